Background: an optimization exercise with open tools, aiming at a short achievable clock period and few clock cycles. Do not read the settings as production practice. RTL that was checked went through simulation tests only; none was proved equivalent to the original. The runs stand in the order in which they began. Some may have run side by side, so a run need not build on the results above it, and the first need not be the original design. Not every run is shown, and edits may drop behaviour that the tests do not exercise. The RTL of run 3 was laid out without a check of its function. Power is estimated from default activity; no workload was simulated.

==> flow/design.v <==
module SingleCycle_MIPS( 
    clk,
    rst_n,
    IR_addr,
    IR,
    RF_writedata,
    ReadDataMem,
    CEN,
    WEN,
    A,
    ReadData2,
    OEN,
    RF_wen,
    RF_waddr
);
    input         clk, rst_n;
    input  [31:0] IR;
    output [31:0] IR_addr ,RF_writedata;
    input  [31:0] ReadDataMem;   
    output        CEN;   
    output        WEN;   
    output [6:0] A;   
    output [31:0] ReadData2;   
    output        OEN;   
    output        RF_wen;     
    output  [4:0] RF_waddr;   
wire [25:0] Inst_25_0;
wire [4:0] Inst_25_21;
wire [4:0] Inst_20_16;
wire [4:0] Inst_15_11;
wire [15:0] Inst_15_0;
wire [31:0] shamt; 
wire [31:0] pc; 
wire [5:0] opcode;
wire [5:0] func;
wire RegDST;
wire ALUSrc;
wire MemToReg;
wire RegWrite; 
wire MemRead;
wire MemWrite;
wire Jump;
wire branch;
wire ALUzero;
wire [3:0]  ALU_Control;
wire [1:0]  ALUOp;
wire [31:0] ALU_Result;
wire [31:0] ALU_datain2_src0;
wire [31:0] ALU_datain2;
wire [4:0]  r_wr_addr;
wire [4:0]  r_rd_addr1;
wire [4:0]  r_wr_addr0;
wire [31:0] r_wr_data;
wire [31:0] r_rd_data1;
wire [31:0] r_rd_data2;
wire [31:0] r_wr_data0;
wire [31:0] pc_plus_4;   
wire _JAL;     
wire _JR;      
wire [31:0] Inst_15_0_signext; 
wire [31:0] br_signext_sl2;
assign opcode = IR[31:26];
assign func  = IR[5:0];
assign Inst_25_0   = IR[25:0];
assign Inst_25_21  = IR[25:21];
assign Inst_20_16  = IR[20:16];
assign Inst_15_11  = IR[15:11];
assign Inst_15_0   = IR[15:0];
assign shamt       = {27'd0,IR[10:6]};
assign OEN = 0;
assign WEN = !MemWrite;
assign CEN = (!opcode)? 1:0;
assign ReadData2 = r_rd_data2;
pc pc_0 ( .clk              (clk           ),
          .rst              (rst_n         ), 
          .br_signextend_sl2(br_signext_sl2), 
          .Inst_25_0        (Inst_25_0     ),
          .Jump             (Jump          ), 
          .branch           (branch        ),
          .ALUzero          (ALUzero       ),
          .pc               (pc            ),
          .pc_plus_4        (pc_plus_4     ),
          ._JR              (_JR           ),
          .r_rd_data1         (r_rd_data1    )
         );
Control_Unit Control_Unit_0( .opcode     (opcode     ),
                             .func       (func       ),
                             .RegDST     (RegDST     ),
                             .ALUSrc     (ALUSrc     ),
                             .MemToReg   (MemToReg   ),
                             .RegWrite   (RegWrite   ),
                             .MemRead    (MemRead    ),
                             .MemWrite   (MemWrite   ),
                             .Jump       (Jump       ),
                             .Branch     (branch     ),
                             .ALUOp      (ALUOp      ),
                             ._JAL       (_JAL       ),
                             ._JR        (_JR        )
                            );
Register register_0(.clk      (clk         ),
                    .rst      (rst_n       ),
                    .RegWrite (RegWrite    ),
                    .Reg_R1   (Inst_25_21  ),
                    .Reg_R2   (Inst_20_16  ),
                    .Reg_W    (r_wr_addr  ),
                    .WriteData(r_wr_data   ),
                    .ReadData1(r_rd_data1  ),
                    .ReadData2(r_rd_data2  )
                    );
ALUControl ALUControl_0(.ALUctrl    (ALU_Control),
	                      .ALUOp      (ALUOp      ),
	                      .ALU_CtrlIn (func       )
                        );
ALU ALU_0(.ALUin1    (r_rd_data1  ),
	        .ALUin2    (ALU_datain2 ),
	        .ALUctrl   (ALU_Control ),
	        .ALUresult (ALU_Result  ),
	        .ALUzero   (ALUzero     )
         );
signextend signextend_0(.in  (Inst_15_0        ),
                        .out (Inst_15_0_signext)
                       );
shift br_lshift_0(.in(Inst_15_0_signext),
                  .out(br_signext_sl2   )
                 );
mux_5 MUX_RegDST(.in0(Inst_20_16), 
               .in1(Inst_15_11), 
               .out(r_wr_addr0), 
               .sel(RegDST    )
              );
mux_5 MUX_RegDST_1(.in0(r_wr_addr0), 
                 .in1(5'd31     ), 
                 .out(r_wr_addr ), 
                 .sel(_JAL      )
                );
mux_32 MUX_Src(.in0(r_rd_data2       ), 
            .in1(Inst_15_0_signext), 
            .out(ALU_datain2      ), 
            .sel(ALUSrc           )
           );
mux_32 MUX_MemToReg(.in0(ALU_Result ), 
                 .in1(ReadDataMem), 
                 .out(r_wr_data0 ), 
                 .sel(MemToReg   )
                );
mux_32 MUX_MemToReg_1(.in0(r_wr_data0), 
                   .in1(pc_plus_4 ), 
                   .out(r_wr_data ), 
                   .sel(_JAL      )
                  );
assign IR_addr = pc;
assign RF_writedata = r_wr_data;
assign RF_wen = RegWrite && (r_wr_addr != 5'd0);
assign RF_waddr = r_wr_addr;
assign A = ALU_Result[8:2];
endmodule
module ALUControl(ALUctrl, ALUOp, ALU_CtrlIn); 
output reg[3:0] ALUctrl;  
input [1:0] ALUOp;  
input [5:0] ALU_CtrlIn;
always@(ALUOp or ALU_CtrlIn)begin
if(ALUOp != 2'b10)begin
case (ALUOp)
  2'b00 : ALUctrl = 4'b0010;  
  2'b01 : ALUctrl = 4'b0110;  
    default: ALUctrl = 4'b1111;
endcase
end
else begin
case(ALU_CtrlIn)
    6'b100000 : ALUctrl = 4'b0010;  
    6'b100010 : ALUctrl = 4'b0110;  
    6'b100100 : ALUctrl = 4'b0000;  
    6'b100101 : ALUctrl = 4'b0001;  
    6'b101010 : ALUctrl = 4'b0111;  
    default: ALUctrl = 4'b1111;
endcase
end
end
endmodule
module ALU(ALUresult, ALUzero, ALUin1, ALUin2, ALUctrl);
input [31:0] ALUin1,ALUin2;
input [3:0] ALUctrl;
output  ALUzero;
output reg[31:0] ALUresult;
always@(ALUin1 or ALUin2 or ALUctrl)begin
case (ALUctrl)
    4'b0010 : ALUresult = ALUin1 + ALUin2;
    4'b0110 : ALUresult = ALUin1 - ALUin2;
    4'b0000 : ALUresult = ALUin1 & ALUin2;
    4'b0001 : ALUresult = ALUin1 | ALUin2;
    4'b0111 : ALUresult = (ALUin1 < ALUin2) ? 1 : 0;
  default: ALUresult = 0;
endcase
end
assign ALUzero = (ALUctrl == 4'b0110 && ALUresult == 0) ? 1 : 0;
endmodule
module mux_32(out, sel, in0, in1);
input [31:0] in0, in1;
input sel;
output reg[31:0] out;
always @(in0 or in1 or sel)begin
case(sel)
    1'b0 : out = in0;
    1'b1 : out = in1;
  default : out = 0 ;
endcase
end
endmodule
module mux_5(out, sel, in0, in1);
input [4:0] in0, in1;
input sel;
output reg[4:0] out;
always @(in0 or in1 or sel)begin
case(sel)
    1'b0 : out = in0;
    1'b1 : out = in1;
  default : out = 0 ;
endcase
end
endmodule
module Control_Unit(opcode, func, RegDST, Jump, Branch, MemRead, MemToReg, ALUOp, MemWrite, ALUSrc, RegWrite,_JAL,_JR);
input[5:0] opcode;
input[5:0] func;
output RegDST;   
output Jump;
output Branch;  
output MemRead;  
output MemToReg;  
output reg[1:0] ALUOp;  
output MemWrite;  
output ALUSrc;  
output RegWrite;
output _JAL; 
output _JR;
assign RegDST    = (opcode==6'b0);
assign ALUSrc    = (opcode!=6'b0) && (opcode!=6'b000100);
assign MemToReg  = (opcode==6'b100011);
assign RegWrite  = (opcode!=6'b101011) && (opcode!=6'b000100) && (opcode!=6'b000010) && (!((opcode==6'd0) &&  (func==6'b001000))); 
assign MemRead   = (opcode==6'b100011);
assign MemWrite  = (opcode==6'b101011) && (opcode !=6'b000010) && (opcode !=6'b000011);
assign Jump      = (opcode==6'b000010) || (opcode== 6'b000011);
assign Branch    = (opcode==6'b000100);
assign _JAL      = (opcode==6'b000011);
assign _JR       = (opcode==6'b0) && (func==6'b001000);
always@(*)begin
    if(opcode == 6'b0) ALUOp = 2'b10;
    else begin
        if(opcode!=6'b000100)ALUOp = 2'b00;
        else ALUOp = 2'b01;
    end
end
endmodule
module shift(in, out);
input [31:0] in;
output [31:0] out;
reg [31:0] shift;
always@(in)begin
shift = in << 2;
end
assign out = shift;
endmodule
module Register(clk,rst,RegWrite, Reg_R1, Reg_R2, Reg_W, WriteData, ReadData1, ReadData2);
input clk;
input rst;
input RegWrite;
input  [4:0] Reg_R1;
input  [4:0] Reg_R2;
input  [4:0] Reg_W;
input  [31:0] WriteData;
output [31:0] ReadData1;
output [31:0] ReadData2;
reg[31:0] register[1:31];
always@(posedge clk or negedge rst) begin
if(rst == 1'b0)begin
register[1] <= 0;
register[2] <= 0;
register[3] <= 0;
register[4] <= 0;
register[5] <= 0;
register[6] <= 0;
register[7] <= 0;
register[8] <= 0;
register[9] <= 0;
register[10] <= 0;
register[11] <= 0;
register[12] <= 0;
register[13] <= 0;
register[14] <= 0;
register[15] <= 0;
register[16] <= 0;
register[17] <= 0;
register[18] <= 0;
register[19] <= 0;
register[20] <= 0;
register[21] <= 0;
register[22] <= 0;
register[23] <= 0;
register[24] <= 0;
register[25] <= 0;
register[26] <= 0;
register[27] <= 0;
register[28] <= 0;
register[29] <= 0;
register[30] <= 0;
register[31] <= 0;
end
else if((RegWrite==1'b1) && (Reg_W!=5'd0)) begin
    register[Reg_W] <= WriteData;
  end
end
assign ReadData1 = (Reg_R1==5'd0) ? 32'd0 : register[Reg_R1];   
assign ReadData2 = (Reg_R2==5'd0) ? 32'd0 : register[Reg_R2];
endmodule
module pc(clk, rst, br_signextend_sl2, Inst_25_0, Jump, branch, ALUzero, pc, pc_plus_4,_JR,r_rd_data1);
input clk, rst;
input [31:0] br_signextend_sl2;
input [25:0] Inst_25_0;
input Jump;
input branch;
input ALUzero;
input _JR;
input[31:0] r_rd_data1;
output [31:0] pc;
output [31:0] pc_plus_4;
reg  [31:0] pc_val;
wire [31:0] br_loc;
wire branch_EN;
assign pc_plus_4 = pc_val + 32'd4;       
assign branch_EN = branch & ALUzero;
assign br_loc = pc_plus_4 + br_signextend_sl2;
assign pc = pc_val;
wire [4:0] Inst_25_21;
assign Inst_25_21 = Inst_25_0[25:21];
always @ (posedge clk or negedge rst) 
begin 
  if (rst==1'b0) begin
    pc_val <= 31'd0;
  end 
 else if (Jump==1'b1) begin
    pc_val <= {pc_plus_4[31:28],Inst_25_0,2'b00};
  end 
  else if (branch_EN==1'b1) begin
    pc_val <= br_loc;
  end
  else if(_JR==1'b1)begin
    pc_val <= r_rd_data1;
  end
  else begin
    pc_val <= pc_plus_4;
  end
end
endmodule
module signextend(in, out);
input [15:0] in;
output [31:0] out;
reg [31:0] ext;
always @(*) begin
 ext [15:0]  = in;
 ext [31:16] = {16{in[15]}};
end
assign out = ext;
endmodule
==> flow/run.sh <==
#!/bin/bash
# synth_recipe.tcl (not shown) runs the flow's synth.tcl, then flattens the netlist and writes it again
# the make line also repeats each setting of config.mk as NAME=value (left out here)
make -C /OpenROAD-flow-scripts/flow DESIGN_CONFIG=/design/flow/config.mk WORK_HOME=/design/flow/orfs CLKGATE_MAP_FILE= SYNTH_SCRIPT=/design/flow/synth_recipe.tcl finish
==> flow/config.mk <==
export PLATFORM = sky130hd
export DESIGN_NAME = SingleCycle_MIPS
export DESIGN_NICKNAME = SingleCycle_MIPS
export VERILOG_FILES = /design/flow/design.v
export SDC_FILE = /design/flow/constraint.sdc
export NUM_CORES = 4
export LEC_CHECK = 0
export CAP_MARGIN = 20
export CORE_MARGIN = 2
export CORE_UTILIZATION = 35
export PLACE_DENSITY = 0.55
export SETUP_SLACK_MARGIN = 0.5
export SLEW_MARGIN = 20
==> flow/constraint.sdc <==
create_clock -name core_clock -period 10.0 [get_ports {clk}]
set_input_delay 2.0000 -clock core_clock [delete_from_list [all_inputs] [get_ports {clk}]]
set_output_delay 2.0000 -clock core_clock [all_outputs]
set_load 0.01 [all_outputs]
==> results of run 1 <==
[logic make-up after synthesis]
group / count (synthesis)
AOI/OAI and AO/OA: 2498
other: 1
and+or+nand+nor: 2112
muxes: 48
xor gates and xnor gates: 54
adders and majority gates: 129
buffers and inverters: 748
DFF: 1024
[per-layer routing]
| layer | track usage, % | vias to the layer above | share of wire (%) |
|---|---|---|---|
| met4 | 26.4 | 15 | 8.0 |
| li1 | - | 26100 | - |
| met3 | 14.3 | 1474 | 12 |
| met1 | 53.0 | 31000 | 38 |
| met5 | 0 | - | 0.037 |
| met2 | 62.8 | 4823 | 42 |
[worst min-delay path, cell delays in order (launching register included)]
cell and delay, ns:
dfrtp_1 0.35, nand2_1 0.05, o21ai_0 0.06
[cell usage in the layout (no fill, tap or decap), types with 20 or more instances in the layout]
cell,netlist,routed
clkbuf_8,0,21
nor2_1,379,288
xnor2_1,37,37
a21o_1,37,37
a221oi_1,171,124
buf_12,0,93
a221oi_2,0,44
nor3_2,1,31
clkbuf_1,524,20
dfrtp_1,1024,1024
a222oi_1,60,60
buf_8,1,26
nand2_1,1124,1094
buf_6,4,142
a22oi_1,505,495
inv_1,145,131
clkbuf_16,0,121
a21oi_1,286,250
o21ai_0,1037,1000
nor2_4,1,78
buf_4,9,965
nand3_1,145,130
a22o_1,158,157
clkinv_2,0,26
a211oi_1,40,29
mux2i_1,44,40
clkdlybuf4s50_1,0,144
nor3_1,95,57
nand4_1,131,131
and3_1,45,43
ha_1,126,101
a21oi_2,2,30
[repair_timing]
action	4_1_cts	5_1_grt
resized for setup	515	264
pin swaps	169	162
cloned	3	3
setup endpoints to repair	37	56
buffers inserted	147	63
[layout make-up]
class | instances | area [sq um]
multi-input combinational | 4842 | 31300
fill | 15400 | 83500
sequential | 1024 | 25600
inverter | 146 | 578
antenna | 7 | 17.5
clock buffer | 158 | 3290
tap | 2160 | 2700
clock inverter | 53 | 627
timing repair buffer | 1400 | 12900
[through the flow]
stage                     utilization [%]  cells  setup TNS [ns]
after global routing                 48.0   9783               0
after global placement               42.4   9353          -27.70
final                                48.0   9790               0
after CTS                            46.8   9714               0
after floorplan                         -   6614               0
after detailed placement             42.4   9353          -25.30
[worst max-delay path by stage]
stage / from / end / slack, ns / cells after the start
after global routing: IR[18] / RF_writedata[31] / 0.17 / 37
after global placement: IR[20] / RF_writedata[31] / -1.80 / 33
after CTS: IR[19] / RF_writedata[29] / 0.41 / 33
after floorplan: IR[19] / RF_writedata[31] / 0.61 / 27
final: IR[19] / RF_writedata[31] / 0.29 / 32
after detailed placement: IR[20] / RF_writedata[31] / -1.74 / 33
[power groups by stage]
stage / sequential [mW] / clock, mW / combinational [mW]
after floorplan: 7.29 / 0 / 3.88
after global placement: 8.38 / 0 / 7.47
after detailed placement: 8.34 / 0 / 7.57
after CTS: 8.32 / 4.53 / 8.18
after global routing: 8.61 / 4.69 / 9.51
final: 8.55 / 4.52 / 8.86
[sequential cells by signal, summed over array words and instances (netlist names)]
signal / count
pc_0.pc_val: 32
register_0.register: 992
==> impl_results.md, run 1 <==
- Placed cell area: 0.0681 sq mm
- Distinct cell type count after synthesis: 94
- Psw: roughly 9.6 mW
- Unrepaired setup endpoints after global routing: true
- Worst-path maximum fanout: 11
- Port Buffers: 176
- CTS H-Tree Depth: 3
- Synth top area cells: dfrtp_1 (45%), o21ai_0 (9.2%), nand2_1 (7.4%), a22oi_1 (6.7%), clkbuf_1 (3.5%)
- P&R area growth vs syn: 36.0%
- Worst setup margin: 0.288 ns
- Via/cell ratio: 6.47
- Post-synthesis compound-gate area fraction: between 20% and 30%
- Final setup fails: 0
- Fin area: 0.0770 sq mm
- Final Power: roughly 22 mW
- Main combinational cell family by area after synthesis: compound AO/OA/AOI/OAI gates
- Synth Area in Simple Gates: between 15 and 20%
- Slowest stage delay, CP: between 0.5 and 0.6 ns
- Yosys top cell area share: a little under half
- Clock Latency Late Sink: approximately 0.80 ns
- Cell Int Power: approximately 12 mW
- Drt total wl: between 300000 and 400000 microns
- Fin nets: between 7000 and 8000
- Register area share after synthesis: roughly 45%
- Leakage power: between 30 and 40 nW
- Period utilization: 97.1%
- First-pass GRT wire length: 489000 microns
- Top cells by count, synth: nand2_1 (1124), o21ai_0 (1037), dfrtp_1 (1024), clkbuf_1 (524), a22oi_1 (505)
- Switching Fraction: 43.8%
- CP delay by family, top: simple AND/OR/NAND/NOR gates
- Gate power share: 40.4%
- Fraction of registers with async set/reset: 100%
- DR DRC count: 0
- CTS tree: built
- RD Place Congestion: roughly 1.1
- YS warnings: 10
- Clock Skews: around 0.061 ns
- Peak Freq: roughly 0.1 GHz
- Area leader, netlist: dfrtp_1
- CTS Root Cell: clkbuf_16
- Crit Reg-Reg Startpoint: register_0.register[30][10]$_DFFE_PN0P_
- Slew Viols, Final: 0
- Most common cell in the synthesized netlist: nand2_1
- Most used cell, CP: buf_4
- Vias in the first global route: about 60000
- Clock Sinks: about 1000
- Clock transition at the registers of the reported paths: 0.06 ns
- Syn nets: around 7000
- Maximum number of pins on one net before global-route repair: 164
- Power per Cell Area: 285 mW/mm^2
- Total number of vias: around 63000
- Total of max-cap violations: 0
- Syn Inst Count: about 6600
- Worst slew margin: 18.2%
- Share of layout cells above drive strength 1: between 20% and 30%
- Register-to-register path setup slack: roughly 2 ns
- Syn avg cell area: approximately 8.6 sq um
- Mapped Area: about 0.057 sq mm
- Hold slack: approximately 0.5 ns
- Seq pwr share: between 30% and 40%
- Die Width: 406 microns
- Critical path launch point type: input port
- Row count: approximately 150
- Core area: roughly 0.16 sq mm
- Yosys reg bits: 1024
- Max Root-Sink Buffers: 3
- Fraction of the mapped netlist area in adder cells: roughly 2.9%
- HP Start: register_0.register[13][23]$_DFFE_PN0P_
- Critical path class: in2out
- Fin. Hold Viols: 0
- Sink of the worst hold path: register_0.register[13][23]$_DFFE_PN0P_
- Drt wl/cell: between 30 and 40 microns
- Crit end category: output pin
- Grt ovf: 0
- Initial DRC count: 9710
- Worst VDD drop: between 0.15 and 0.2 mV
- WHS Path Cells: 2
- Num CTS Buffers: between 100 and 150
- Number of flops mapped to enable cells by yosys: 0
- Final HPWL DP: between 200000 and 250000 microns
- Tot GR Track Use: a little over two fifths
- XOR/XNOR Fraction of Synth Area: less than 1%
- Mux cell area share after synthesis: less than 1%
- Starting density of the core: a little over a third
- Main synth FF type: dfrtp_1
- Worst slew pin tran: about 1.2 ns
- Status: timing/DRC/antenna clean
- Die area: between 0.15 and 0.2 sq mm
- Pre-CTS setup slack: -1.74 ns
- CP required: ~8.0 ns
- RR Endpoint: pc_0.pc_val[27]$_DFF_PN0_
- Cts hold-fix bufs: 0
- Final Critical Period: around 9.7 ns
- Antenna-violating nets left: 0
- CP bufs+invs: 13
- Arr. time, crit path: between 7 and 8 ns
- Die Y: 406 microns
- Worst reg2reg path depth: 51
- I/O pins: around 180
- Clock network power share: roughly a fifth
- HP Class: reg2reg
- Slowest-stage cell, CP: or4_1
- Drt first pass iters: 13
- Antenna violations before repair: 12
Testbench counts, summed over its fixed seeds: cycles 129,679.
==> run 2: changes to the inputs <==
==> flow/design.v (replaced) <==
module SingleCycle_MIPS(
    clk,
    rst_n,
    IR_addr,
    IR,
    RF_writedata,
    ReadDataMem,
    CEN,
    WEN,
    A,
    ReadData2,
    OEN,
    RF_wen,
    RF_waddr
);
    input         clk, rst_n;
    input  [31:0] IR;
    output [31:0] IR_addr, RF_writedata;
    input  [31:0] ReadDataMem;
    output        CEN;
    output        WEN;
    output  [6:0] A;
    output [31:0] ReadData2;
    output        OEN;
    output        RF_wen;
    output  [4:0] RF_waddr;
    reg  [31:0] pcF;
    reg         vD;
    reg  [31:0] irD, pcD;
    reg         vE, wenE, ldE, stE, brE, ptE;
    reg   [4:0] waE;
    reg  [31:0] aE, bE, sdE, altE;
    reg         fA, fB, fS;
    reg         opAdd, opSub, opAnd, opOr, opSlt;
    reg         wenM, ldM, cenM, wenMemM;
    reg   [4:0] waM;
    reg  [31:0] resM, sdM;
    reg         wenW;
    reg   [4:0] waW;
    reg  [31:0] wdW;
    reg  [31:0] rf [1:31];
    wire [5:0] op = irD[31:26];
    wire [5:0] fn = irD[5:0];
    wire [4:0] rs = irD[25:21];
    wire [4:0] rt = irD[20:16];
    wire [4:0] rd = irD[15:11];
    wire isR   = (op == 6'h00);
    wire isJR  = isR && (fn == 6'h08);
    wire isJ   = (op == 6'h02);
    wire isJAL = (op == 6'h03);
    wire isBEQ = (op == 6'h04);
    wire isLW  = (op == 6'h23);
    wire isSW  = (op == 6'h2b);
    wire useRs = !(isJ || isJAL);
    wire useRt = isR || isBEQ || isSW;
    wire [4:0] waD = isJAL ? 5'd31 : (isR ? rd : rt);
    wire wrD   = !(isSW || isBEQ || isJ || isJR) && (waD != 5'd0);
    wire rsEqRt = (rs == rt);
    wire brTaken = isBEQ && (rsEqRt || irD[15]);    
    wire [31:0] sext = {{16{irD[15]}}, irD[15:0]};
    wire [31:0] pc4D = pcD + 32'd4;
    wire [31:0] btgt = pc4D + {sext[29:0], 2'b00};
    wire [31:0] jtgt = {pc4D[31:28], irD[25:0], 2'b00};
    function [31:0] rdreg;
        input [4:0] r;
        begin
            if (r == 5'd0) rdreg = 32'd0;
            else if (wenM && waM == r) rdreg = ldM ? ReadDataMem : resM;
            else if (wenW && waW == r) rdreg = wdW;
            else rdreg = rf[r];
        end
    endfunction
    wire [31:0] rsV = rdreg(rs);
    wire [31:0] rtV = rdreg(rt);
    wire eHitRs = vE && wenE && (waE == rs);
    wire eHitRt = vE && wenE && (waE == rt);
    wire ldUse  = vE && ldE && wenE && ((useRs && waE == rs) || (useRt && waE == rt));
    wire jrHaz  = isJR && (eHitRs || (wenM && ldM && waM == rs));
    wire stall  = vD && (ldUse || jrHaz);
    wire redirE = vE && brE && (eq != ptE);
    wire redirD = vD && !stall && (isJ || isJAL || brTaken || isJR);
    wire [31:0] tgtD = isJR ? rsV : (isBEQ ? btgt : jtgt);
    wire goD = vD && !stall && !redirE;    
    wire [31:0] xa = fA ? resM : aE;
    wire [31:0] xb = fB ? resM : bE;
    wire [31:0] xs = fS ? resM : sdE;
    wire eq = (xa == xb);
    wire [31:0] sum  = xa + xb;
    wire [31:0] diff = xa - xb;
    wire ltu = (xa < xb);
    wire [31:0] res = ({32{opAdd}} & sum) | ({32{opSub}} & diff) |
                      ({32{opAnd}} & (xa & xb)) | ({32{opOr}} & (xa | xb)) |
                      {31'd0, opSlt & ltu};
    integer i;
    always @(posedge clk or negedge rst_n) begin
        if (!rst_n) begin
            pcF <= 32'd0;
            vD <= 1'b0; irD <= 32'd0; pcD <= 32'd0;
            vE <= 1'b0; wenE <= 1'b0; ldE <= 1'b0; stE <= 1'b0; brE <= 1'b0; ptE <= 1'b0;
            waE <= 5'd0; aE <= 32'd0; bE <= 32'd0; sdE <= 32'd0; altE <= 32'd0;
            fA <= 1'b0; fB <= 1'b0; fS <= 1'b0;
            opAdd <= 1'b0; opSub <= 1'b0; opAnd <= 1'b0; opOr <= 1'b0; opSlt <= 1'b0;
            wenM <= 1'b0; ldM <= 1'b0; cenM <= 1'b1; wenMemM <= 1'b1;
            waM <= 5'd0; resM <= 32'd0; sdM <= 32'd0;
            wenW <= 1'b0; waW <= 5'd0; wdW <= 32'd0;
        end else begin
            if (redirE) begin
                pcF <= altE;
                vD <= 1'b0;
            end else if (stall) begin
                pcF <= pcF;
            end else if (redirD) begin
                pcF <= tgtD;
                vD <= 1'b0;
            end else begin
                pcF <= pcF + 32'd4;
                vD <= 1'b1;
                irD <= IR;
                pcD <= pcF;
            end
            vE   <= goD && !(isJ || isJR || (isBEQ && rsEqRt));
            wenE <= goD && wrD;
            ldE  <= goD && isLW;
            stE  <= goD && isSW;
            brE  <= goD && isBEQ && !rsEqRt;
            ptE  <= irD[15];
            altE <= irD[15] ? pc4D : btgt;
            waE  <= waD;
            aE   <= isJAL ? pc4D : rsV;
            bE   <= (isR || isBEQ) ? rtV : (isJAL ? 32'd0 : sext);
            sdE  <= rtV;
            fA   <= eHitRs && !isJAL;
            fB   <= eHitRt && (isR || isBEQ);
            fS   <= eHitRt;
            opAdd <= !isR || (fn == 6'h20);
            opSub <= isR && (fn == 6'h22);
            opAnd <= isR && (fn == 6'h24);
            opOr  <= isR && (fn == 6'h25);
            opSlt <= isR && (fn == 6'h2a);
            wenM <= vE && wenE;
            ldM  <= vE && ldE;
            cenM <= !(vE && (ldE || stE));
            wenMemM <= !(vE && stE);
            waM  <= waE;
            resM <= res;
            sdM  <= xs;
            wenW <= wenM;
            waW  <= waM;
            wdW  <= ldM ? ReadDataMem : resM;
        end
    end
    genvar g;
    generate
        for (g = 1; g < 32; g = g + 1) begin : regs
            always @(posedge clk or negedge rst_n) begin
                if (!rst_n) rf[g] <= 32'd0;
                else if (wenW && waW == g) rf[g] <= wdW;
            end
        end
    endgenerate
    assign IR_addr      = pcF;
    assign A            = resM[8:2];
    assign ReadData2    = sdM;
    assign CEN          = cenM;
    assign WEN          = wenMemM;
    assign OEN          = 1'b0;
    assign RF_wen       = wenW;
    assign RF_waddr     = waW;
    assign RF_writedata = wdW;
endmodule
==> run 2 against run 1 <==
Synthesized area grew 28%. Global-route usage shrank 8.5 points. Register-to-register slack gained 2.1 ns. Count of clock-buffer cells in the layout grew 65. Sequential share of layout area grew 7.4 points. Sequential cell count grew 323. Power grew 14%. Non-clock buffer count shrank 999. Highest routed layer unchanged.
==> impl_results.md, run 2 <==
- Clock Latency Late Sink: 0.87 ns (+0.07 ns)
- Register-to-register path setup slack: 4.15 ns (+2.13 ns)
- Grt ovf: 0 (unchanged)
- P&R area growth vs syn: 14.5%
- Fin. Hold Viols: 0 (unchanged)
- Fin nets: 6844 (-11%)
- Most frequent cells in the layout: dfrtp_1 (1340), mux2_2 (1123), a22oi_1 (752)
- Area leader, netlist: dfrtp_1
- Fraction of registers with async set/reset: 100% (unchanged)
- Critical path class: reg2reg
- Worst slew pin tran: 1.33 ns (+0.108 ns)
- Die area: 0.211 sq mm (+28%)
- Most common cell after layout, fill and taps aside: dfrtp_1
- Slowest-stage cell, CP: and2_1
- Main synth FF type: dfrtp_1
- Largest register FFs: 992 (unchanged)
- Clock Skews: 0.0626 ns (+0.00141 ns)
- Post-CTS Resized: 0 (-100%)
- Worst-path maximum fanout: 44 (+33)
- First-pass GRT wire length: 505000 microns (+3.3%)
- Setup bufs post-CTS: 0 (-100%)
- Syn nets: 6884 (+1.1%)
- Mapped Area: 0.0724 sq mm (+28%)
- HP Class: reg2reg
- CP bufs+invs: 2 (-11)
- Synth top area cells: dfrtp_1 (46%), mux2_2 (17%), a22oi_1 (7.8%), ha_1 (2.3%), clkbuf_1 (2.1%)
- Peak Freq: 0.171 GHz (+66%)
- Die Width: 459 microns (+13%)
- Hold slack: 0.443 ns (-0.0538 ns)
- Status: timing/DRC/antenna clean
- Biggest register: rf
- Total of max-cap violations: 0 (unchanged)
- Worst reg2reg path depth: 11 (-78%)
- Crit Reg-Reg Startpoint: irD[22]$_DFFE_PN0P_
- Initial DRC count: 12800 (+32%)
- Antenna-violating nets left: 0 (unchanged)
- Clock Sinks: 1347 (+32%)
- CP required: 10.74 ns (+2.74 ns)
- I/O pins: 178 (unchanged)
- Critical path launch point type: flop
- Yosys reg bits: 1347 (+32%)
- HP Start: pcD[0]$_DFFE_PN0P_
- Leakage power: 35.2 nW (+2.4%)
- Clock transition at the registers of the reported paths: 0.06 ns (about the same)
- Psw: 10.0 mW (+4.2%)
- Num CTS Buffers: 152 (+31%)
- Drt total wl: 369000 microns (+2.8%)
- CTS tree: built
- Max Root-Sink Buffers: 3 (unchanged)
- Total number of vias: 65300 (+3.1%)
- CTS H-Tree Depth: 4 (+1)
- Power per Cell Area: 302 mW/mm^2 (+6.0%)
- Worst setup margin: 4.15 ns (+3.86 ns)
- Seq pwr share: 42.0% (+3.0 points)
- Slew Viols, Final: 0 (unchanged)
- WHS Path Cells: 0 (-2)
- Worst-path cell chain: nor2b_4 > buf_4 > and2_1 > buf_4 > a22oi_1 > nand4_1 > nor4_1 > o21ai_0 > o211ai_1 > a21o_1 > o22ai_1
- Switching Fraction: 40.0% (-3.8 points)
- Drt first pass iters: 14 (+1)
- Vias in the first global route: 62100 (+4.2%)
- CP delay by family, top: compound AO/OA/AOI/OAI gates
- Gate power share: 33.9% (-6.5 points)
- Distinct cell type count after synthesis: 94 (unchanged)
- YS warnings: 34 (+24)
- RR Endpoint: pcF[19]$_DFFE_PN0P_
- Setup Total Neg Slack: 0 ns (unchanged)
- Share of layout cells above drive strength 1: 25.9% (+0.50 points)
- Yosys top cell area share: 46.5% (+1.2 points)
- Crit end category: flop
- Cts hold-fix bufs: 0 (unchanged)
- Syn avg cell area: 10.8 sq um (+27%)
- Via/cell ratio: 6.89 (+6.5%)
- Worst slew margin: 11.0% (-7.2 points)
- Period utilization: 58.5% (-39 points)
- Core area: 0.205 sq mm (+28%)
- Row count: 166 (+13%)
- Sink of the worst hold path: altE[0]$_DFF_PN0_
- RD Place Congestion: 0.980 (-8.2%)
- Drt wl/cell: 38.9 microns (+6.2%)
- Pre-CTS setup slack: 4.46 ns (+6.20 ns)
- Port Buffers: 176 (unchanged)
- Final setup fails: 0 (unchanged)
- Cell Int Power: 15.0 mW (+22%)
- Final Critical Period: 5.85 ns (-3.86 ns)
- DR DRC count: 0 (unchanged)
- Unrepaired setup endpoints after global routing: false
- Number of flops mapped to enable cells by yosys: 0 (unchanged)
- Starting density of the core: 35.3% (about the same)
- Tot GR Track Use: 33.9% (-8.5 points)
- Most common cell in the synthesized netlist: dfrtp_1
- Syn Inst Count: 6681 (+1.0%)
- Final HPWL DP: 223000 microns (-10%)
- Slowest stage delay, CP: 1.12 ns (+0.59 ns)
- Die Y: 459 microns (+13%)
- Antenna violations before repair: 32 (+20)
- CTS Root Cell: clkbuf_16
- Clock network power share: 24.1% (+3.5 points)
- Most used cell, CP: buf_4
- Top cells by count, synth: dfrtp_1 (1345), mux2_2 (1123), a22oi_1 (752), clkbuf_1 (413), nand2_1 (355)
- Register area share after synthesis: 46.5% (+1.3 points)
- Worst VDD drop: 0.207 mV (+21%)
- Arr. time, crit path: 6.59 ns (-1.12 ns)
- Maximum number of pins on one net before global-route repair: 157 (-4.3%)
-- run 2: changes by cell type after synthesis, moves of 60 or more --
cell | before | now
dfrtp_1 | 1024 | 1345
a221oi_1 | 171 | 24
buf_1 | 38 | 99
clkbuf_1 | 524 | 413
o21ai_0 | 1037 | 163
mux2i_1 | 44 | 112
nand3_1 | 145 | 205
mux2_2 | 4 | 1123
a22o_1 | 158 | 26
nand2_1 | 1124 | 355
a22oi_1 | 505 | 752
nor2_1 | 379 | 241
and3_1 | 45 | 139
-- run 2: per-layer routing --
| metal | track usage (%) | vias to the layer above | share of wire, % |
|---|---|---|---|
| met1 | 42.5 | 32700 | 37 |
| li1 | - | 25100 | - |
| met3 | 14.5 | 1750 | 15 |
| met2 | 47.4 | 5803 | 40 |
| met5 | 1.03 | - | 0.091 |
| met4 | 22.0 | 19 | 8.2 |
-- run 2: how the worst max path moves through the flow --
stage	startpoint	end	depth (start not counted)
floorplan	fB$_DFF_PN0_	irD[0]$_DFFE_PN0P_	13
global placement	fB$_DFF_PN0_	pcF[26]$_DFFE_PN0P_	11
detailed placement	fB$_DFF_PN0_	pcD[1]$_DFFE_PN0P_	11
CTS	fB$_DFF_PN0_	pcD[1]$_DFFE_PN0P_	11
global route	fB$_DFF_PN0_	irD[6]$_DFFE_PN0P_	11
finish	irD[22]$_DFFE_PN0P_	pcF[19]$_DFFE_PN0P_	11
-- run 2: through the flow --
step / std cells / instance area [sq um] / total power [mW] / utilization [%]
after global placement: 9171 / 77500 / 18.4 / 37.8
after floorplan: 6681 / 72400 / 14.6 / -
after CTS: 9452 / 82800 / 24.6 / 40.4
after global routing: 9457 / 82900 / 25.9 / 40.4
after detailed placement: 9172 / 77500 / 18.5 / 37.8
final: 9472 / 82900 / 25.0 / 40.4
-- run 2: final cells by class --
cell class              instances  area (sq um)
well taps                    2688          3360
diodes                         17          42.5
clock buffers                 223          4560
multi-input cells            4589         36400
flip-flops and latches       1347         33700
repair buffers                401          3590
inverters                     150           563
clock inverters                57           763
fillers                     19800        122000
-- run 2: power by group through the flow --
stage	clock network [mW]	logic (mW)	registers, mW
2_1_floorplan	0	5.12	9.48
3_3_place_gp	0	8.01	10.4
3_5_place_dp	0	8.16	10.4
4_1_cts	6.05	8.20	10.3
5_1_grt	6.28	8.93	10.7
6_report	6.03	8.48	10.5
-- run 2: cells by family (layout without fill, tap and decap cells) --
family | after synthesis | after routing | share of synthesized area [%]
xor+xnor | 113 | 113 | 1.37
compound gates | 1661 | 1661 | 16.5
fa+ha+maj | 137 | 137 | 2.40
mux | 1235 | 1235 | 19.0
buf+inv | 745 | 831 | 4.08
other cells | 1 | 18 | 0.00518
flops | 1347 | 1347 | 46.5
simple gates | 1442 | 1442 | 10.1
Testbench counts for the RTL of run 2, summed over its fixed seeds: cycles 163,242.
==> run 3: changes to the inputs <==
==> flow/design.v (replaced) <==
module SingleCycle_MIPS(
    clk,
    rst_n,
    IR_addr,
    IR,
    RF_writedata,
    ReadDataMem,
    CEN,
    WEN,
    A,
    ReadData2,
    OEN,
    RF_wen,
    RF_waddr
);
    input         clk, rst_n;
    input  [31:0] IR;
    output [31:0] IR_addr, RF_writedata;
    input  [31:0] ReadDataMem;
    output        CEN;
    output        WEN;
    output  [6:0] A;
    output [31:0] ReadData2;
    output        OEN;
    output        RF_wen;
    output  [4:0] RF_waddr;
    localparam BI = 4;           
    localparam BN = 1 << BI;     
    reg  [31:0] pcF;
    reg         vD, hitD, bjrD, fjD;
    reg  [31:0] irD, pcD, pc4D, npD;
    reg  [31:0] rsRawD, rtRawD;     
    reg         fillW, fjrW, corrW;
    reg   [BI-1:0] cidxW;
    reg   [7:0] ctgtW;
    reg   [BI-1:0] fidxW;
    reg   [7-BI:0] ftagW;
    reg   [7:0] ftgtW;
    reg         vE, wenE, ldE, brE, jrE, ptE;
    reg   [4:0] waE;
    reg  [31:0] aE, bE, altE;
    reg         fA, fB;
    reg         opAdd, opSub, opAnd, opOr, opSlt;
    reg   [BI-1:0] idxE;
    reg         cenE, wenMemE;
    reg   [6:0] addrE;
    reg  [31:0] sdE;
    reg         wenW;
    reg   [4:0] waW;
    reg  [31:0] wdW;
    reg  [31:0] rf [1:31];
    reg  [31:1] rv;
    reg  [BN-1:0] bv, bjr;
    reg   [7-BI:0] bt_tag [0:BN-1];
    reg   [7:0] bt_tgt [0:BN-1];
    wire [BI-1:0] idxF = pcF[BI+1:2];
    wire [7-BI:0] tagF = pcF[9:BI+2];
    wire [BN-1:0] match;
    genvar h;
    generate
        for (h = 0; h < BN; h = h + 1) begin : bm
            assign match[h] = bv[h] && (bt_tag[h] == tagF);
        end
    endgenerate
    wire        hitF = match[idxF];
    wire [31:0] pc4F = pcF + 32'd4;
    wire        isJF   = (IR[31:27] == 5'b00001);
    wire [31:0] jtgtF  = {pc4F[31:28], IR[25:0], 2'b00};
    wire        useJF  = !hitF && isJF;
    wire [31:0] btbF   = {pcF[31:10], bt_tgt[idxF], pcF[1:0]};
    wire [31:0] npF    = useJF ? jtgtF : (hitF ? btbF : pc4F);
    function [31:0] rdreg;
        input [4:0] r;
        begin
            if (r == 5'd0) rdreg = 32'd0;
            else if (wenW && waW == r) rdreg = wdW;
            else rdreg = rf[r] & {32{rv[r]}};
        end
    endfunction
    wire [31:0] rsF = rdreg(IR[25:21]);
    wire [31:0] rtF = rdreg(IR[20:16]);
    wire [5:0] op = irD[31:26];
    wire [5:0] fn = irD[5:0];
    wire [4:0] rs = irD[25:21];
    wire [4:0] rt = irD[20:16];
    wire [4:0] rd = irD[15:11];
    wire isR   = (op == 6'h00);
    wire isJR  = isR && (fn == 6'h08);
    wire isJ   = (op == 6'h02);
    wire isJAL = (op == 6'h03);
    wire isBEQ = (op == 6'h04);
    wire isLW  = (op == 6'h23);
    wire isSW  = (op == 6'h2b);
    wire [4:0] waD = isJAL ? 5'd31 : (isR ? rd : rt);
    wire wrD   = !(isSW || isBEQ || isJ || isJR) && (waD != 5'd0);
    wire rsEqRt = (rs == rt);
    wire [31:0] sext = {{16{irD[15]}}, irD[15:0]};
    wire [31:0] btgt = pc4D + {sext[29:0], 2'b00};
    wire [31:0] jtgt = {pc4D[31:28], irD[25:0], 2'b00};
    wire [31:0] rsV = (wenW && waW == rs) ? wdW : rsRawD;
    wire [31:0] rtV = (wenW && waW == rt) ? wdW : rtRawD;
    wire [8:0]  addrD = rsV[8:0] + irD[8:0];
    wire eHitRs = wenE && (waE == rs);
    wire eHitRt = wenE && (waE == rt);
    wire predJr = isJR && hitD && bjrD;     
    wire memHaz = 1'b0;
    wire jrHaz  = isJR && !predJr && eHitRs;
    wire stall  = vD && (memHaz || jrHaz);
    wire early  = isBEQ && !rsEqRt && ((rs == 5'd0 && eHitRt) || (rt == 5'd0 && eHitRs)) &&
                  !ldE && (opAdd || opSub);
    wire takeD  = isJ || isJAL || (isBEQ && (rsEqRt || (early ? zE : irD[15])));
    wire [31:0] tgtBJ = isBEQ ? btgt : jtgt;
    wire fetchedT = fjD || (npD == tgtBJ);      
    wire fetchedS = (npD == pc4D);              
    wire rightD = isJR ? predJr : (takeD ? fetchedT : fetchedS);
    wire redirD = vD && !stall && !rightD;
    wire [31:0] dnext = isJR ? rsV : (takeD ? (isBEQ ? btgt : jtgt) : pc4D);
    wire [31:0] xa = fA ? wdW : aE;
    wire [31:0] xb = fB ? wdW : bE;
    wire eq   = (xa == xb);
    wire [31:0] zx = xa ^ xb;
    wire [31:0] zo = xa | xb;
    wire zAdd = !zx[0] && (zx[31:1] == zo[30:0]);
    wire zE   = opAdd ? zAdd : eq;
    wire jreq = (xa == altE);
    wire [31:0] sum  = xa + xb;
    wire [31:0] diff = xa - xb;
    wire ltu = (xa < xb);
    wire [31:0] res = ({32{opAdd}} & sum) | ({32{opSub}} & diff) |
                      ({32{opAnd}} & (xa & xb)) | ({32{opOr}} & (xa | xb)) |
                      {31'd0, opSlt & ltu};
    wire [31:0] wdNext = ldE ? ReadDataMem : res;
    wire [8:0]  addrF  = wdNext[8:0] + irD[8:0];
    wire redirE = vE && ((brE && (eq != ptE)) || (jrE && !jreq));
    wire [31:0] tgtE = jrE ? xa : altE;
    wire goD   = vD && !stall && !redirE;    
    wire fillD = redirD && !redirE && ((isBEQ && takeD && !early) || isJR);
    always @(posedge clk or negedge rst_n) begin
        if (!rst_n) begin
            pcF <= 32'd0;
            vD <= 1'b0;
            vE <= 1'b0; wenE <= 1'b0; ldE <= 1'b0; brE <= 1'b0; jrE <= 1'b0;
            cenE <= 1'b1; wenMemE <= 1'b1;
            wenW <= 1'b0;
        end else begin
            if (redirE) begin
                pcF <= tgtE;
                vD <= 1'b0;
            end else if (stall) begin
                pcF <= pcF;
            end else if (redirD) begin
                pcF <= dnext;
                vD <= 1'b0;
            end else begin
                pcF <= npF;
                vD <= 1'b1;
            end
            vE   <= goD && !(isJ || (isJR && !predJr) || (isBEQ && rsEqRt));
            jrE  <= goD && isJR && predJr;
            wenE <= goD && wrD;
            ldE  <= goD && isLW;
            brE  <= goD && isBEQ && !rsEqRt && !early;
            cenE <= !(goD && (isLW || isSW));
            wenMemE <= !(goD && isSW);
            wenW <= vE && wenE;
        end
    end
    always @(posedge clk) begin
        rsRawD <= stall ? rsV : rsF;
        rtRawD <= stall ? rtV : rtF;
        if (!stall) begin
            irD <= IR;
            pcD <= pcF;
            pc4D <= pc4F;
            npD <= npF;
            hitD <= hitF;
            fjD <= useJF;
            bjrD <= bjr[idxF];
        end
        idxE <= pcD[BI+1:2];
        ptE  <= irD[15];
        altE <= predJr ? npD : (irD[15] ? pc4D : btgt);
        waE  <= waD;
        aE   <= isJAL ? pc4D : rsV;
        bE   <= (isR || isBEQ) ? rtV : (isJAL ? 32'd0 : sext);
        fA   <= eHitRs && !isJAL;
        fB   <= eHitRt && (isR || isBEQ);
        opAdd <= !isR || (fn == 6'h20);
        opSub <= isR && (fn == 6'h22);
        opAnd <= isR && (fn == 6'h24);
        opOr  <= isR && (fn == 6'h25);
        opSlt <= isR && (fn == 6'h2a);
        addrE <= eHitRs ? addrF[8:2] : addrD[8:2];
        sdE  <= eHitRt ? wdNext : rtV;
        waW  <= waE;
        wdW  <= wdNext;
    end
    always @(posedge clk or negedge rst_n) begin
        if (!rst_n) begin
            bv <= {BN{1'b0}}; bjr <= {BN{1'b0}}; fillW <= 1'b0; corrW <= 1'b0;
        end else begin
            fillW <= fillD;
            corrW <= redirE && jrE;
            if (fillW) begin
                bv[fidxW] <= 1'b1;
                bjr[fidxW] <= fjrW;
            end
        end
    end
    always @(posedge clk) begin
        fjrW  <= isJR;
        fidxW <= pcD[BI+1:2];
        ftagW <= pcD[9:BI+2];
        ftgtW <= dnext[9:2];
        cidxW <= idxE;
        ctgtW <= xa[9:2];
        if (corrW) begin
            bt_tgt[cidxW] <= ctgtW;
        end else if (fillW) begin
            bt_tag[fidxW] <= ftagW;
            bt_tgt[fidxW] <= ftgtW;
        end
    end
    genvar g;
    generate
        for (g = 1; g < 32; g = g + 1) begin : regs
            always @(posedge clk)
                if (wenW && waW == g) rf[g] <= wdW;
            always @(posedge clk or negedge rst_n)
                if (!rst_n) rv[g] <= 1'b0;
                else if (wenW && waW == g) rv[g] <= 1'b1;
        end
    endgenerate
    assign IR_addr      = pcF;
    assign A            = addrE;
    assign ReadData2    = sdE;
    assign CEN          = cenE;
    assign WEN          = wenMemE;
    assign OEN          = 1'b0;
    assign RF_wen       = wenW;
    assign RF_waddr     = waW;
    assign RF_writedata = wdW;
endmodule
==> flow/flow/run.sh (new file) <==
#!/bin/bash
set -euo pipefail
bash standard.sh synth > synth.log 2>&1
bash standard.sh SETUP_SLACK_MARGIN=7 TNS_END_PERCENT=20 finish > layout.log 2>&1
==> flow/standard.sh (new file) <==
#!/bin/bash
# synth_recipe.tcl (not shown) runs the flow's synth.tcl, then flattens the netlist and writes it again
# the make line also repeats each setting of config.mk as NAME=value (left out here)
make -C /OpenROAD-flow-scripts/flow DESIGN_CONFIG=/design/flow/config.mk WORK_HOME=/design/flow/orfs CLKGATE_MAP_FILE= SYNTH_SCRIPT=/design/flow/synth_recipe.tcl "${@:-finish}"
--- a/flow/config.mk
+++ b/flow/config.mk
@@ -7,6 +7,9 @@
 export LEC_CHECK = 0
+export ABC_CLOCK_PERIOD_IN_PS = 2500
 export CAP_MARGIN = 20
 export CORE_MARGIN = 2
-export CORE_UTILIZATION = 35
-export PLACE_DENSITY = 0.55
+export CORE_UTILIZATION = 50
+export CTS_CLUSTER_DIAMETER = 50
+export CTS_CLUSTER_SIZE = 24
+export PLACE_DENSITY = 0.65
 export SETUP_SLACK_MARGIN = 0.5
removed: flow/run.sh
==> run 3 against run 2 <==
Sequential share of layout area increased by 7.0 points. Synthesized cell count decreased by 2.6%. Final cell count decreased by 2.4%. Count of clock-buffer cells in the layout decreased by 53. Synthesized area increased by 10%. Highest routed layer unchanged.
==> impl_results.md, run 3 <==
- Fraction of registers with async set/reset: 6.33% (-94 points)
- Antenna violations before repair: 34 (+6.3%)
- RD Place Congestion: 1.02 (+4.5%)
- Grt ovf: 0 (unchanged)
- Via/cell ratio: 7.74 (+12%)
- Placed cell area: 0.0848 sq mm (+9.4%)
- XOR/XNOR Fraction of Synth Area: 3.68% (+2.3 points)
- Post-synthesis compound-gate area fraction: 18.3% (+1.9 points)
- YS warnings: 34 (unchanged)
- Most common cell after layout, fill and taps aside: edfxtp_1
- Status: timing/DRC/antenna clean
- Most used cell, CP: buf_6
- Drt total wl: 410000 microns (+11%)
- Top cells by count, synth: edfxtp_1 (1291), nor2_1 (420), clkbuf_1 (375), nand2_1 (352), a221oi_1 (332)
- Clock Latency Late Sink: 0.87 ns (about the same)
- Worst VDD drop: 0.226 mV (+9.1%)
- Maximum number of pins on one net before global-route repair: 70 (-55%)
- Tot GR Track Use: 47.4% (+14 points)
- Most frequent cells in the layout: edfxtp_1 (1291), buf_4 (404), nand2_1 (325)
- Critical path launch point type: flop
- Final HPWL DP: 230000 microns (+3.1%)
- Arr. time, crit path: 5.52 ns (-1.07 ns)
- Antenna-violating nets left: 0 (unchanged)
- Fin area: 0.0989 sq mm (+19%)
- Main synth FF type: edfxtp_1
- Syn avg cell area: 12.2 sq um (+13%)
- Row count: 146 (-12%)
- HP Class: reg2reg
- CTS Root Cell: clkbuf_16
- Fraction of the mapped netlist area in adder cells: 2.40% (about the same)
- Worst setup margin: 5.20 ns (+1.05 ns)
- First-pass GRT wire length: 531000 microns (+5.1%)
- Biggest register: rf
- DR DRC count: 0 (unchanged)
- I/O pins: 178 (unchanged)
- Crit end category: flop
- Clock Skews: 0.0676 ns (+0.00506 ns)
- Yosys top cell area share: 48.6% (+2.2 points)
- Inst Count DP: 8504 (-7.3%)
- Num CTS Buffers: 152 (unchanged)
- Worst-path maximum fanout: 10 (-77%)
- Starting density of the core: 50.3% (+15 points)
- P&R area growth vs syn: 24.1%
- Core area: 0.158 sq mm (-23%)
- Period utilization: 48.0% (-11 points)
- Clock transition at the registers of the reported paths: 0.08 ns (+0.02 ns)
- CP required: 10.71 ns (-0.03 ns)
- Synth top area cells: edfxtp_1 (49%), dfxtp_1 (7.0%), a221oi_1 (3.6%), dfrtp_1 (3.3%), a22o_1 (3.1%)
- CTS tree: built
- Worst slew margin: 9.10% (-1.9 points)
- Pre-CTS setup slack: 3.15 ns (-1.31 ns)
- Critical path class: reg2reg
- Unrepaired setup endpoints after global routing: true
- Die Width: 403 microns (-12%)
- Drt wl/cell: 44.3 microns (+14%)
- Syn Inst Count: 6510 (-2.6%)
- Regs by FF count: rf: 992 flops, bt_tgt: 128 flops, bt_tag: 64 flops
- Die area: 0.163 sq mm (-23%)
- Final Critical Period: 4.80 ns (-1.05 ns)
- Share of layout cells above drive strength 1: 23.7% (-2.3 points)
- Fillers: 12100 (-39%)
- Power per Cell Area: 265 mW/mm^2 (-12%)
- Yosys reg bits: 1675 (+24%)
- Clock Sinks: 1675 (+24%)
- Fin. Hold Viols: 0 (unchanged)
- Die Y: 403 microns (-12%)
- Area leader, netlist: edfxtp_1
- Final setup fails: 0 (unchanged)
- Fin nets: 7224 (+5.6%)
- Vias in the first global route: 64900 (+4.5%)
- Register area share after synthesis: 59.0% (+12 points)
- Leakage power: 34.7 nW (-1.4%)
- Slew Viols, Final: 0 (unchanged)
- Total number of vias: 71500 (+9.5%)
- Total of max-cap violations: 0 (unchanged)
- Port Buffers: 176 (unchanged)
- Setup Total Neg Slack: 0 ns (unchanged)
- Final Non-Filler Cells: 9247 (-2.4%)
- CTS H-Tree Depth: 4 (unchanged)
- Synth Area in Simple Gates: 8.80% (-1.3 points)
- Slowest stage delay, CP: 0.49 ns (-0.63 ns)
- Mapped Area: 0.0797 sq mm (+10%)
- Largest register FFs: 992 (unchanged)
- Max Root-Sink Buffers: 3 (unchanged)
- Distinct cell type count after synthesis: 110 (+17%)
- Most common cell in the synthesized netlist: edfxtp_1
- Drt first pass iters: 11 (-3)
- Slowest-stage cell, CP: xor2_1
- Mux cell area share after synthesis: 4.74% (-14 points)
- Number of flops mapped to enable cells by yosys: 1291 (+1291)
- Main combinational cell family by area after synthesis: compound AO/OA/AOI/OAI gates
- Peak Freq: 0.208 GHz (+22%)
- Worst slew pin tran: 1.34 ns (+0.00220 ns)
- Worst-path cell chain: buf_12 > buf_16 > mux2i_4 > ha_4 > xor2_1 > nand4_1 > nor4_2 > a22oi_2 > nand2_2 > a21oi_4 > nand4b_1 > a2111oi_2 > nand4_1 > nor3_4 > buf_6 > a211oi_4 > buf_6 > buf_6 > a221o_1
- Syn nets: 6727 (-2.3%)
- Initial DRC count: 15500 (+22%)
==> run 3: cell types whose count changed after synthesis, moves of 278 or more <==
cell	change
a221oi_1	+308
a22oi_1	-443
dfrtp_1	-1241
dfxtp_1	+278
edfxtp_1	+1291
mux2_2	-1104
==> run 3: worst paths after layout <==
check                                 start                 end  slack (ns)  cells past startpoint
setup / recovery                 fA$_DFF_P_  pcF[5]$_DFFE_PN0P_        5.20                     19
hold / removal             pcD[8]$_DFFE_PN_    ftagW[2]$_DFF_P_        0.33                      0
setup reg to reg                 fA$_DFF_P_  pcF[5]$_DFFE_PN0P_        5.20                     19
hold reg to reg            pcD[8]$_DFFE_PN_    ftagW[2]$_DFF_P_        0.33                      0
max in group asynchronous             rst_n  rv[18]$_DFFE_PN0P_        7.41                      2
min in group asynchronous             rst_n  pcF[5]$_DFFE_PN0P_        1.17                      1
==> run 3: per-layer routing <==
metal,part of all wire [%],global-route usage [%],up-vias
met5,0.16,1.31,-
li1,-,-,26800
met2,39,64.3,7543
met4,10,33.6,50
met1,33,59.5,34900
met3,17,21.9,2272
==> run 3: where the power goes <==
group / switching [mW] / total, mW / internal [mW] / leakage [nW]
Combinational: 6.01 / 9.74 / 3.74 / 16.5
Clock: 3.20 / 6.46 / 3.26 / 2.64
Sequential: 0.999 / 9.96 / 8.96 / 15.5
Total: 10.2 / 26.2 / 16.0 / 34.7
==> run 3: layout make-up <==
type,instances,area (sq um),area share [%]
well taps,2072,2590,2.62
clock inverters,115,1520,1.53
inverters,170,692,0.700
clock buffers,170,4000,4.04
flip-flops and latches,1675,47100,47.7
repair buffers,804,8680,8.78
repair inverters,1,8.76,0.00886
multi-input cells,4203,34200,34.6
diodes,37,92.6,0.0936
==> run 3: logic make-up (layout without fill, tap and decap cells) <==
logic type,Yosys count,after routing
AND/OR/NAND/NOR,1444,1448
adder cells (fa/ha/maj),151,151
multiplexers,299,299
other,1,38
AO/OA/AOI/OAI,1971,1971
XOR/XNOR,333,333
buffers and inverters,636,1260
flip-flops,1675,1675
==> run 3: worst max-delay path: cells and delay by family (launching register included) <==
| family | cells | cell delay (ns) |
|---|---|---|
| multiplexers | 1 | 0.38 |
| XOR/XNOR | 1 | 0.49 |
| buffers and inverters | 5 | 0.74 |
| flip-flops | 1 | 0.46 |
| adder cells (fa/ha/maj) | 1 | 0.30 |
| AO/OA/AOI/OAI | 5 | 0.94 |
| AND/OR/NAND/NOR | 6 | 1.34 |
==> run 3: what timing repair did <==
item	in CTS	in global routing
resized for setup	688	478
gates cloned	18	23
hold buffers	0	0
endpoints found under the setup margin	633	672
setup buffers	205	175
pin swaps	108	89
==> run 3: stage by stage <==
step	hold WS (ns)	utilization, %	power (mW)
3_5_place_dp	0.327	53.5	17.0
2_1_floorplan	0.323	-	13.5
5_1_grt	0.354	62.4	26.5
6_report	0.330	62.4	26.2
3_3_place_gp	0.324	53.5	16.9
4_1_cts	0.337	60.2	24.3
==> run 4: changes to the inputs <==
==> flow/design.v (replaced) <==
module SingleCycle_MIPS(
    clk,
    rst_n,
    IR_addr,
    IR,
    RF_writedata,
    ReadDataMem,
    CEN,
    WEN,
    A,
    ReadData2,
    OEN,
    RF_wen,
    RF_waddr
);
    input         clk, rst_n;
    input  [31:0] IR;
    output [31:0] IR_addr, RF_writedata;
    input  [31:0] ReadDataMem;
    output        CEN;
    output        WEN;
    output  [6:0] A;
    output [31:0] ReadData2;
    output        OEN;
    output        RF_wen;
    output  [4:0] RF_waddr;
    localparam BI = 4;           
    localparam BN = 1 << BI;     
    reg  [31:0] pcF;
    reg         vD, hitD, bjrD, fjD;
    reg  [31:0] irD, pcD, pc4D, npD;
    reg  [31:0] rsRawD, rtRawD;     
    reg         rsOkD, rtOkD;       
    reg         byWs, byWt, by2s, by2t, eHitRs, eHitRt;
    reg         fillW, fjrW, corrW, fretW, retE, cretW, jalW;
    reg   [7:0] jtgtW;
    reg   [BI-1:0] cidxW;
    reg   [7-BI:0] ctagW, tagE;
    reg   [7:0] ctgtW;
    reg   [BI-1:0] fidxW;
    reg   [7-BI:0] ftagW;
    reg   [7:0] ftgtW;
    reg         vE, wenE, ldE, brE, jrE, ptE;
    reg   [4:0] waE;
    reg  [31:0] aE, bE, altE, ttgtE;
    reg         tbadE;              
    reg         opAdd, opSub, opAnd, opOr, opSlt;
    reg   [BI-1:0] idxE;
    reg         cenE, wenMemE;      
    reg         started;            
    reg         startedO;           
    reg         zE, zOkE;           
    reg   [6:0] addrE;
    reg  [31:0] sdE;
    reg         wenW;
    reg   [4:0] waW;
    reg  [31:0] wdW;
    reg         wen2;
    reg   [4:0] wa2;
    reg  [31:0] wd2;
    reg  [31:0] rf [1:31];
    reg  [31:1] rv;
    reg  [BN-1:0] bv, bjr, bret;    
    reg   [7-BI:0] bt_tag [0:BN-1];
    reg   [7:0] bt_tgt [0:BN-1];
    wire [BI-1:0] idxF = pcF[BI+1:2];
    wire [7-BI:0] tagF = pcF[9:BI+2];
    wire [BN-1:0] match;
    genvar h;
    generate
        for (h = 0; h < BN; h = h + 1) begin : bm
            assign match[h] = bv[h] && (bt_tag[h] == tagF);
        end
    endgenerate
    wire        hitF = match[idxF];
    wire [31:0] pc4F = pcF + 32'd4;
    wire        isJF   = (IR[31:27] == 5'b00001);
    wire [31:0] jtgtF  = {pc4F[31:28], IR[25:0], 2'b00};
    wire        useJF  = !hitF && isJF;
    wire [31:0] btbF   = {pcF[31:10], bt_tgt[idxF], pcF[1:0]};
    wire [31:0] npF    = useJF ? jtgtF : (hitF ? btbF : pc4F);
    wire [31:0] rfx [0:31];
    wire [31:0] rvx = {rv, 1'b0};
    genvar q;
    generate
        assign rfx[0] = 32'd0;
        for (q = 1; q < 32; q = q + 1) begin : rfw
            assign rfx[q] = rf[q];
        end
    endgenerate
    wire [31:0] rsF  = rfx[IR[25:21]];
    wire [31:0] rtF  = rfx[IR[20:16]];
    wire        rsOkF = rvx[IR[25:21]];
    wire        rtOkF = rvx[IR[20:16]];
    wire [5:0] opF    = IR[31:26];
    wire       fR     = (opF == 6'h00);
    wire       fJR    = fR && (IR[5:0] == 6'h08);
    wire       fJ     = (opF == 6'h02);
    wire       fJAL   = (opF == 6'h03);
    wire       fBEQ   = (opF == 6'h04);
    wire       fLW    = (opF == 6'h23);
    wire       fSW    = (opF == 6'h2b);
    wire [4:0] fWa    = fJAL ? 5'd31 : (fR ? IR[15:11] : IR[20:16]);
    wire       fWr    = !(fSW || fBEQ || fJ || fJR) && (fWa != 5'd0);
    wire       fEq    = (IR[25:21] == IR[20:16]);
    reg        isR, isJR, isJ, isJAL, isBEQ, isLW, isSW, wrD, rsEqRt;
    reg  [4:0] waD;
    wire [5:0] fn = irD[5:0];
    wire [4:0] rs = irD[25:21];
    wire [4:0] rt = irD[20:16];
    wire [31:0] sext = {{16{irD[15]}}, irD[15:0]};
    wire [29:0] btw;
    ksadd #(30, 5) add_bt(.a(pc4D[31:2]), .b(sext[29:0]), .ci(1'b0), .s(btw), .co());
    wire [31:0] btgt = {btw, pc4D[1:0]};
    wire [31:0] jtgt = {pc4D[31:28], irD[25:0], 2'b00};
    wire [31:0] rsV = byWs ? wdW : by2s ? wd2 : (rsRawD & {32{rsOkD}});
    wire [31:0] rtV = byWt ? wdW : by2t ? wd2 : (rtRawD & {32{rtOkD}});
    wire [8:0]  addrD;
    ksadd #(9, 4) add_ad(.a(rsV[8:0]), .b(irD[8:0]), .ci(1'b0), .s(addrD), .co());
    wire predJr = isJR && ((hitD && bjrD) || eHitRs);
    wire stall  = 1'b0;
    wire early  = isBEQ && !rsEqRt && ((rs == 5'd0 && eHitRt) || (rt == 5'd0 && eHitRs)) &&
                  zOkE;
    wire takeJ  = isJ || isJAL || (isBEQ && rsEqRt);
    wire takeT  = takeJ || (isBEQ && (early || irD[15]));
    wire takeN  = takeJ || (isBEQ && !early && irD[15]);
    wire [31:0] tgtBJ = isBEQ ? btgt : jtgt;
    wire [29:0] ka = pc4D[31:2], kb = sext[29:0], kk = npD[31:2];
    wire [29:0] kc = ka ^ kb ^ kk;
    wire [29:0] kg = (ka & kb) | ((ka | kb) & ~kk);
    wire mB = (npD[1:0] == pc4D[1:0]) && !kc[0] && (kc[29:1] == kg[28:0]);
    wire mJ = (npD == jtgt);
    wire claimT = fjD || (hitD && !bjrD);
    wire claimS = !fjD && !hitD;
    wire rightT = isJR ? predJr : (takeT ? claimT : claimS);
    wire rightN = isJR ? predJr : (takeN ? claimT : claimS);
    wire [31:0] dnT = isJR ? rsV : (takeT ? tgtBJ : pc4D);
    wire [31:0] dnN = isJR ? rsV : (takeN ? tgtBJ : pc4D);
    wire [31:0] nxT = (vD && !rightT) ? dnT : npF;
    wire [31:0] nxN = (vD && !rightN) ? dnN : npF;
    wire takeD  = zE ? takeT : takeN;
    wire rightD = zE ? rightT : rightN;
    wire redirD = vD && !stall && !rightD;
    wire [31:0] dnext = zE ? dnT : dnN;
    wire [31:0] nxD = zE ? nxT : nxN;
    wire [31:0] zA = isJAL ? pc4D : rsV;
    wire [31:0] zB = (isR || isBEQ) ? rtV : (isJAL ? 32'd0 : sext);
    wire [31:0] zx = zA ^ zB;
    wire [31:0] zo = zA | zB;
    wire zAddD = !zx[0] && (zx[31:1] == zo[30:0]);
    wire zSubD = (zA == zB);
    wire nAdd  = !isR || (fn == 6'h20);
    wire nSub  = isR && (fn == 6'h22);
    wire [31:0] xa = aE;
    wire [31:0] xb = bE;
    wire eq   = (xa == xb);
    wire jreq = (xa == altE);
    wire [31:0] sum, diff;
    wire        nbor;
    ksadd #(32, 5) add_s(.a(xa), .b(xb), .ci(1'b0), .s(sum), .co());
    ksadd #(32, 5) add_d(.a(xa), .b(~xb), .ci(1'b1), .s(diff), .co(nbor));
    wire ltu = !nbor;                       
    wire [31:0] res = ({32{opAdd}} & sum) | ({32{opSub}} & diff) |
                      ({32{opAnd}} & (xa & xb)) | ({32{opOr}} & (xa | xb)) |
                      {31'd0, opSlt & ltu};
    wire [31:0] wdNext = ldE ? ReadDataMem : res;
    wire [8:0]  im9 = irD[8:0];
    wire [8:0]  nb9 = ~xb[8:0];
    wire [8:0]  csA_s = xa[8:0] ^ xb[8:0] ^ im9;
    wire [8:0]  csA_c = (xa[8:0] & xb[8:0]) | (xa[8:0] & im9) | (xb[8:0] & im9);
    wire [8:0]  csS_s = xa[8:0] ^ nb9 ^ im9;
    wire [8:0]  csS_c = (xa[8:0] & nb9) | (xa[8:0] & im9) | (nb9 & im9);
    wire [8:0]  adAdd, adSub, adAnd, adOr, adL, adImm1;
    ksadd #(9, 4) add_fa(.a(csA_s), .b({csA_c[7:0], 1'b0}), .ci(1'b0), .s(adAdd), .co());
    ksadd #(9, 4) add_fs(.a(csS_s), .b({csS_c[7:0], 1'b1}), .ci(1'b0), .s(adSub), .co());
    ksadd #(9, 4) add_fn(.a(xa[8:0] & xb[8:0]), .b(im9), .ci(1'b0), .s(adAnd), .co());
    ksadd #(9, 4) add_fo(.a(xa[8:0] | xb[8:0]), .b(im9), .ci(1'b0), .s(adOr), .co());
    ksadd #(9, 4) add_fl(.a(ReadDataMem[8:0]), .b(im9), .ci(1'b0), .s(adL), .co());
    ksadd #(9, 4) add_f1(.a(9'd1), .b(im9), .ci(1'b0), .s(adImm1), .co());
    wire [8:0]  addrF = ldE ? adL :
                        ({9{opAdd}} & adAdd) | ({9{opSub}} & adSub) |
                        ({9{opAnd}} & adAnd) | ({9{opOr}} & adOr) |
                        ({9{opSlt}} & (ltu ? adImm1 : im9)) |
                        ({9{!(opAdd || opSub || opAnd || opOr || opSlt)}} & im9);
    wire tgtMis = tbadE && (eq || !brE);       
    wire redirE = vE && ((brE && (eq != ptE)) || (jrE && !jreq) || tgtMis);
    wire [31:0] tgtE = jrE ? xa : (tgtMis ? ttgtE : altE);
    wire goD   = vD && !stall && !redirE;    
    wire fillD = redirD && !redirE && ((isBEQ && takeD && !early) || isJR);
    always @(posedge clk)
        pcF <= (redirE || !started) ? (tgtE & {32{started}}) : nxD;
    always @(posedge clk) begin
        cenE <= !(goD && (isLW || isSW));
        wenMemE <= !(goD && isSW);
    end
    always @(posedge clk or negedge rst_n) begin
        if (!rst_n) begin
            started <= 1'b0; startedO <= 1'b0;
            vD <= 1'b0;
            vE <= 1'b0; wenE <= 1'b0; ldE <= 1'b0; brE <= 1'b0; jrE <= 1'b0; tbadE <= 1'b0;
            wenW <= 1'b0; wen2 <= 1'b0;
        end else begin
            started <= 1'b1;
            startedO <= started;
            vD  <= started && !redirE && !redirD;
            vE   <= goD && !(isJR && !predJr);
            jrE  <= goD && isJR && predJr;
            wenE <= goD && wrD;
            ldE  <= goD && isLW;
            brE  <= goD && isBEQ && !rsEqRt && !early;
            tbadE <= goD && !redirD && takeD && !fjD && !isJR && !(isBEQ ? mB : mJ);
            wenW <= vE && wenE;
            wen2 <= wenW;
        end
    end
    wire [4:0] nrs = IR[25:21];
    wire [4:0] nrt = IR[20:16];
    always @(posedge clk) begin
        rsRawD <= rsF;
        rtRawD <= rtF;
        rsOkD  <= rsOkF;
        rtOkD  <= rtOkF;
        byWs   <= wenE && (waE == nrs);
        byWt   <= wenE && (waE == nrt);
        by2s   <= wenW && (waW == nrs);
        by2t   <= wenW && (waW == nrt);
        eHitRs <= vD && wrD && (waD == nrs);
        eHitRt <= vD && wrD && (waD == nrt);
        wa2    <= waW;
        wd2    <= wdW;
        begin
            irD <= IR;
            isR <= fR; isJR <= fJR; isJ <= fJ; isJAL <= fJAL; isBEQ <= fBEQ;
            isLW <= fLW; isSW <= fSW; wrD <= fWr; rsEqRt <= fEq; waD <= fWa;
            pcD <= pcF;
            pc4D <= pc4F;
            npD <= npF;
            hitD <= hitF;
            fjD <= useJF;
            bjrD <= bjr[idxF];
        end
        idxE <= pcD[BI+1:2];
        tagE <= pcD[9:BI+2];
        retE <= (rs == 5'd31);
        ptE  <= irD[15];
        altE <= predJr ? npD : (irD[15] ? pc4D : btgt);
        ttgtE <= tgtBJ;
        waE  <= waD;
        aE   <= isJAL ? pc4D : (eHitRs ? wdNext : rsV);
        bE   <= (isR || isBEQ) ? (eHitRt ? wdNext : rtV) : (isJAL ? 32'd0 : sext);
        opAdd <= nAdd;
        opSub <= nSub;
        zE    <= nAdd ? zAddD : zSubD;
        zOkE  <= (nAdd || nSub) && !isLW && !(eHitRs && !isJAL) && !(eHitRt && (isR || isBEQ));
        opAnd <= isR && (fn == 6'h24);
        opOr  <= isR && (fn == 6'h25);
        opSlt <= isR && (fn == 6'h2a);
        addrE <= eHitRs ? addrF[8:2] : addrD[8:2];
        sdE  <= eHitRt ? wdNext : rtV;
        waW  <= waE;
        wdW  <= wdNext;
    end
    integer k;
    always @(posedge clk or negedge rst_n) begin
        if (!rst_n) begin
            bv <= {BN{1'b0}}; bjr <= {BN{1'b0}}; bret <= {BN{1'b0}};
            fillW <= 1'b0; corrW <= 1'b0; jalW <= 1'b0;
        end else begin
            fillW <= fillD;
            corrW <= redirE && jrE;
            jalW  <= goD && isJAL;
            if (corrW) begin
                bv[cidxW] <= 1'b1;
                bjr[cidxW] <= 1'b1;
                bret[cidxW] <= cretW;
            end else if (fillW) begin
                bv[fidxW] <= 1'b1;
                bjr[fidxW] <= fjrW;
                bret[fidxW] <= fretW;
            end
        end
    end
    always @(posedge clk) begin
        fjrW  <= isJR;
        fretW <= isJR && (rs == 5'd31);
        cretW <= retE;
        jtgtW <= pc4D[9:2];
        fidxW <= pcD[BI+1:2];
        ftagW <= pcD[9:BI+2];
        ftgtW <= dnext[9:2];
        cidxW <= idxE;
        ctagW <= tagE;
        ctgtW <= xa[9:2];
        if (corrW) begin
            bt_tag[cidxW] <= ctagW;
            bt_tgt[cidxW] <= ctgtW;
        end else if (fillW) begin
            bt_tag[fidxW] <= ftagW;
            bt_tgt[fidxW] <= ftgtW;
        end
        for (k = 0; k < BN; k = k + 1)
            if (jalW && bret[k] && !(corrW && cidxW == k) && !(fillW && fidxW == k))
                bt_tgt[k] <= jtgtW;
    end
    genvar g;
    generate
        for (g = 1; g < 32; g = g + 1) begin : regs
            always @(posedge clk)
                if (wenW && waW == g) rf[g] <= wdW;
            always @(posedge clk or negedge rst_n)
                if (!rst_n) rv[g] <= 1'b0;
                else if (wenW && waW == g) rv[g] <= 1'b1;
        end
    endgenerate
    assign IR_addr      = pcF;
    assign A            = addrE;
    assign ReadData2    = sdE;
    assign CEN          = cenE || !startedO;
    assign WEN          = wenMemE || !startedO;
    assign OEN          = 1'b0;
    assign RF_wen       = wenW;
    assign RF_waddr     = waW;
    assign RF_writedata = wdW;
endmodule
module ksadd #(parameter W = 32, parameter L = 5) (a, b, ci, s, co);
    input  [W-1:0] a, b;
    input          ci;
    output [W-1:0] s;
    output         co;
    wire [W-1:0] p = a ^ b;
    wire [W-1:0] G [0:L];
    wire [W-1:0] P [0:L];
    assign G[0] = (a & b) | {{(W-1){1'b0}}, p[0] & ci};
    assign P[0] = p;
    genvar l, i;
    generate
        for (l = 1; l <= L; l = l + 1) begin : lv
            for (i = 0; i < W; i = i + 1) begin : bt
                if (i >= (1 << (l - 1))) begin : pr
                    assign G[l][i] = G[l-1][i] | (P[l-1][i] & G[l-1][i - (1 << (l - 1))]);
                    assign P[l][i] = P[l-1][i] & P[l-1][i - (1 << (l - 1))];
                end else begin : cp
                    assign G[l][i] = G[l-1][i];
                    assign P[l][i] = P[l-1][i];
                end
            end
        end
    endgenerate
    assign s  = p ^ {G[L][W-2:0], ci};
    assign co = G[L][W-1];
endmodule
==> flow/flow/run.sh (replaced) <==
#!/bin/bash
set -euo pipefail
bash standard.sh synth > synth.log 2>&1
bash standard.sh SETUP_SLACK_MARGIN=7 TNS_END_PERCENT=100 \
  "BUFFER_PORTS_ARGS=-buffer_cell sky130_fd_sc_hd__buf_4" finish > layout.log 2>&1
--- a/flow/config.mk
+++ b/flow/config.mk
@@ -10,6 +10,6 @@
 export CORE_MARGIN = 2
-export CORE_UTILIZATION = 50
+export CORE_UTILIZATION = 38
 export CTS_CLUSTER_DIAMETER = 50
 export CTS_CLUSTER_SIZE = 24
-export PLACE_DENSITY = 0.65
+export PLACE_DENSITY = 0.5
 export SETUP_SLACK_MARGIN = 0.5
==> run 4 against run 3 <==
Clock skew is 0.0074 ns higher. Wire length is 27% higher. Cell area is 22% higher. First-iteration DRC count is 14% higher. Power is 2.6% higher. Count of clock-buffer cells in the layout is 55 higher. Maximum frequency is 28% higher. Still clean on timing, DRC and antenna. Via count is 18% higher. Critical path type unchanged. Largest power group unchanged.
==> impl_results.md, run 4 <==
- Final HPWL DP: 270000 microns (+17%)
- Metal1 wirelength: 179000 microns (+31%)
- Via/cell ratio: 7.07 (-8.7%)
- Fin nets: 9097 (+26%)
- Top cells by count, synth: edfxtp_1 (1184), a22oi_1 (702), nor2_1 (573), dfxtp_1 (514), nand2_1 (434)
- Clock Sinks: 1790 (+6.9%)
- Port Buffers: 176 (unchanged)
- Maximum number of pins on one net before global-route repair: 65 (-7.1%)
- Main synth FF type: edfxtp_1
- CP required: 10.78 ns (+0.07 ns)
- Psw: 9.81 mW (-3.9%)
- Crit Reg-Reg Startpoint: rtOkD$_DFF_P_
- Mapped Area: 0.0869 sq mm (+9.1%)
- Final Power: 26.8 mW (+2.6%)
- Die Y: 482 microns (+20%)
- Syn avg cell area: 11.4 sq um (-7.0%)
- Final Critical Period: 3.76 ns (-1.05 ns)
- Largest register FFs: 992 (unchanged)
- Clock Skews: 0.0751 ns (+0.00741 ns)
- Area of the multi-input gates: 0.0419 sq mm (+22%)
- Register area share after synthesis: 55.4% (-3.6 points)
- Leakage power: 45.0 nW (+30%)
- Crit end category: flop
- Setup Total Neg Slack: 0 ns (unchanged)
- RD Place Congestion: 0.998 (-2.6%)
- Core area: 0.227 sq mm (+44%)
- Vias in the first global route: 76400 (+18%)
- Unrepaired setup endpoints after global routing: true
- Sequential cell area: 0.0486 sq mm (+3.3%)
- Worst setup margin: 6.24 ns (+1.05 ns)
- Fraction of the mapped netlist area in adder cells: 4.54% (+2.1 points)
- Fin area: 0.121 sq mm (+22%)
- Regs by FF count: rf: 992 flops, bt_tgt: 128 flops, bt_tag: 64 flops
- Fillers: 19100 (+58%)
- Yosys top cell area share: 40.9% (-7.7 points)
- Clock transition at the registers of the reported paths: 0.07 ns (about the same)
- YS warnings: 5 (-85%)
- Highest metal used: met5
- HP Start: pcD[2]$_DFF_P_
- Post-synthesis compound-gate area fraction: 19.0% (+0.69 points)
- Fin. Hold Viols: 0 (unchanged)
- Met3 wire len: 76600 microns (+8.7%)
- Drt first pass iters: 15 (+4)
- Max Root-Sink Buffers: 3 (unchanged)
- Die area: 0.233 sq mm (+43%)
- Biggest register: rf
- Most frequent cells in the layout: edfxtp_1 (1184), buf_4 (763), a22oi_1 (616)
- Synth Area in Simple Gates: 10.1% (+1.3 points)
- Status: timing/DRC/antenna clean
- I/O pins: 178 (unchanged)
- Synth top area cells: edfxtp_1 (41%), dfxtp_1 (12%), a22oi_1 (6.1%), ha_1 (3.4%), dfrtp_1 (2.6%)
- Pre-CTS setup slack: 4.83 ns (+1.68 ns)
- Worst slew pin tran: 1.35 ns (+0.0174 ns)
- Cell Int Power: 17.0 mW (+6.8%)
- Antenna-violating nets left: 0 (unchanged)
- Worst VDD drop: 0.146 mV (-36%)
- Row count: 175 (+20%)
- Seq pwr share: 36.2% (-1.9 points)
- Fraction of registers with async set/reset: 5.14% (-1.2 points)
- P&R area growth vs syn: 38.6%
- Fin util: 53.0% (-9.5 points)
- First-pass GRT wire length: 662000 microns (+25%)
- CTS Root Cell: clkbuf_16
- DR DRC count: 0 (unchanged)
- Clock Latency Late Sink: 0.91 ns (+0.04 ns)
- Critical path class: reg2reg
- Yosys reg bits: 1790 (+6.9%)
- Worst-path maximum fanout: 8 (-2)
- HP Class: reg2reg
- Placed cell area: 0.0939 sq mm (+11%)
- CTS H-Tree Depth: 4 (unchanged)
- Gate power share: 32.5% (-4.7 points)
- Area leader, netlist: edfxtp_1
- Final setup fails: 0 (unchanged)
- Tot GR Track Use: 41.7% (-5.7 points)
- Drt wl/cell: 43.4 microns (-2.0%)
- Drt total wl: 521000 microns (+27%)
- Initial DRC count: 17700 (+14%)
- Power per Cell Area: 223 mW/mm^2 (-16%)
- Critical path launch point type: flop
- Hold slack: 0.321 ns (-0.00910 ns)
- Total of max-cap violations: 0 (unchanged)
- Mux cell area share after synthesis: 3.99% (-0.76 points)
- Syn nets: 7989 (+19%)
- WL met2: 210000 microns (+31%)
- Share of layout cells above drive strength 1: 34.3% (+11 points)
- Main combinational cell family by area after synthesis: compound AO/OA/AOI/OAI gates
- CP startpoint: rtOkD$_DFF_P_
- Distinct cell type count after synthesis: 94 (-15%)
- Period utilization: 37.6% (-10 points)
- Slew Viols, Final: 0 (unchanged)
- Num CTS Buffers: 208 (+37%)
- Most common cell in the synthesized netlist: edfxtp_1
- Antenna violations before repair: 56 (+65%)
- Grt ovf: 0 (unchanged)
- Clock network power share: 31.3% (+6.6 points)
- Number of flops mapped to enable cells by yosys: 1184 (-8.3%)
- Final Non-Filler Cells: 12000 (+30%)
- Inst Count DP: 10600 (+24%)
- Switching Fraction: 36.5% (-2.5 points)
- Peak Freq: 0.266 GHz (+28%)
- CTS tree: built
- Total number of vias: 84700 (+18%)
- Die Width: 482 microns (+20%)
- XOR/XNOR Fraction of Synth Area: 3.47% (-0.21 points)
- Arr. time, crit path: 4.53 ns (-0.99 ns)
- Most common cell after layout, fill and taps aside: edfxtp_1
- Starting density of the core: 38.2% (-12 points)
- Worst slew margin: 9.70% (+0.61 points)
- Syn Inst Count: 7637 (+17%)
-- run 4: changes by cell type after synthesis, sizes merged, moves of 121 or more --
cell	before	now
a22oi	309	702
dfxtp	278	514
a221oi	333	179
a21oi	293	414
nor2	422	573
a22o	286	155
-- run 4: kinds of logic (layout without fill, tap and decap cells) --
group | after synthesis | after routing
flip-flops | 1790 | 1790
XOR/XNOR | 344 | 344
AO/OA/AOI/OAI | 2329 | 2329
AND/OR/NAND/NOR | 1832 | 1835
adder cells (fa/ha/maj) | 286 | 286
multiplexers | 258 | 258
other | 2 | 55
buffers and inverters | 796 | 2088
-- run 4: final timing paths --
kind                       slack [ns]  depth (start not counted)                  to
max                              6.24                          9          zE$_DFF_P_
min                              0.32                          0     idxE[0]$_DFF_P_
max reg2reg                      6.24                          9          zE$_DFF_P_
min reg2reg                      0.32                          0     idxE[0]$_DFF_P_
max in group asynchronous        7.60                          2      wenW$_DFF_PN0_
min in group asynchronous        1.11                          1  bv[10]$_DFFE_PN0P_
-- run 4: final cells by class --
class                      count  area share (%)
multi-input combinational   5054            34.7
clock buffer                 225            4.48
clock inverter               172            1.84
timing repair buffer        1402            14.4
inverter                     288           0.980
sequential                  1790            40.4
antenna                       53           0.110
timing repair inverter         1         0.00727
tap                         3009            3.12
-- run 4: metal layers --
layer  vias to the layer above  track usage [%]
met5                         -             1.59
met4                        51             30.2
met3                      2863             18.1
met2                      8474             59.8
met1                     41500             49.6
li1                      31900                -
-- run 4: power groups by stage --
stage | Combinational, mW | Sequential, mW | Clock (mW)
after floorplan | 2.94 | 9.70 | 0
after global placement | 5.44 | 9.80 | 0
after detailed placement | 5.46 | 9.81 | 0
after CTS | 7.94 | 9.66 | 8.36
after global routing | 8.92 | 9.72 | 8.67
final | 8.73 | 9.72 | 8.39
-- run 4: critical path, cell delays in order, from the launching register on --
cell      delay [ns]
dfxtp_1         0.59
nor2b_4         0.49
a221oi_1        0.16
a21oi_1         0.70
a21oi_1         0.18
ha_1            0.42
nor4_1          0.37
nand4_1         0.15
nor4_1          0.33
a31o_2          0.22
-- run 4: repair_timing --
item | in CTS | in global routing
gates resized for setup | 1475 | 486
buffers inserted | 623 | 236
pin swaps | 307 | 369
hold endpoints to repair | 0 | 0
cloned | 82 | 31
hold buffers | 0 | 0
endpoints found under the setup margin | 529 | 415
Testbench counts for the RTL of run 4, summed over its fixed seeds: cycles 137,130.
==> run 5: changes to the inputs <==
--- a/flow/config.mk
+++ b/flow/config.mk
@@ -10,6 +10,6 @@
 export CORE_MARGIN = 2
-export CORE_UTILIZATION = 38
-export CTS_CLUSTER_DIAMETER = 50
-export CTS_CLUSTER_SIZE = 24
-export PLACE_DENSITY = 0.5
+export CORE_UTILIZATION = 40
+export CTS_CLUSTER_DIAMETER = 40
+export CTS_CLUSTER_SIZE = 20
+export PLACE_DENSITY = 0.55
 export SETUP_SLACK_MARGIN = 0.5
==> run 5 against run 4 <==
Still clean. Via count up 1.3%. Die area down 5.0%. Sequential power about the same. Core utilization up 3.1 points. Synthesized area unchanged. First-iteration DRC count up 8.3%. Critical path type unchanged. Highest routed layer unchanged.
==> impl_results.md, run 5 <==
- Status: timing/DRC/antenna clean
- Hold slack: 0.325 ns (+0.00423 ns)
- Final Critical Period: 3.75 ns (-0.00805 ns)
- Initial DRC count: 19200 (+8.3%)
- CTS H-Tree Depth: 5 (+1)
- Drt wl/cell: 42.1 microns (-3.0%)
- Power per Cell Area: 236 mW/mm^2 (+6.0%)
- Die Width: 470 microns (-2.5%)
- Worst slew margin: 12.4% (+2.7 points)
- Syn nets: 7989 (unchanged)
- Distinct cell type count after synthesis: 94 (unchanged)
- Clock Skews: 0.106 ns (+0.0305 ns)
- Clock Latency Late Sink: 1.00 ns (+0.09 ns)
- Slew Viols, Final: 0 (unchanged)
- RD Place Congestion: 0.993 (-0.54%)
- Critical path launch point type: flop
- Unrepaired setup endpoints after global routing: true
- WHS Path Cells: 0 (unchanged)
- Register-to-register path setup slack: 6.25 ns (about the same)
- Fin nets: 9102 (+0.055%)
- P&R area growth vs syn: 39.6%
- Syn avg cell area: 11.4 sq um (unchanged)
- Final Power: 28.6 mW (+6.7%)
- Row count: 171 (-2.3%)
- Post-synthesis compound-gate area fraction: 19.0% (unchanged)
- Max Root-Sink Buffers: 4 (+1)
- XOR/XNOR Fraction of Synth Area: 3.47% (unchanged)
- CTS tree: built
- Antenna-violating nets left: 0 (unchanged)
- Biggest register: rf
- Fraction of registers with async set/reset: 5.14% (unchanged)
- First-pass GRT wire length: 628000 microns (-5.1%)
- Final HPWL DP: 254000 microns (-6.0%)
- Number of flops mapped to enable cells by yosys: 1184 (unchanged)
- CP delay by family, top: simple AND/OR/NAND/NOR gates
- Fraction of the mapped netlist area in adder cells: 4.54% (unchanged)
- Clock Sinks: 1790 (unchanged)
- Top cells by count, synth: edfxtp_1 (1184), a22oi_1 (702), nor2_1 (573), dfxtp_1 (514), nand2_1 (434)
- Via/cell ratio: 7.23 (+2.3%)
- Mux cell area share after synthesis: 3.99% (unchanged)
- Yosys reg bits: 1790 (unchanged)
- Register area share after synthesis: 55.4% (unchanged)
- Synth top area cells: edfxtp_1 (41%), dfxtp_1 (12%), a22oi_1 (6.1%), ha_1 (3.4%), dfrtp_1 (2.6%)
- Total of max-cap violations: 0 (unchanged)
- Grt ovf: 0 (unchanged)
- Inst Count DP: 10400 (-1.7%)
- Most used cell, CP: or4_4
- Syn Inst Count: 7637 (unchanged)
- Drt total wl: 500000 microns (-3.9%)
- Worst-path cell chain: inv_1 > ha_1 > or4_4 > or4_4 > o41a_1 > o22ai_4 > a21boi_4 > buf_12 > or3_4 > nor2_4 > a22oi_1 > o211ai_1
- Die Y: 470 microns (-2.5%)
- Num CTS Buffers: 292 (+40%)
- Area leader, netlist: edfxtp_1
- I/O pins: 178 (unchanged)
- Main synth FF type: edfxtp_1
- Worst setup margin: 6.25 ns (+0.00805 ns)
- Worst reg2reg path depth: 12 (+3)
- Most common cell after layout, fill and taps aside: edfxtp_1
- Antenna violations before repair: 69 (+23%)
- Clock transition at the registers of the reported paths: 0.05 ns (-0.02 ns)
- Worst VDD drop: 0.175 mV (+20%)
- Maximum number of pins on one net before global-route repair: 67 (+3.1%)
- CTS Root Cell: clkbuf_16
- CP bufs+invs: 2 (+2)
- Worst-path maximum fanout: 6 (-2)
- Crit end category: flop
- Synth Area in Simple Gates: 10.1% (unchanged)
- Slowest-stage cell, CP: or4_4
- Drt first pass iters: 15 (unchanged)
- Arr. time, crit path: 4.56 ns (+0.03 ns)
- Regs by FF count: rf: 992 flops, bt_tgt: 128 flops, bt_tag: 64 flops
- Critical path class: reg2reg
- Cts hold-fix bufs: 0 (unchanged)
- Yosys top cell area share: 40.9% (unchanged)
- Peak Freq: 0.267 GHz (+0.21%)
- Leakage power: 45.5 nW (+1.1%)
- Tot GR Track Use: 40.8% (-0.95 points)
- Core area: 0.217 sq mm (-4.8%)
- Final setup fails: 0 (unchanged)
- YS warnings: 5 (unchanged)
- Worst slew pin tran: 1.31 ns (-0.0405 ns)
- Share of layout cells above drive strength 1: 34.9% (+0.53 points)
- DR DRC count: 0 (unchanged)
- Total number of vias: 85900 (+1.3%)
- Main combinational cell family by area after synthesis: compound AO/OA/AOI/OAI gates
- Setup Total Neg Slack: 0 ns (unchanged)
- Mapped Area: 0.0869 sq mm (unchanged)
- HP Class: reg2reg
- WP depth: 12 (+3)
- Starting density of the core: 40.1% (+1.9 points)
- Vias in the first global route: 76400 (-0.039%)
- Most frequent cells in the layout: edfxtp_1 (1184), buf_4 (746), a22oi_1 (651)
- Largest register FFs: 992 (unchanged)
- Pre-CTS setup slack: 4.97 ns (+0.134 ns)
- Port Buffers: 176 (unchanged)
- Slowest stage delay, CP: 0.46 ns (-0.24 ns)
- Fin. Hold Viols: 0 (unchanged)
- CP required: 10.81 ns (+0.03 ns)
- Period utilization: 37.5% (-0.081 points)
- Die area: 0.221 sq mm (-5.0%)
- Most common cell in the synthesized netlist: edfxtp_1
- Final Non-Filler Cells: 11900 (-0.93%)
==> run 5: cell families after synthesis <==
group                      count (synthesis)
AOI/OAI and AO/OA                       2329
and+or+nand+nor                         1832
DFF                                     1790
buffers and inverters                    796
xor gates and xnor gates                 344
adders and majority gates                286
muxes                                    258
other                                      2
==> run 5: metrics by stage <==
| stage | area, sq um | utilization, % |
|---|---|---|
| after floorplan | 89600 | - |
| after global placement | 93500 | 43.2 |
| after detailed placement | 93500 | 43.2 |
| after CTS | 114000 | 52.8 |
| after global routing | 121000 | 56.0 |
| final | 121000 | 56.0 |
==> run 5: worst register-to-register path, delay by kind of cell (launching register included) <==
family	cells	cell delay (ns)
flops	1	0.40
buf+inv	2	0.26
simple gates	4	1.54
fa+ha+maj	1	0.33
compound gates	5	1.07
==> run 5: cell type report <==
type	instances	area (sq um)
timing repair buffer	1317	16000
multi-input combinational	5059	42000
clock buffer	324	7600
sequential	1790	48700
antenna	65	163
tap	2854	3570
timing repair inverter	2	18.8
inverter	288	1200
fill	17700	95200
clock inverter	183	2110
==> run 5: what timing repair did <==
| item | 4_1_cts | 5_1_grt |
|---|---|---|
| pin swaps | 203 | 307 |
| endpoints found under the setup margin | 595 | 425 |
| resized for setup | 1327 | 569 |
| gates cloned | 73 | 47 |
| buffers inserted | 462 | 338 |
==> run 5: routing by layer <==
metal | global-route usage (%) | routed length [microns] | up-vias
li1 | - | - | 31900
met1 | 48.6 | 168000 | 41600
met2 | 58.1 | 198000 | 9091
met3 | 18.1 | 79400 | 3229
met4 | 29.6 | 52200 | 82
met5 | 0.541 | 2140 | -
==> run 5: where the power goes <==
group / total [mW] / internal [mW] / switching (mW)
clock: 10.3 / 6.21 / 4.06
combinational: 8.63 / 3.51 / 5.13
sequential: 9.74 / 9.00 / 0.736
total: 28.6 / 18.7 / 9.92
==> run 5: worst paths after layout <==
check | from | to
worst min-delay path | pcD[4]$_DFF_P_ | idxE[2]$_DFF_P_
worst max register to register | bE[0]$_DFF_P_ | pcF[28]$_DFF_P_
worst min register to register | pcD[4]$_DFF_P_ | idxE[2]$_DFF_P_
min in group asynchronous | rst_n | bv[3]$_DFFE_PN0P_
worst max-delay path | bE[0]$_DFF_P_ | pcF[28]$_DFF_P_
max in group asynchronous | rst_n | bjr[14]$_DFFE_PN0P_

[what the ideal ports hide]
No port has a modelled driver above. Below, the same layouts with a new extraction and two added sets of constraints.
Step 1 assumes that a clkbuf_16 drives the clock port and a buf_2 every other input.
Step 2, shift: input delay + t, output delay - t, t = (earliest + latest rising clock arrival at the registers) / 2. This alone moves slack from input paths to output paths.
Three values: ideal, step 1, step 2; two values: the first two.
run	t, ns	setup WS [ns]	worst data-port slew with drivers (ns)
run 1	0.865	0.288 / 0.249 / -0.333	0.11
run 2	0.921	4.148 / 4.148 / 4.148	0.09
run 3	0.932	5.198 / 5.198 / 4.746	0.30
run 4	0.960	6.243 / 6.243 / 5.482	0.51
run 5	1.036	6.251 / 6.251 / 5.469	0.47
Met with ideal ports but missed after step 2: setup timing in run 1. For run 5, which loses most, drivers alone change the setup slack by 0.000 ns; drivers and shift together by -0.782 ns.
